This design comes from an exercise in tuning for small area and a short achievable clock period on the open sky130 flow, not from production work.
Function was checked by simulation only, so behaviour that the tests miss may differ from the original.
Runs are listed by start time; runs that overlapped did not see each other's results, and the first one shown may already differ from the original design.
The series may have gaps, and a smaller design here may also do less where the tests do not look.

==> flow/design.v <==
`default_nettype none
module des(
	input wire clk,
	input wire rst,
	input wire [63:0] id,
	input wire [63:0] key,
	input wire invalid,
	output reg [63:0] od,
	output reg outvalid
);
	reg [31:0] l[0:16];
	reg [31:0] r[0:16];
	reg [31:0] x[0:16];
	reg [27:0] kl[0:16], kr[0:16];
	reg [16:0] valid;
	reg [3:0] sbox0[0:63], sbox1[0:63], sbox2[0:63], sbox3[0:63], sbox4[0:63], sbox5[0:63], sbox6[0:63], sbox7[0:63];
	always @(posedge clk) begin
		l[0] <= {
			id[ 6], id[14], id[22], id[30], id[38], id[46], id[54], id[62],
			id[ 4], id[12], id[20], id[28], id[36], id[44], id[52], id[60],
			id[ 2], id[10], id[18], id[26], id[34], id[42], id[50], id[58],
			id[ 0], id[ 8], id[16], id[24], id[32], id[40], id[48], id[56]
		};
		r[0] <= {
			id[ 7], id[15], id[23], id[31], id[39], id[47], id[55], id[63],
			id[ 5], id[13], id[21], id[29], id[37], id[45], id[53], id[61],
			id[ 3], id[11], id[19], id[27], id[35], id[43], id[51], id[59],
			id[ 1], id[ 9], id[17], id[25], id[33], id[41], id[49], id[57]
		};
		x[0] <= 32'h0;
		kl[0] <= {
			key[ 7], key[15], key[23], key[31], key[39], key[47], key[55],
			key[63], key[ 6], key[14], key[22], key[30], key[38], key[46],
			key[54], key[62], key[ 5], key[13], key[21], key[29], key[37],
			key[45], key[53], key[61], key[ 4], key[12], key[20], key[28]
		};
		kr[0] <= {
			key[ 1], key[ 9], key[17], key[25], key[33], key[41], key[49],
			key[57], key[ 2], key[10], key[18], key[26], key[34], key[42],
			key[50], key[58], key[ 3], key[11], key[19], key[27], key[35],
			key[43], key[51], key[59], key[36], key[44], key[52], key[60]
		};
		valid[0] <= invalid & ~rst;
	end
	wire [63:0] rout = {r[16] ^ x[16], l[16]};
	always @(posedge clk) begin
		od <= {
			rout[24], rout[56], rout[16], rout[48], rout[ 8], rout[40], rout[ 0], rout[32],
			rout[25], rout[57], rout[17], rout[49], rout[ 9], rout[41], rout[ 1], rout[33],
			rout[26], rout[58], rout[18], rout[50], rout[10], rout[42], rout[ 2], rout[34],
			rout[27], rout[59], rout[19], rout[51], rout[11], rout[43], rout[ 3], rout[35],
			rout[28], rout[60], rout[20], rout[52], rout[12], rout[44], rout[ 4], rout[36],
			rout[29], rout[61], rout[21], rout[53], rout[13], rout[45], rout[ 5], rout[37],
			rout[30], rout[62], rout[22], rout[54], rout[14], rout[46], rout[ 6], rout[38],
			rout[31], rout[63], rout[23], rout[55], rout[15], rout[47], rout[ 7], rout[39]
		};
		outvalid <= valid[16] & ~rst;
	end
	genvar i;
	generate
		for(i = 0; i < 16; i = i + 1) begin
			wire [27:0] nkl = (i == 0 || i == 1 || i == 8 || i == 15) ? {kl[i][26:0], kl[i][27]} : {kl[i][25:0], kl[i][27:26]};
			wire [27:0] nkr = (i == 0 || i == 1 || i == 8 || i == 15) ? {kr[i][26:0], kr[i][27]} : {kr[i][25:0], kr[i][27:26]};
			wire [55:0] rkey = {nkl, nkr};
			wire [47:0] subkey = {
				rkey[42], rkey[39], rkey[45], rkey[32], rkey[55], rkey[51], rkey[53],
				rkey[28], rkey[41], rkey[50], rkey[35], rkey[46], rkey[33], rkey[37],
				rkey[44], rkey[52], rkey[30], rkey[48], rkey[40], rkey[49], rkey[29],
				rkey[36], rkey[43], rkey[54], rkey[15], rkey[ 4], rkey[25], rkey[19],
				rkey[ 9], rkey[ 1], rkey[26], rkey[16], rkey[ 5], rkey[11], rkey[23],
				rkey[ 8], rkey[12], rkey[ 7], rkey[17], rkey[ 0], rkey[22], rkey[ 3],
				rkey[10], rkey[14], rkey[ 6], rkey[20], rkey[27], rkey[24]
			};
			wire [31:0] rid = r[i] ^ x[i];
			wire [47:0] idex = {rid[0], rid[31:27], rid[28:23], rid[24:19], rid[20:15], rid[16:11], rid[12:7], rid[8:3], rid[4:0], rid[31]};
			wire [47:0] idxor = idex ^ subkey;
			wire [31:0] foutp = {sbox0[idxor[47:42]], sbox1[idxor[41:36]], sbox2[idxor[35:30]], sbox3[idxor[29:24]], sbox4[idxor[23:18]], sbox5[idxor[17:12]], sbox6[idxor[11:6]], sbox7[idxor[5:0]]};
			wire [31:0] fout = {
				foutp[16], foutp[25], foutp[12], foutp[11], foutp[3], foutp[20], foutp[4], foutp[15],
		 		foutp[31], foutp[17], foutp[9], foutp[6], foutp[27], foutp[14], foutp[1], foutp[22],
				foutp[30], foutp[24], foutp[8], foutp[18], foutp[0], foutp[5], foutp[29], foutp[23],
				foutp[13], foutp[19], foutp[2], foutp[26], foutp[10], foutp[21], foutp[28], foutp[7]
			};
			always @(posedge clk) begin
				kl[i+1] <= nkl;
				kr[i+1] <= nkr;
				l[i+1] <= r[i] ^ x[i];
				r[i+1] <= l[i];
				x[i+1] <= fout;
				valid[i+1] <= valid[i] & ~rst;
			end
		end
	endgenerate
	initial begin
	sbox0[0] = 14;
	sbox0[1] = 0;
	sbox0[2] = 4;
	sbox0[3] = 15;
	sbox0[4] = 13;
	sbox0[5] = 7;
	sbox0[6] = 1;
	sbox0[7] = 4;
	sbox0[8] = 2;
	sbox0[9] = 14;
	sbox0[10] = 15;
	sbox0[11] = 2;
	sbox0[12] = 11;
	sbox0[13] = 13;
	sbox0[14] = 8;
	sbox0[15] = 1;
	sbox0[16] = 3;
	sbox0[17] = 10;
	sbox0[18] = 10;
	sbox0[19] = 6;
	sbox0[20] = 6;
	sbox0[21] = 12;
	sbox0[22] = 12;
	sbox0[23] = 11;
	sbox0[24] = 5;
	sbox0[25] = 9;
	sbox0[26] = 9;
	sbox0[27] = 5;
	sbox0[28] = 0;
	sbox0[29] = 3;
	sbox0[30] = 7;
	sbox0[31] = 8;
	sbox0[32] = 4;
	sbox0[33] = 15;
	sbox0[34] = 1;
	sbox0[35] = 12;
	sbox0[36] = 14;
	sbox0[37] = 8;
	sbox0[38] = 8;
	sbox0[39] = 2;
	sbox0[40] = 13;
	sbox0[41] = 4;
	sbox0[42] = 6;
	sbox0[43] = 9;
	sbox0[44] = 2;
	sbox0[45] = 1;
	sbox0[46] = 11;
	sbox0[47] = 7;
	sbox0[48] = 15;
	sbox0[49] = 5;
	sbox0[50] = 12;
	sbox0[51] = 11;
	sbox0[52] = 9;
	sbox0[53] = 3;
	sbox0[54] = 7;
	sbox0[55] = 14;
	sbox0[56] = 3;
	sbox0[57] = 10;
	sbox0[58] = 10;
	sbox0[59] = 0;
	sbox0[60] = 5;
	sbox0[61] = 6;
	sbox0[62] = 0;
	sbox0[63] = 13;
	sbox1[0] = 15;
	sbox1[1] = 3;
	sbox1[2] = 1;
	sbox1[3] = 13;
	sbox1[4] = 8;
	sbox1[5] = 4;
	sbox1[6] = 14;
	sbox1[7] = 7;
	sbox1[8] = 6;
	sbox1[9] = 15;
	sbox1[10] = 11;
	sbox1[11] = 2;
	sbox1[12] = 3;
	sbox1[13] = 8;
	sbox1[14] = 4;
	sbox1[15] = 14;
	sbox1[16] = 9;
	sbox1[17] = 12;
	sbox1[18] = 7;
	sbox1[19] = 0;
	sbox1[20] = 2;
	sbox1[21] = 1;
	sbox1[22] = 13;
	sbox1[23] = 10;
	sbox1[24] = 12;
	sbox1[25] = 6;
	sbox1[26] = 0;
	sbox1[27] = 9;
	sbox1[28] = 5;
	sbox1[29] = 11;
	sbox1[30] = 10;
	sbox1[31] = 5;
	sbox1[32] = 0;
	sbox1[33] = 13;
	sbox1[34] = 14;
	sbox1[35] = 8;
	sbox1[36] = 7;
	sbox1[37] = 10;
	sbox1[38] = 11;
	sbox1[39] = 1;
	sbox1[40] = 10;
	sbox1[41] = 3;
	sbox1[42] = 4;
	sbox1[43] = 15;
	sbox1[44] = 13;
	sbox1[45] = 4;
	sbox1[46] = 1;
	sbox1[47] = 2;
	sbox1[48] = 5;
	sbox1[49] = 11;
	sbox1[50] = 8;
	sbox1[51] = 6;
	sbox1[52] = 12;
	sbox1[53] = 7;
	sbox1[54] = 6;
	sbox1[55] = 12;
	sbox1[56] = 9;
	sbox1[57] = 0;
	sbox1[58] = 3;
	sbox1[59] = 5;
	sbox1[60] = 2;
	sbox1[61] = 14;
	sbox1[62] = 15;
	sbox1[63] = 9;
	sbox2[0] = 10;
	sbox2[1] = 13;
	sbox2[2] = 0;
	sbox2[3] = 7;
	sbox2[4] = 9;
	sbox2[5] = 0;
	sbox2[6] = 14;
	sbox2[7] = 9;
	sbox2[8] = 6;
	sbox2[9] = 3;
	sbox2[10] = 3;
	sbox2[11] = 4;
	sbox2[12] = 15;
	sbox2[13] = 6;
	sbox2[14] = 5;
	sbox2[15] = 10;
	sbox2[16] = 1;
	sbox2[17] = 2;
	sbox2[18] = 13;
	sbox2[19] = 8;
	sbox2[20] = 12;
	sbox2[21] = 5;
	sbox2[22] = 7;
	sbox2[23] = 14;
	sbox2[24] = 11;
	sbox2[25] = 12;
	sbox2[26] = 4;
	sbox2[27] = 11;
	sbox2[28] = 2;
	sbox2[29] = 15;
	sbox2[30] = 8;
	sbox2[31] = 1;
	sbox2[32] = 13;
	sbox2[33] = 1;
	sbox2[34] = 6;
	sbox2[35] = 10;
	sbox2[36] = 4;
	sbox2[37] = 13;
	sbox2[38] = 9;
	sbox2[39] = 0;
	sbox2[40] = 8;
	sbox2[41] = 6;
	sbox2[42] = 15;
	sbox2[43] = 9;
	sbox2[44] = 3;
	sbox2[45] = 8;
	sbox2[46] = 0;
	sbox2[47] = 7;
	sbox2[48] = 11;
	sbox2[49] = 4;
	sbox2[50] = 1;
	sbox2[51] = 15;
	sbox2[52] = 2;
	sbox2[53] = 14;
	sbox2[54] = 12;
	sbox2[55] = 3;
	sbox2[56] = 5;
	sbox2[57] = 11;
	sbox2[58] = 10;
	sbox2[59] = 5;
	sbox2[60] = 14;
	sbox2[61] = 2;
	sbox2[62] = 7;
	sbox2[63] = 12;
	sbox3[0] = 7;
	sbox3[1] = 13;
	sbox3[2] = 13;
	sbox3[3] = 8;
	sbox3[4] = 14;
	sbox3[5] = 11;
	sbox3[6] = 3;
	sbox3[7] = 5;
	sbox3[8] = 0;
	sbox3[9] = 6;
	sbox3[10] = 6;
	sbox3[11] = 15;
	sbox3[12] = 9;
	sbox3[13] = 0;
	sbox3[14] = 10;
	sbox3[15] = 3;
	sbox3[16] = 1;
	sbox3[17] = 4;
	sbox3[18] = 2;
	sbox3[19] = 7;
	sbox3[20] = 8;
	sbox3[21] = 2;
	sbox3[22] = 5;
	sbox3[23] = 12;
	sbox3[24] = 11;
	sbox3[25] = 1;
	sbox3[26] = 12;
	sbox3[27] = 10;
	sbox3[28] = 4;
	sbox3[29] = 14;
	sbox3[30] = 15;
	sbox3[31] = 9;
	sbox3[32] = 10;
	sbox3[33] = 3;
	sbox3[34] = 6;
	sbox3[35] = 15;
	sbox3[36] = 9;
	sbox3[37] = 0;
	sbox3[38] = 0;
	sbox3[39] = 6;
	sbox3[40] = 12;
	sbox3[41] = 10;
	sbox3[42] = 11;
	sbox3[43] = 1;
	sbox3[44] = 7;
	sbox3[45] = 13;
	sbox3[46] = 13;
	sbox3[47] = 8;
	sbox3[48] = 15;
	sbox3[49] = 9;
	sbox3[50] = 1;
	sbox3[51] = 4;
	sbox3[52] = 3;
	sbox3[53] = 5;
	sbox3[54] = 14;
	sbox3[55] = 11;
	sbox3[56] = 5;
	sbox3[57] = 12;
	sbox3[58] = 2;
	sbox3[59] = 7;
	sbox3[60] = 8;
	sbox3[61] = 2;
	sbox3[62] = 4;
	sbox3[63] = 14;
	sbox4[0] = 2;
	sbox4[1] = 14;
	sbox4[2] = 12;
	sbox4[3] = 11;
	sbox4[4] = 4;
	sbox4[5] = 2;
	sbox4[6] = 1;
	sbox4[7] = 12;
	sbox4[8] = 7;
	sbox4[9] = 4;
	sbox4[10] = 10;
	sbox4[11] = 7;
	sbox4[12] = 11;
	sbox4[13] = 13;
	sbox4[14] = 6;
	sbox4[15] = 1;
	sbox4[16] = 8;
	sbox4[17] = 5;
	sbox4[18] = 5;
	sbox4[19] = 0;
	sbox4[20] = 3;
	sbox4[21] = 15;
	sbox4[22] = 15;
	sbox4[23] = 10;
	sbox4[24] = 13;
	sbox4[25] = 3;
	sbox4[26] = 0;
	sbox4[27] = 9;
	sbox4[28] = 14;
	sbox4[29] = 8;
	sbox4[30] = 9;
	sbox4[31] = 6;
	sbox4[32] = 4;
	sbox4[33] = 11;
	sbox4[34] = 2;
	sbox4[35] = 8;
	sbox4[36] = 1;
	sbox4[37] = 12;
	sbox4[38] = 11;
	sbox4[39] = 7;
	sbox4[40] = 10;
	sbox4[41] = 1;
	sbox4[42] = 13;
	sbox4[43] = 14;
	sbox4[44] = 7;
	sbox4[45] = 2;
	sbox4[46] = 8;
	sbox4[47] = 13;
	sbox4[48] = 15;
	sbox4[49] = 6;
	sbox4[50] = 9;
	sbox4[51] = 15;
	sbox4[52] = 12;
	sbox4[53] = 0;
	sbox4[54] = 5;
	sbox4[55] = 9;
	sbox4[56] = 6;
	sbox4[57] = 10;
	sbox4[58] = 3;
	sbox4[59] = 4;
	sbox4[60] = 0;
	sbox4[61] = 5;
	sbox4[62] = 14;
	sbox4[63] = 3;
	sbox5[0] = 12;
	sbox5[1] = 10;
	sbox5[2] = 1;
	sbox5[3] = 15;
	sbox5[4] = 10;
	sbox5[5] = 4;
	sbox5[6] = 15;
	sbox5[7] = 2;
	sbox5[8] = 9;
	sbox5[9] = 7;
	sbox5[10] = 2;
	sbox5[11] = 12;
	sbox5[12] = 6;
	sbox5[13] = 9;
	sbox5[14] = 8;
	sbox5[15] = 5;
	sbox5[16] = 0;
	sbox5[17] = 6;
	sbox5[18] = 13;
	sbox5[19] = 1;
	sbox5[20] = 3;
	sbox5[21] = 13;
	sbox5[22] = 4;
	sbox5[23] = 14;
	sbox5[24] = 14;
	sbox5[25] = 0;
	sbox5[26] = 7;
	sbox5[27] = 11;
	sbox5[28] = 5;
	sbox5[29] = 3;
	sbox5[30] = 11;
	sbox5[31] = 8;
	sbox5[32] = 9;
	sbox5[33] = 4;
	sbox5[34] = 14;
	sbox5[35] = 3;
	sbox5[36] = 15;
	sbox5[37] = 2;
	sbox5[38] = 5;
	sbox5[39] = 12;
	sbox5[40] = 2;
	sbox5[41] = 9;
	sbox5[42] = 8;
	sbox5[43] = 5;
	sbox5[44] = 12;
	sbox5[45] = 15;
	sbox5[46] = 3;
	sbox5[47] = 10;
	sbox5[48] = 7;
	sbox5[49] = 11;
	sbox5[50] = 0;
	sbox5[51] = 14;
	sbox5[52] = 4;
	sbox5[53] = 1;
	sbox5[54] = 10;
	sbox5[55] = 7;
	sbox5[56] = 1;
	sbox5[57] = 6;
	sbox5[58] = 13;
	sbox5[59] = 0;
	sbox5[60] = 11;
	sbox5[61] = 8;
	sbox5[62] = 6;
	sbox5[63] = 13;
	sbox6[0] = 4;
	sbox6[1] = 13;
	sbox6[2] = 11;
	sbox6[3] = 0;
	sbox6[4] = 2;
	sbox6[5] = 11;
	sbox6[6] = 14;
	sbox6[7] = 7;
	sbox6[8] = 15;
	sbox6[9] = 4;
	sbox6[10] = 0;
	sbox6[11] = 9;
	sbox6[12] = 8;
	sbox6[13] = 1;
	sbox6[14] = 13;
	sbox6[15] = 10;
	sbox6[16] = 3;
	sbox6[17] = 14;
	sbox6[18] = 12;
	sbox6[19] = 3;
	sbox6[20] = 9;
	sbox6[21] = 5;
	sbox6[22] = 7;
	sbox6[23] = 12;
	sbox6[24] = 5;
	sbox6[25] = 2;
	sbox6[26] = 10;
	sbox6[27] = 15;
	sbox6[28] = 6;
	sbox6[29] = 8;
	sbox6[30] = 1;
	sbox6[31] = 6;
	sbox6[32] = 1;
	sbox6[33] = 6;
	sbox6[34] = 4;
	sbox6[35] = 11;
	sbox6[36] = 11;
	sbox6[37] = 13;
	sbox6[38] = 13;
	sbox6[39] = 8;
	sbox6[40] = 12;
	sbox6[41] = 1;
	sbox6[42] = 3;
	sbox6[43] = 4;
	sbox6[44] = 7;
	sbox6[45] = 10;
	sbox6[46] = 14;
	sbox6[47] = 7;
	sbox6[48] = 10;
	sbox6[49] = 9;
	sbox6[50] = 15;
	sbox6[51] = 5;
	sbox6[52] = 6;
	sbox6[53] = 0;
	sbox6[54] = 8;
	sbox6[55] = 15;
	sbox6[56] = 0;
	sbox6[57] = 14;
	sbox6[58] = 5;
	sbox6[59] = 2;
	sbox6[60] = 9;
	sbox6[61] = 3;
	sbox6[62] = 2;
	sbox6[63] = 12;
	sbox7[0] = 13;
	sbox7[1] = 1;
	sbox7[2] = 2;
	sbox7[3] = 15;
	sbox7[4] = 8;
	sbox7[5] = 13;
	sbox7[6] = 4;
	sbox7[7] = 8;
	sbox7[8] = 6;
	sbox7[9] = 10;
	sbox7[10] = 15;
	sbox7[11] = 3;
	sbox7[12] = 11;
	sbox7[13] = 7;
	sbox7[14] = 1;
	sbox7[15] = 4;
	sbox7[16] = 10;
	sbox7[17] = 12;
	sbox7[18] = 9;
	sbox7[19] = 5;
	sbox7[20] = 3;
	sbox7[21] = 6;
	sbox7[22] = 14;
	sbox7[23] = 11;
	sbox7[24] = 5;
	sbox7[25] = 0;
	sbox7[26] = 0;
	sbox7[27] = 14;
	sbox7[28] = 12;
	sbox7[29] = 9;
	sbox7[30] = 7;
	sbox7[31] = 2;
	sbox7[32] = 7;
	sbox7[33] = 2;
	sbox7[34] = 11;
	sbox7[35] = 1;
	sbox7[36] = 4;
	sbox7[37] = 14;
	sbox7[38] = 1;
	sbox7[39] = 7;
	sbox7[40] = 9;
	sbox7[41] = 4;
	sbox7[42] = 12;
	sbox7[43] = 10;
	sbox7[44] = 14;
	sbox7[45] = 8;
	sbox7[46] = 2;
	sbox7[47] = 13;
	sbox7[48] = 0;
	sbox7[49] = 15;
	sbox7[50] = 6;
	sbox7[51] = 12;
	sbox7[52] = 10;
	sbox7[53] = 9;
	sbox7[54] = 13;
	sbox7[55] = 0;
	sbox7[56] = 15;
	sbox7[57] = 3;
	sbox7[58] = 3;
	sbox7[59] = 5;
	sbox7[60] = 5;
	sbox7[61] = 6;
	sbox7[62] = 8;
	sbox7[63] = 11;
	end
endmodule
==> flow/run.sh <==
#!/bin/bash
# synth_recipe.tcl (not shown) runs the flow's synth.tcl, then flattens the netlist and writes it again
# the make line also repeats each setting of config.mk as NAME=value (left out here)
make -C /OpenROAD-flow-scripts/flow DESIGN_CONFIG=/design/flow/config.mk WORK_HOME=/design/flow/orfs CLKGATE_MAP_FILE= SYNTH_SCRIPT=/design/flow/synth_recipe.tcl finish
==> flow/config.mk <==
export PLATFORM = sky130hd
export DESIGN_NAME = des
export DESIGN_NICKNAME = des
export VERILOG_FILES = /design/flow/design.v
export SDC_FILE = /design/flow/constraint.sdc
export NUM_CORES = 4
export LEC_CHECK = 0
export CAP_MARGIN = 20
export CORE_MARGIN = 2
export CORE_UTILIZATION = 40
export PLACE_DENSITY = 0.6
export SLEW_MARGIN = 20
==> flow/constraint.sdc <==
create_clock -name core_clock -period 3.3 [get_ports {clk}]
set_input_delay 0.6600 -clock core_clock [delete_from_list [all_inputs] [get_ports {clk}]]
set_output_delay 0.6600 -clock core_clock [all_outputs]
set_load 0.01 [all_outputs]
==> flow_results.xml, run 1 <==
<?xml version="1.0" encoding="UTF-8"?>
<metrics>
  <group name="worst_setup_path">
    <metric name="timing.rr.start" unit="">x[8][28]$_DFF_P_</metric>
    <metric name="critical_path.endpoint" unit="">x[9][23]$_DFF_P_</metric>
    <metric name="worst_r2r_endpoint" unit="">x[9][23]$_DFF_P_</metric>
    <metric name="critical_path_class" unit="">reg2reg</metric>
    <metric name="r2r.worst_path.cells" unit="">8</metric>
    <metric name="crit_end_category" unit="">flop</metric>
    <metric name="category_of_the_worst_setup_path_launch_point" unit="">flop</metric>
    <metric name="required" unit="ps">4130</metric>
    <metric name="timing.critical_path.fanout_max" unit="">8</metric>
    <metric name="cp-startpoint" unit="">x[8][28]$_DFF_P_</metric>
    <metric name="worstPathArrival" unit="ps">3920</metric>
    <metric name="r2r_slack" unit="ps">210</metric>
  </group>
  <group name="cells_and_area">
    <metric name="drive_gt1_share" unit="%">11.32</metric>
    <metric name="final_net_count" unit="">15610</metric>
    <metric name="final-instance-count-excl-fill" unit="">19860</metric>
    <metric name="final_area" unit="sq um">170300</metric>
    <metric name="layout_stage_area_growth_over_the_synthesis_result" unit="%">12.29</metric>
    <metric name="fillers" unit="">35150</metric>
  </group>
  <group name="timing">
    <metric name="final-setup-viol-count" unit="">0</metric>
    <metric name="timing.clock.skew" unit="ps">45.96</metric>
    <metric name="final.period_utilization" unit="%">93.63</metric>
    <metric name="grt_setup_unrepaired" unit="">no</metric>
    <metric name="timing.final.max_slew_violations" unit="">0</metric>
    <metric name="final-hold-violation-count" unit="">0</metric>
    <metric name="slew_headroom" unit="%">28.03</metric>
    <metric name="fin_worst_hold_slack" unit="ps">181.7</metric>
    <metric name="finalWorstPathRequiredPeriod" unit="ps">3090</metric>
    <metric name="max_slew.worst_pin.slew" unit="ps">1072</metric>
    <metric name="max_freq" unit="MHz">323.6</metric>
    <metric name="finalSetupTns" unit="ps">0</metric>
  </group>
  <group name="clocking">
    <metric name="cts_num_sinks" unit="">2570</metric>
    <metric name="cts.htree.levels" unit="">5</metric>
    <metric name="tritoncts" unit="">done</metric>
    <metric name="root_buffer" unit="">sky130_fd_sc_hd__clkbuf_16</metric>
    <metric name="cts_resized" unit="">0</metric>
    <metric name="insertion_delay" unit="ps">930</metric>
    <metric name="clkSlewWorstSetupHoldPaths" unit="ps">60</metric>
    <metric name="post-cts-setup-buffer-count" unit="">0</metric>
    <metric name="clockBufferDepth" unit="">4</metric>
    <metric name="clock_buffers_created_by_tritoncts" unit="">283</metric>
    <metric name="post_cts_hold_buffer_count" unit="">0</metric>
  </group>
  <group name="detailed_routing">
    <metric name="detail_route.iter0.violations" unit="">10080</metric>
    <metric name="drc_errors" unit="">0</metric>
    <metric name="via_count" unit="">110400</metric>
    <metric name="drtAntennaViolNets" unit="">0</metric>
    <metric name="avgRoutedWirePerCell" unit="microns">21.62</metric>
    <metric name="totalWireLength" unit="microns">429400</metric>
    <metric name="drt-vias-per-instance" unit="">5.557</metric>
    <metric name="drt_pass1_iterations" unit="">6</metric>
  </group>
  <group name="placed_design">
    <metric name="port_buffers" unit="">187</metric>
    <metric name="gp_congestion" unit="">0.9392</metric>
    <metric name="detailed_place.area" unit="sq um">160200</metric>
    <metric name="dpl.cell_count" unit="">19250</metric>
    <metric name="hpwl" unit="microns">333500</metric>
  </group>
  <group name="synth">
    <metric name="portion_of_the_post_synthesis_area_used_by_sequential_elements" unit="%">33.92</metric>
    <metric name="post_synth_num_cell_types" unit="">87</metric>
    <metric name="synth_top_area_share" unit="%">33.92</metric>
    <metric name="postSynthCellCount" unit="">14360</metric>
    <metric name="synth_area_leader_cell" unit="">sky130_fd_sc_hd__dfxtp_1</metric>
    <metric name="most_frequent_cell_after_synthesis" unit="">sky130_fd_sc_hd__dfxtp_1</metric>
    <metric name="synthesis.area_per_instance" unit="sq um">10.56</metric>
    <metric name="synth_warnings" unit="">6</metric>
    <metric name="async_flop_share" unit="%">0</metric>
    <metric name="syn-num-nets" unit="">15450</metric>
    <metric name="synthFlopType" unit="">sky130_fd_sc_hd__dfxtp_1</metric>
    <metric name="synthesis.area" unit="sq um">151700</metric>
    <metric name="synth_seq_cells" unit="">2570</metric>
    <metric name="ys_top_cells_by_area" unit="">sky130_fd_sc_hd__dfxtp_1 (34%), sky130_fd_sc_hd__ha_1 (7.9%), sky130_fd_sc_hd__mux4_2 (7.9%)</metric>
    <metric name="synth_common_cells" unit="">sky130_fd_sc_hd__dfxtp_1 (2570), sky130_fd_sc_hd__ha_1 (959), sky130_fd_sc_hd__nor2_1 (957)</metric>
    <metric name="synth_edf_count" unit="">0</metric>
  </group>
  <group name="die">
    <metric name="placementRows" unit="">226</metric>
    <metric name="pin_count" unit="">196</metric>
    <metric name="floorplan.initialDensity" unit="%">40.10</metric>
    <metric name="fp.dieH" unit="microns">619.8</metric>
    <metric name="dieArea" unit="sq um">384200</metric>
    <metric name="design.core.area" unit="sq um">378300</metric>
    <metric name="die_w" unit="microns">619.8</metric>
  </group>
  <group name="grt">
    <metric name="globalRouteOverflowTotal" unit="">0</metric>
    <metric name="maximum_number_of_pins_on_one_net_before_global_route_repair" unit="">31</metric>
    <metric name="grt_pass1_vias" unit="">102100</metric>
    <metric name="grt_first_pass_wirelength" unit="microns">639300</metric>
    <metric name="track_usage" unit="%">21.51</metric>
    <metric name="grt_antenna_before_repair" unit="">30</metric>
  </group>
  <group name="status">
    <metric name="status" unit="">finished clean</metric>
  </group>
  <group name="run">
    <metric name="max_cap_violations" unit="">0</metric>
  </group>
  <group name="worst_hold_path">
    <metric name="worstHoldPathType" unit="">in2reg</metric>
  </group>
</metrics>
## stage by stage
stage | setup WS [ps] | utilization [%]
after global routing | 138.2 | 45.02
after CTS | 213.9 | 44.95
after global placement | 332.2 | 42.33
after floorplan | 565.7 | -
final | 210.1 | 45.02
after detailed placement | 250.1 | 42.33
## critical path: stages (launching register included)
cell	delay (ps)
sky130_fd_sc_hd__dfxtp_1	610
sky130_fd_sc_hd__xnor3_1	610
sky130_fd_sc_hd__ha_1	490
sky130_fd_sc_hd__inv_1	170
sky130_fd_sc_hd__nand2_1	120
sky130_fd_sc_hd__nand2_1	70
sky130_fd_sc_hd__mux4_2	460
sky130_fd_sc_hd__o22ai_1	290
sky130_fd_sc_hd__buf_4	180
## sequential cells by signal, indices dropped and copies added, names as in the netlist
name / count
kl: 444
kr: 444
l: 544
od: 64
outvalid: 1
r: 544
valid: 17
x: 512
## worst min-delay path by stage
stage | depth (start not counted) | end | start | slack (ps)
floorplan | 0 | kl[10][10]$_DFF_P_ | kl[9][8]$_DFF_P_ | 310
global placement | 0 | r[10][14]$_DFF_P_ | l[9][14]$_DFF_P_ | 310
detailed placement | 0 | kl[2][19]$_DFF_P_ | kl[1][18]$_DFF_P_ | 310
CTS | 1 | r[0][2]$_DFF_P_ | id[41] | 100
global route | 1 | r[0][20]$_DFF_P_ | id[29] | 140
finish | 1 | kl[0][21]$_DFF_P_ | key[55] | 180
## per-layer routing
layer | vias up | wire [microns] | global-route usage, %
li1 | 52950 | - | -
met4 | 0 | 41420 | 18.42
met5 | - | 0 | 0
met3 | 899 | 18760 | 1.965
met2 | 3849 | 197700 | 34.61
met1 | 52660 | 171500 | 26.02
## logic make-up (layout without fill, tap and decap cells)
family                     after synthesis  in the layout  synth area share [%]
buffers and inverters                 1526           1909                 3.926
adders and majority gates              959            959                 7.910
other                                    0             96                     0
xor gates and xnor gates              1828           1828                 17.72
AOI/OAI and AO/OA                     3324           3324                 15.19
and+or+nand+nor                       2845           2845                 8.178
DFF                                   2570           2570                 33.92
muxes                                 1311           1311                 13.16
## area by class of cell
type                       instances  area (sq um)  share of cell area [%]
clock inverter                   141          1901                   1.116
timing repair buffer             631          5218                   3.063
tap                             5016          6276                   3.684
multi-input combinational      10270         94360                   55.39
clock buffer                     369          8021                   4.709
antenna                           96         240.2                  0.1410
inverter                         768          2883                   1.692
sequential                      2570         51450                   30.20
## cells in the final DEF, fill, tap and decap left out, types with 53 or more instances in the layout
cell type / count
sky130_fd_sc_hd__or3_1: 68
sky130_fd_sc_hd__diode_2: 96
sky130_fd_sc_hd__and2_1: 53
sky130_fd_sc_hd__a21o_1: 77
sky130_fd_sc_hd__xor3_1: 362
sky130_fd_sc_hd__o21ai_0: 594
sky130_fd_sc_hd__o2111ai_1: 66
sky130_fd_sc_hd__a211o_1: 55
sky130_fd_sc_hd__nand2_1: 920
sky130_fd_sc_hd__dfxtp_1: 2570
sky130_fd_sc_hd__mux4_2: 531
sky130_fd_sc_hd__o211ai_1: 335
sky130_fd_sc_hd__inv_1: 736
sky130_fd_sc_hd__a211oi_1: 396
sky130_fd_sc_hd__o22ai_1: 65
sky130_fd_sc_hd__nor2_1: 957
sky130_fd_sc_hd__xnor2_1: 451
sky130_fd_sc_hd__nand3_1: 303
sky130_fd_sc_hd__a221oi_1: 74
sky130_fd_sc_hd__a31oi_1: 210
sky130_fd_sc_hd__nand2b_1: 56
sky130_fd_sc_hd__nor3_1: 305
sky130_fd_sc_hd__clkbuf_16: 296
sky130_fd_sc_hd__o311ai_0: 111
sky130_fd_sc_hd__clkdlybuf4s50_1: 187
sky130_fd_sc_hd__xor2_1: 609
sky130_fd_sc_hd__xnor3_1: 379
sky130_fd_sc_hd__mux2_2: 107
sky130_fd_sc_hd__o31ai_1: 86
sky130_fd_sc_hd__buf_4: 443
sky130_fd_sc_hd__a311oi_1: 93
sky130_fd_sc_hd__mux2i_1: 669
sky130_fd_sc_hd__o221ai_1: 121
sky130_fd_sc_hd__ha_1: 959
sky130_fd_sc_hd__a21oi_1: 552
Power of run 1 is not shown: default switching activity piles up to over one toggle a cycle in this logic, so the estimate is an artifact.
--- run 2: outline of the changes from run 1 ---
flow/design.v: 608 -> 1513 lines; modules unchanged: 0
  des: edited, 607 -> 474 lines, shown in part
  des_sb0: new, 131 lines
  des_sb1: new, 127 lines
  des_sb2: new, 118 lines
  des_sb3: new, 126 lines
  des_sb4: new, 142 lines, not shown
  des_sb5: new, 145 lines, not shown
  des_sb6: new, 114 lines
  des_sb7: new, 135 lines, not shown
==> module des as of run 2, first 19 of 474 lines <==
module des(
	input wire clk,
	input wire rst,
	input wire [63:0] id,
	input wire [63:0] key,
	input wire invalid,
	output wire [63:0] od,
	output wire outvalid
);
	wire [47:0] x1 = {id[57], id[7], id[15], id[23], id[31], id[39], id[31], id[39], id[47], id[55], id[63], id[5], id[63], id[5], id[13], id[21], id[29], id[37], id[29], id[37], id[45], id[53], id[61], id[3], id[61], id[3], id[11], id[19], id[27], id[35], id[27], id[35], id[43], id[51], id[59], id[1], id[59], id[1], id[9], id[17], id[25], id[33], id[25], id[33], id[41], id[49], id[57], id[7]} ^ {key[54], key[13], key[30], key[4], key[15], key[47], key[31], key[7], key[62], key[55], key[45], key[22], key[61], key[29], key[38], key[39], key[20], key[6], key[5], key[63], key[28], key[37], key[46], key[23], key[42], key[36], key[25], key[10], key[27], key[60], key[17], key[34], key[59], key[11], key[41], key[35], key[3], key[43], key[26], key[1], key[49], key[44], key[19], key[50], key[51], key[2], key[9], key[33]};
	wire [3:0] s1_0;
	des_sb0 u1_0 (.x5(x1[47]), .x4(x1[46]), .x3(x1[45]), .x2(x1[44]), .x1(x1[43]), .x0(x1[42]), .y3(s1_0[3]), .y2(s1_0[2]), .y1(s1_0[1]), .y0(s1_0[0]));
	wire [3:0] s1_1;
	des_sb1 u1_1 (.x5(x1[41]), .x4(x1[40]), .x3(x1[39]), .x2(x1[38]), .x1(x1[37]), .x0(x1[36]), .y3(s1_1[3]), .y2(s1_1[2]), .y1(s1_1[1]), .y0(s1_1[0]));
	wire [3:0] s1_2;
	des_sb2 u1_2 (.x5(x1[35]), .x4(x1[34]), .x3(x1[33]), .x2(x1[32]), .x1(x1[31]), .x0(x1[30]), .y3(s1_2[3]), .y2(s1_2[2]), .y1(s1_2[1]), .y0(s1_2[0]));
	wire [3:0] s1_3;
	des_sb3 u1_3 (.x5(x1[29]), .x4(x1[28]), .x3(x1[27]), .x2(x1[26]), .x1(x1[25]), .x0(x1[24]), .y3(s1_3[3]), .y2(s1_3[2]), .y1(s1_3[1]), .y0(s1_3[0]));
	wire [3:0] s1_4;
==> module des_sb0 as of run 2 <==
module des_sb0 ( 
    x5, x4, x3, x2, x1, x0,
    y3, y2, y1, y0  );
  input  x5, x4, x3, x2, x1, x0;
  output y3, y2, y1, y0;
  wire new_n11, new_n12, new_n13, new_n14, new_n15, new_n16, new_n17,
    new_n18, new_n19, new_n20, new_n21, new_n22, new_n23, new_n24, new_n25,
    new_n26, new_n27, new_n28, new_n29, new_n30, new_n31, new_n32, new_n33,
    new_n34, new_n35, new_n36, new_n37, new_n38, new_n39, new_n40, new_n41,
    new_n42, new_n43, new_n44, new_n45, new_n46, new_n47, new_n48, new_n49,
    new_n50, new_n51, new_n52, new_n53, new_n54, new_n55, new_n56, new_n57,
    new_n59, new_n60, new_n61, new_n62, new_n63, new_n64, new_n65, new_n66,
    new_n67, new_n68, new_n69, new_n70, new_n71, new_n72, new_n73, new_n74,
    new_n75, new_n76, new_n77, new_n78, new_n79, new_n81, new_n82, new_n83,
    new_n84, new_n85, new_n86, new_n87, new_n88, new_n89, new_n90, new_n91,
    new_n92, new_n93, new_n94, new_n95, new_n96, new_n97, new_n98, new_n99,
    new_n100, new_n101, new_n102, new_n103, new_n104, new_n105, new_n107,
    new_n108, new_n109, new_n110, new_n111, new_n112, new_n113, new_n114,
    new_n115, new_n116, new_n117, new_n118, new_n119, new_n120;
  assign new_n11 = x5 & x3;
  assign new_n12 = x4 & ~x2;
  assign new_n13 = x1 & ~new_n12;
  assign new_n14 = ~x4 & x2;
  assign new_n15 = ~x0 & ~new_n14;
  assign new_n16 = new_n13 & ~new_n15;
  assign new_n17 = new_n11 & new_n16;
  assign new_n18 = ~x4 & ~x3;
  assign new_n19 = x5 & x2;
  assign new_n20 = x0 & new_n19;
  assign new_n21 = new_n18 & ~new_n20;
  assign new_n22 = x1 & ~x0;
  assign new_n23 = ~x1 & x0;
  assign new_n24 = ~new_n22 & ~new_n23;
  assign new_n25 = ~new_n21 & new_n24;
  assign new_n26 = ~new_n12 & ~new_n14;
  assign new_n27 = ~x5 & new_n26;
  assign new_n28 = new_n15 & ~new_n27;
  assign new_n29 = new_n25 & new_n28;
  assign new_n30 = ~new_n17 & ~new_n29;
  assign new_n31 = x5 & ~new_n12;
  assign new_n32 = new_n15 & new_n31;
  assign new_n33 = new_n30 & new_n32;
  assign new_n34 = x3 & ~x2;
  assign new_n35 = new_n24 & ~new_n34;
  assign new_n36 = ~new_n18 & ~new_n24;
  assign new_n37 = ~x5 & ~new_n36;
  assign new_n38 = ~new_n35 & new_n37;
  assign new_n39 = x5 & ~x3;
  assign new_n40 = x4 & ~x0;
  assign new_n41 = ~new_n19 & ~new_n40;
  assign new_n42 = ~new_n39 & ~new_n41;
  assign new_n43 = x4 & x3;
  assign new_n44 = x5 & x0;
  assign new_n45 = ~new_n43 & new_n44;
  assign new_n46 = ~new_n18 & new_n45;
  assign new_n47 = ~new_n42 & ~new_n46;
  assign new_n48 = ~x1 & ~new_n47;
  assign new_n49 = x1 & x0;
  assign new_n50 = x2 & new_n43;
  assign new_n51 = ~new_n49 & new_n50;
  assign new_n52 = x4 & new_n39;
  assign new_n53 = ~new_n26 & new_n49;
  assign new_n54 = ~new_n52 & new_n53;
  assign new_n55 = ~new_n51 & ~new_n54;
  assign new_n56 = ~new_n48 & new_n55;
  assign new_n57 = ~new_n38 & new_n56;
  assign y3 = ~new_n33 & new_n57;
  assign new_n59 = ~x5 & new_n14;
  assign new_n60 = ~new_n52 & ~new_n59;
  assign new_n61 = ~x1 & ~new_n60;
  assign new_n62 = ~new_n34 & ~new_n61;
  assign new_n63 = ~x4 & ~new_n62;
  assign new_n64 = ~new_n24 & ~new_n63;
  assign new_n65 = ~x5 & ~x2;
  assign new_n66 = ~new_n43 & ~new_n54;
  assign new_n67 = new_n65 & ~new_n66;
  assign new_n68 = ~new_n18 & new_n20;
  assign new_n69 = new_n25 & ~new_n68;
  assign new_n70 = ~new_n67 & new_n69;
  assign new_n71 = ~new_n64 & ~new_n70;
  assign new_n72 = ~new_n27 & ~new_n52;
  assign new_n73 = new_n22 & ~new_n72;
  assign new_n74 = new_n11 & new_n26;
  assign new_n75 = ~new_n19 & ~new_n65;
  assign new_n76 = ~x3 & new_n75;
  assign new_n77 = ~new_n74 & ~new_n76;
  assign new_n78 = ~x1 & ~new_n77;
  assign new_n79 = ~new_n73 & ~new_n78;
  assign y2 = new_n71 | ~new_n79;
  assign new_n81 = ~x4 & x3;
  assign new_n82 = ~new_n39 & ~new_n81;
  assign new_n83 = ~new_n26 & ~new_n82;
  assign new_n84 = ~x3 & new_n27;
  assign new_n85 = ~new_n83 & ~new_n84;
  assign new_n86 = x0 & ~new_n85;
  assign new_n87 = ~new_n32 & ~new_n86;
  assign new_n88 = ~x1 & ~new_n87;
  assign new_n89 = ~x0 & new_n14;
  assign new_n90 = ~new_n34 & ~new_n89;
  assign new_n91 = ~x5 & ~new_n81;
  assign new_n92 = ~new_n90 & new_n91;
  assign new_n93 = ~x4 & new_n75;
  assign new_n94 = new_n16 & new_n93;
  assign new_n95 = ~x2 & ~x1;
  assign new_n96 = new_n43 & ~new_n95;
  assign new_n97 = new_n24 & new_n96;
  assign new_n98 = ~new_n94 & ~new_n97;
  assign new_n99 = ~new_n92 & new_n98;
  assign new_n100 = ~new_n18 & ~new_n76;
  assign new_n101 = new_n22 & ~new_n100;
  assign new_n102 = ~new_n20 & new_n74;
  assign new_n103 = ~new_n47 & new_n102;
  assign new_n104 = ~new_n101 & ~new_n103;
  assign new_n105 = new_n99 & new_n104;
  assign y1 = ~new_n88 & new_n105;
  assign new_n107 = ~x5 & ~new_n24;
  assign new_n108 = ~new_n14 & ~new_n107;
  assign new_n109 = ~x2 & x0;
  assign new_n110 = x3 & ~new_n109;
  assign new_n111 = ~new_n89 & new_n110;
  assign new_n112 = ~new_n108 & new_n111;
  assign new_n113 = ~new_n61 & ~new_n92;
  assign new_n114 = ~new_n112 & new_n113;
  assign new_n115 = ~new_n13 & ~new_n109;
  assign new_n116 = ~new_n16 & new_n39;
  assign new_n117 = ~new_n115 & new_n116;
  assign new_n118 = new_n49 & new_n84;
  assign new_n119 = ~new_n117 & ~new_n118;
  assign new_n120 = new_n114 & new_n119;
  assign y0 = ~new_n30 | ~new_n120;
endmodule
==> module des_sb1 as of run 2 <==
module des_sb1 ( 
    x5, x4, x3, x2, x1, x0,
    y3, y2, y1, y0  );
  input  x5, x4, x3, x2, x1, x0;
  output y3, y2, y1, y0;
  wire new_n11, new_n12, new_n13, new_n14, new_n15, new_n16, new_n17,
    new_n18, new_n19, new_n20, new_n21, new_n22, new_n23, new_n24, new_n25,
    new_n26, new_n27, new_n28, new_n29, new_n30, new_n31, new_n32, new_n33,
    new_n34, new_n35, new_n36, new_n37, new_n38, new_n39, new_n40, new_n41,
    new_n42, new_n43, new_n44, new_n45, new_n46, new_n47, new_n49, new_n50,
    new_n51, new_n52, new_n53, new_n54, new_n55, new_n56, new_n57, new_n58,
    new_n59, new_n60, new_n61, new_n62, new_n63, new_n64, new_n65, new_n66,
    new_n67, new_n68, new_n70, new_n71, new_n72, new_n73, new_n74, new_n75,
    new_n76, new_n77, new_n78, new_n79, new_n80, new_n81, new_n82, new_n83,
    new_n84, new_n85, new_n86, new_n87, new_n88, new_n89, new_n90, new_n91,
    new_n92, new_n93, new_n94, new_n96, new_n97, new_n98, new_n99,
    new_n100, new_n101, new_n102, new_n103, new_n104, new_n105, new_n106,
    new_n107, new_n108, new_n109, new_n110, new_n111, new_n112, new_n113,
    new_n114, new_n115, new_n116;
  assign new_n11 = ~x3 & x1;
  assign new_n12 = x5 & ~new_n11;
  assign new_n13 = x5 & x1;
  assign new_n14 = ~x5 & ~x1;
  assign new_n15 = ~new_n13 & ~new_n14;
  assign new_n16 = ~x0 & ~new_n15;
  assign new_n17 = x1 & x0;
  assign new_n18 = x3 & ~x1;
  assign new_n19 = x0 & new_n18;
  assign new_n20 = ~x1 & ~new_n19;
  assign new_n21 = ~new_n17 & ~new_n20;
  assign new_n22 = x3 & ~new_n21;
  assign new_n23 = ~new_n16 & ~new_n22;
  assign new_n24 = ~new_n12 & ~new_n23;
  assign new_n25 = ~x3 & ~x0;
  assign new_n26 = new_n20 & ~new_n25;
  assign new_n27 = ~new_n24 & ~new_n26;
  assign new_n28 = ~x2 & ~new_n27;
  assign new_n29 = x2 & new_n27;
  assign new_n30 = x4 & ~new_n29;
  assign new_n31 = ~new_n28 & new_n30;
  assign new_n32 = x5 & new_n26;
  assign new_n33 = ~x5 & x3;
  assign new_n34 = ~x2 & x1;
  assign new_n35 = ~new_n33 & ~new_n34;
  assign new_n36 = new_n33 & new_n34;
  assign new_n37 = x0 & ~new_n36;
  assign new_n38 = ~new_n35 & new_n37;
  assign new_n39 = x2 & x1;
  assign new_n40 = ~x3 & new_n39;
  assign new_n41 = ~new_n36 & ~new_n40;
  assign new_n42 = ~x0 & ~new_n41;
  assign new_n43 = ~new_n15 & new_n25;
  assign new_n44 = ~x4 & ~new_n43;
  assign new_n45 = ~new_n42 & new_n44;
  assign new_n46 = ~new_n38 & new_n45;
  assign new_n47 = ~new_n32 & new_n46;
  assign y3 = ~new_n31 & ~new_n47;
  assign new_n49 = ~x2 & new_n15;
  assign new_n50 = ~x2 & ~x1;
  assign new_n51 = ~x5 & ~new_n50;
  assign new_n52 = ~new_n49 & ~new_n51;
  assign new_n53 = x0 & ~new_n52;
  assign new_n54 = x4 & ~new_n53;
  assign new_n55 = ~x4 & new_n53;
  assign new_n56 = ~new_n54 & ~new_n55;
  assign new_n57 = ~x3 & ~new_n16;
  assign new_n58 = ~new_n56 & new_n57;
  assign new_n59 = x2 & ~new_n15;
  assign new_n60 = x4 & ~x0;
  assign new_n61 = ~x3 & x0;
  assign new_n62 = ~new_n60 & ~new_n61;
  assign new_n63 = ~new_n49 & new_n62;
  assign new_n64 = ~new_n59 & new_n63;
  assign new_n65 = ~new_n18 & ~new_n39;
  assign new_n66 = ~new_n15 & new_n60;
  assign new_n67 = ~new_n65 & new_n66;
  assign new_n68 = ~new_n64 & ~new_n67;
  assign y2 = new_n58 | ~new_n68;
  assign new_n70 = ~new_n17 & ~new_n49;
  assign new_n71 = x5 & new_n70;
  assign new_n72 = ~x3 & ~new_n71;
  assign new_n73 = x3 & new_n70;
  assign new_n74 = ~new_n24 & new_n73;
  assign new_n75 = ~new_n72 & ~new_n74;
  assign new_n76 = ~new_n40 & ~new_n50;
  assign new_n77 = ~x5 & ~new_n76;
  assign new_n78 = ~x4 & ~new_n77;
  assign new_n79 = ~new_n75 & new_n78;
  assign new_n80 = x0 & new_n39;
  assign new_n81 = ~x0 & ~new_n39;
  assign new_n82 = ~x3 & ~new_n81;
  assign new_n83 = ~new_n80 & new_n82;
  assign new_n84 = x3 & ~new_n39;
  assign new_n85 = ~x2 & x0;
  assign new_n86 = ~new_n50 & ~new_n85;
  assign new_n87 = new_n84 & new_n86;
  assign new_n88 = ~new_n83 & ~new_n87;
  assign new_n89 = x5 & ~new_n88;
  assign new_n90 = ~x3 & new_n51;
  assign new_n91 = new_n88 & new_n90;
  assign new_n92 = x4 & ~new_n91;
  assign new_n93 = ~new_n89 & new_n92;
  assign new_n94 = ~new_n74 & new_n93;
  assign y1 = ~new_n79 & ~new_n94;
  assign new_n96 = x0 & ~new_n76;
  assign new_n97 = x5 & x2;
  assign new_n98 = ~x0 & new_n97;
  assign new_n99 = ~new_n96 & ~new_n98;
  assign new_n100 = ~x4 & ~new_n99;
  assign new_n101 = x2 & ~x1;
  assign new_n102 = ~x0 & new_n101;
  assign new_n103 = x4 & ~new_n102;
  assign new_n104 = x2 & ~new_n103;
  assign new_n105 = ~x5 & ~new_n104;
  assign new_n106 = ~new_n22 & new_n105;
  assign new_n107 = ~new_n100 & ~new_n106;
  assign new_n108 = x4 & ~new_n25;
  assign new_n109 = ~new_n101 & new_n108;
  assign new_n110 = ~new_n107 & ~new_n109;
  assign new_n111 = ~new_n85 & ~new_n103;
  assign new_n112 = new_n12 & ~new_n19;
  assign new_n113 = ~new_n111 & new_n112;
  assign new_n114 = new_n22 & new_n51;
  assign new_n115 = ~new_n55 & new_n114;
  assign new_n116 = ~new_n113 & ~new_n115;
  assign y0 = new_n110 | ~new_n116;
endmodule
==> module des_sb2 as of run 2 <==
module des_sb2 ( 
    x5, x4, x3, x2, x1, x0,
    y3, y2, y1, y0  );
  input  x5, x4, x3, x2, x1, x0;
  output y3, y2, y1, y0;
  wire new_n11, new_n12, new_n13, new_n14, new_n15, new_n16, new_n17,
    new_n18, new_n19, new_n20, new_n21, new_n22, new_n23, new_n24, new_n25,
    new_n26, new_n27, new_n28, new_n29, new_n30, new_n31, new_n32, new_n33,
    new_n34, new_n35, new_n36, new_n37, new_n38, new_n39, new_n40, new_n41,
    new_n42, new_n43, new_n44, new_n45, new_n46, new_n48, new_n49, new_n50,
    new_n51, new_n52, new_n53, new_n54, new_n55, new_n56, new_n57, new_n58,
    new_n59, new_n60, new_n61, new_n62, new_n63, new_n64, new_n65, new_n66,
    new_n67, new_n68, new_n69, new_n70, new_n71, new_n73, new_n74, new_n75,
    new_n76, new_n77, new_n78, new_n79, new_n80, new_n81, new_n82, new_n83,
    new_n84, new_n85, new_n86, new_n87, new_n88, new_n90, new_n91, new_n92,
    new_n93, new_n94, new_n95, new_n96, new_n97, new_n98, new_n99,
    new_n100, new_n101, new_n102, new_n103, new_n104, new_n105, new_n106,
    new_n107, new_n108;
  assign new_n11 = ~x5 & ~x4;
  assign new_n12 = ~x5 & ~x1;
  assign new_n13 = x5 & x1;
  assign new_n14 = ~new_n12 & ~new_n13;
  assign new_n15 = x4 & x3;
  assign new_n16 = ~new_n14 & new_n15;
  assign new_n17 = new_n14 & ~new_n15;
  assign new_n18 = ~new_n16 & ~new_n17;
  assign new_n19 = ~new_n11 & ~new_n18;
  assign new_n20 = x2 & ~x0;
  assign new_n21 = ~x2 & x0;
  assign new_n22 = ~x4 & x0;
  assign new_n23 = x4 & ~x0;
  assign new_n24 = ~new_n22 & ~new_n23;
  assign new_n25 = ~x5 & new_n24;
  assign new_n26 = new_n21 & ~new_n25;
  assign new_n27 = ~new_n20 & ~new_n26;
  assign new_n28 = new_n19 & ~new_n27;
  assign new_n29 = ~x3 & ~x1;
  assign new_n30 = x3 & x1;
  assign new_n31 = ~x4 & new_n30;
  assign new_n32 = ~x2 & ~x0;
  assign new_n33 = ~new_n31 & new_n32;
  assign new_n34 = ~new_n29 & new_n33;
  assign new_n35 = ~new_n19 & new_n34;
  assign new_n36 = x2 & x0;
  assign new_n37 = new_n18 & new_n36;
  assign new_n38 = new_n20 & new_n31;
  assign new_n39 = ~x4 & ~new_n29;
  assign new_n40 = x4 & new_n29;
  assign new_n41 = ~new_n39 & ~new_n40;
  assign new_n42 = ~x5 & ~x2;
  assign new_n43 = ~new_n41 & new_n42;
  assign new_n44 = ~new_n38 & ~new_n43;
  assign new_n45 = ~new_n37 & new_n44;
  assign new_n46 = ~new_n35 & new_n45;
  assign y3 = ~new_n28 & new_n46;
  assign new_n48 = x5 & ~new_n24;
  assign new_n49 = ~new_n25 & ~new_n48;
  assign new_n50 = x2 & new_n49;
  assign new_n51 = x1 & new_n20;
  assign new_n52 = x1 & new_n49;
  assign new_n53 = ~new_n51 & ~new_n52;
  assign new_n54 = ~new_n50 & ~new_n53;
  assign new_n55 = ~new_n36 & ~new_n49;
  assign new_n56 = x3 & ~x1;
  assign new_n57 = new_n55 & new_n56;
  assign new_n58 = ~x4 & ~new_n21;
  assign new_n59 = x4 & ~x2;
  assign new_n60 = ~x5 & ~x3;
  assign new_n61 = ~new_n59 & new_n60;
  assign new_n62 = ~new_n58 & new_n61;
  assign new_n63 = ~x5 & new_n56;
  assign new_n64 = ~new_n29 & ~new_n30;
  assign new_n65 = x5 & ~new_n64;
  assign new_n66 = ~new_n63 & ~new_n65;
  assign new_n67 = ~x1 & new_n24;
  assign new_n68 = ~new_n36 & ~new_n67;
  assign new_n69 = ~new_n66 & ~new_n68;
  assign new_n70 = ~new_n62 & ~new_n69;
  assign new_n71 = ~new_n57 & new_n70;
  assign y2 = new_n54 | ~new_n71;
  assign new_n73 = ~new_n31 & ~new_n63;
  assign new_n74 = ~new_n21 & ~new_n73;
  assign new_n75 = ~new_n27 & new_n64;
  assign new_n76 = ~new_n74 & ~new_n75;
  assign new_n77 = ~new_n51 & ~new_n76;
  assign new_n78 = x4 & ~new_n64;
  assign new_n79 = new_n55 & new_n78;
  assign new_n80 = ~x4 & new_n32;
  assign new_n81 = ~new_n14 & new_n80;
  assign new_n82 = ~new_n12 & ~new_n30;
  assign new_n83 = x5 & ~x0;
  assign new_n84 = x2 & ~new_n22;
  assign new_n85 = ~new_n83 & new_n84;
  assign new_n86 = new_n82 & new_n85;
  assign new_n87 = ~new_n81 & ~new_n86;
  assign new_n88 = ~new_n79 & new_n87;
  assign y1 = new_n77 | ~new_n88;
  assign new_n90 = ~x3 & new_n52;
  assign new_n91 = ~new_n32 & ~new_n90;
  assign new_n92 = ~new_n11 & ~new_n30;
  assign new_n93 = ~new_n39 & new_n92;
  assign new_n94 = new_n33 & ~new_n93;
  assign new_n95 = ~new_n91 & ~new_n94;
  assign new_n96 = ~new_n21 & ~new_n51;
  assign new_n97 = x4 & ~new_n96;
  assign new_n98 = new_n20 & new_n67;
  assign new_n99 = ~new_n97 & ~new_n98;
  assign new_n100 = x5 & x3;
  assign new_n101 = ~new_n99 & new_n100;
  assign new_n102 = ~x1 & new_n42;
  assign new_n103 = ~new_n65 & ~new_n102;
  assign new_n104 = new_n22 & ~new_n103;
  assign new_n105 = new_n24 & ~new_n82;
  assign new_n106 = new_n103 & new_n105;
  assign new_n107 = ~new_n104 & ~new_n106;
  assign new_n108 = ~new_n101 & new_n107;
  assign y0 = new_n95 | ~new_n108;
endmodule
==> module des_sb3 as of run 2 <==
module des_sb3 ( 
    x5, x4, x3, x2, x1, x0,
    y3, y2, y1, y0  );
  input  x5, x4, x3, x2, x1, x0;
  output y3, y2, y1, y0;
  wire new_n11, new_n12, new_n13, new_n14, new_n15, new_n16, new_n17,
    new_n18, new_n19, new_n20, new_n21, new_n22, new_n23, new_n24, new_n25,
    new_n26, new_n27, new_n28, new_n29, new_n30, new_n31, new_n32, new_n33,
    new_n34, new_n35, new_n36, new_n37, new_n38, new_n39, new_n40, new_n41,
    new_n42, new_n43, new_n44, new_n45, new_n46, new_n47, new_n48, new_n49,
    new_n50, new_n51, new_n52, new_n53, new_n54, new_n55, new_n56, new_n57,
    new_n58, new_n59, new_n60, new_n61, new_n63, new_n64, new_n65, new_n66,
    new_n67, new_n68, new_n69, new_n70, new_n71, new_n72, new_n73, new_n74,
    new_n75, new_n76, new_n77, new_n78, new_n79, new_n80, new_n81, new_n82,
    new_n83, new_n84, new_n85, new_n86, new_n87, new_n89, new_n90, new_n91,
    new_n92, new_n93, new_n94, new_n95, new_n96, new_n97, new_n98, new_n99,
    new_n100, new_n101, new_n102, new_n103, new_n104, new_n105, new_n106,
    new_n107, new_n109, new_n110, new_n111, new_n112, new_n113, new_n114,
    new_n115;
  assign new_n11 = x5 & x3;
  assign new_n12 = x1 & ~new_n11;
  assign new_n13 = ~x5 & ~x3;
  assign new_n14 = ~x1 & ~new_n13;
  assign new_n15 = x1 & ~x0;
  assign new_n16 = ~x1 & x0;
  assign new_n17 = ~new_n15 & ~new_n16;
  assign new_n18 = ~new_n14 & new_n17;
  assign new_n19 = ~new_n12 & new_n18;
  assign new_n20 = x2 & new_n19;
  assign new_n21 = x4 & x2;
  assign new_n22 = ~x4 & ~x2;
  assign new_n23 = ~new_n21 & ~new_n22;
  assign new_n24 = x3 & ~x1;
  assign new_n25 = ~new_n23 & new_n24;
  assign new_n26 = ~x2 & ~x1;
  assign new_n27 = ~new_n12 & ~new_n26;
  assign new_n28 = ~x4 & ~x0;
  assign new_n29 = ~new_n13 & new_n28;
  assign new_n30 = ~new_n27 & new_n29;
  assign new_n31 = ~new_n25 & ~new_n30;
  assign new_n32 = ~new_n20 & new_n31;
  assign new_n33 = ~new_n18 & ~new_n21;
  assign new_n34 = ~new_n12 & ~new_n33;
  assign new_n35 = new_n32 & new_n34;
  assign new_n36 = ~x5 & x2;
  assign new_n37 = x5 & ~x2;
  assign new_n38 = ~new_n36 & ~new_n37;
  assign new_n39 = x4 & new_n16;
  assign new_n40 = new_n38 & new_n39;
  assign new_n41 = ~x3 & x1;
  assign new_n42 = new_n23 & new_n41;
  assign new_n43 = ~new_n11 & ~new_n13;
  assign new_n44 = ~x2 & x1;
  assign new_n45 = ~x4 & x0;
  assign new_n46 = ~new_n44 & new_n45;
  assign new_n47 = new_n43 & new_n46;
  assign new_n48 = ~new_n42 & ~new_n47;
  assign new_n49 = ~new_n40 & new_n48;
  assign new_n50 = ~new_n35 & new_n49;
  assign new_n51 = ~new_n38 & new_n41;
  assign new_n52 = ~x5 & ~x4;
  assign new_n53 = x5 & x4;
  assign new_n54 = ~new_n52 & ~new_n53;
  assign new_n55 = ~x1 & new_n54;
  assign new_n56 = x2 & ~new_n55;
  assign new_n57 = ~x2 & new_n54;
  assign new_n58 = x3 & ~new_n57;
  assign new_n59 = ~new_n56 & new_n58;
  assign new_n60 = ~new_n51 & ~new_n59;
  assign new_n61 = ~x0 & ~new_n60;
  assign y3 = new_n50 & ~new_n61;
  assign new_n63 = x3 & ~new_n38;
  assign new_n64 = new_n15 & ~new_n63;
  assign new_n65 = ~x2 & ~new_n64;
  assign new_n66 = ~new_n42 & ~new_n65;
  assign new_n67 = ~x0 & ~new_n66;
  assign new_n68 = ~new_n42 & ~new_n64;
  assign new_n69 = new_n60 & new_n68;
  assign new_n70 = ~new_n67 & ~new_n69;
  assign new_n71 = new_n15 & new_n38;
  assign new_n72 = ~x3 & x0;
  assign new_n73 = ~new_n45 & ~new_n72;
  assign new_n74 = ~new_n71 & new_n73;
  assign new_n75 = new_n13 & new_n16;
  assign new_n76 = new_n27 & ~new_n75;
  assign new_n77 = ~new_n74 & new_n76;
  assign new_n78 = ~new_n15 & ~new_n77;
  assign new_n79 = new_n21 & ~new_n78;
  assign new_n80 = new_n19 & ~new_n54;
  assign new_n81 = ~x0 & ~new_n11;
  assign new_n82 = ~new_n53 & new_n81;
  assign new_n83 = x0 & ~new_n13;
  assign new_n84 = new_n26 & ~new_n83;
  assign new_n85 = ~new_n82 & new_n84;
  assign new_n86 = ~new_n80 & ~new_n85;
  assign new_n87 = ~new_n79 & new_n86;
  assign y2 = new_n70 | ~new_n87;
  assign new_n89 = ~new_n16 & ~new_n66;
  assign new_n90 = x4 & ~new_n89;
  assign new_n91 = ~x1 & new_n63;
  assign new_n92 = ~new_n44 & ~new_n54;
  assign new_n93 = ~x3 & ~new_n57;
  assign new_n94 = ~new_n92 & new_n93;
  assign new_n95 = ~new_n91 & ~new_n94;
  assign new_n96 = ~new_n16 & ~new_n95;
  assign new_n97 = ~new_n75 & ~new_n96;
  assign new_n98 = ~new_n90 & new_n97;
  assign new_n99 = ~x2 & ~new_n98;
  assign new_n100 = ~new_n25 & new_n95;
  assign new_n101 = ~x0 & ~new_n100;
  assign new_n102 = ~x4 & ~new_n41;
  assign new_n103 = x1 & ~new_n36;
  assign new_n104 = ~new_n102 & ~new_n103;
  assign new_n105 = new_n18 & new_n104;
  assign new_n106 = ~new_n77 & ~new_n105;
  assign new_n107 = ~new_n101 & new_n106;
  assign y1 = ~new_n99 & new_n107;
  assign new_n109 = x4 & new_n44;
  assign new_n110 = new_n50 & new_n109;
  assign new_n111 = x0 & ~new_n95;
  assign new_n112 = ~new_n71 & ~new_n75;
  assign new_n113 = x4 & ~new_n112;
  assign new_n114 = new_n32 & ~new_n113;
  assign new_n115 = ~new_n111 & new_n114;
  assign y0 = ~new_n110 & new_n115;
endmodule
==> module des_sb6 as of run 2 <==
module des_sb6 ( 
    x5, x4, x3, x2, x1, x0,
    y3, y2, y1, y0  );
  input  x5, x4, x3, x2, x1, x0;
  output y3, y2, y1, y0;
  wire new_n11, new_n12, new_n13, new_n14, new_n15, new_n16, new_n17,
    new_n18, new_n19, new_n20, new_n21, new_n22, new_n23, new_n24, new_n25,
    new_n26, new_n27, new_n28, new_n29, new_n30, new_n31, new_n32, new_n33,
    new_n34, new_n35, new_n36, new_n37, new_n38, new_n39, new_n40, new_n41,
    new_n42, new_n43, new_n44, new_n45, new_n46, new_n47, new_n48, new_n49,
    new_n50, new_n51, new_n53, new_n54, new_n55, new_n56, new_n57, new_n58,
    new_n59, new_n60, new_n61, new_n62, new_n63, new_n64, new_n65, new_n66,
    new_n67, new_n68, new_n69, new_n70, new_n71, new_n73, new_n74, new_n75,
    new_n76, new_n77, new_n78, new_n79, new_n80, new_n81, new_n82, new_n83,
    new_n84, new_n85, new_n86, new_n87, new_n88, new_n89, new_n91, new_n92,
    new_n93, new_n94, new_n95, new_n96, new_n97, new_n98, new_n99,
    new_n100, new_n101, new_n102, new_n103, new_n104, new_n105;
  assign new_n11 = ~x1 & ~x0;
  assign new_n12 = x2 & new_n11;
  assign new_n13 = ~x2 & x1;
  assign new_n14 = x2 & ~x1;
  assign new_n15 = ~new_n13 & ~new_n14;
  assign new_n16 = ~x5 & ~new_n15;
  assign new_n17 = x5 & new_n15;
  assign new_n18 = ~new_n16 & ~new_n17;
  assign new_n19 = x3 & new_n18;
  assign new_n20 = ~new_n12 & new_n19;
  assign new_n21 = x3 & ~x0;
  assign new_n22 = ~x3 & x0;
  assign new_n23 = ~new_n21 & ~new_n22;
  assign new_n24 = ~new_n18 & new_n23;
  assign new_n25 = x0 & new_n15;
  assign new_n26 = ~x0 & new_n13;
  assign new_n27 = ~new_n25 & ~new_n26;
  assign new_n28 = ~new_n19 & new_n27;
  assign new_n29 = ~new_n24 & new_n28;
  assign new_n30 = ~new_n20 & ~new_n29;
  assign new_n31 = x5 & new_n23;
  assign new_n32 = x5 & ~x3;
  assign new_n33 = x3 & x2;
  assign new_n34 = ~new_n32 & ~new_n33;
  assign new_n35 = ~new_n23 & new_n34;
  assign new_n36 = ~new_n31 & ~new_n35;
  assign new_n37 = ~x1 & ~new_n23;
  assign new_n38 = x1 & new_n23;
  assign new_n39 = ~new_n37 & ~new_n38;
  assign new_n40 = new_n36 & new_n39;
  assign new_n41 = ~new_n30 & ~new_n40;
  assign new_n42 = ~x1 & ~new_n35;
  assign new_n43 = ~new_n41 & new_n42;
  assign new_n44 = x1 & ~new_n36;
  assign new_n45 = ~x4 & ~new_n44;
  assign new_n46 = ~new_n43 & new_n45;
  assign new_n47 = ~x0 & ~new_n18;
  assign new_n48 = ~new_n11 & new_n32;
  assign new_n49 = new_n47 & new_n48;
  assign new_n50 = x4 & new_n30;
  assign new_n51 = ~new_n49 & ~new_n50;
  assign y3 = new_n46 | ~new_n51;
  assign new_n53 = ~new_n12 & ~new_n13;
  assign new_n54 = new_n32 & ~new_n53;
  assign new_n55 = ~x5 & x3;
  assign new_n56 = ~new_n38 & new_n55;
  assign new_n57 = ~x3 & ~x2;
  assign new_n58 = ~new_n27 & ~new_n57;
  assign new_n59 = ~new_n56 & new_n58;
  assign new_n60 = ~new_n54 & ~new_n59;
  assign new_n61 = x4 & ~new_n60;
  assign new_n62 = x5 & ~x4;
  assign new_n63 = ~x5 & x4;
  assign new_n64 = ~new_n62 & ~new_n63;
  assign new_n65 = ~new_n39 & ~new_n64;
  assign new_n66 = ~x5 & ~new_n33;
  assign new_n67 = x1 & new_n21;
  assign new_n68 = ~new_n66 & ~new_n67;
  assign new_n69 = ~x4 & new_n15;
  assign new_n70 = ~new_n68 & new_n69;
  assign new_n71 = ~new_n65 & ~new_n70;
  assign y2 = new_n61 | ~new_n71;
  assign new_n73 = ~new_n13 & new_n39;
  assign new_n74 = ~x2 & new_n38;
  assign new_n75 = ~new_n73 & ~new_n74;
  assign new_n76 = ~new_n48 & ~new_n56;
  assign new_n77 = ~x2 & ~new_n26;
  assign new_n78 = ~new_n76 & new_n77;
  assign new_n79 = ~x5 & ~new_n78;
  assign new_n80 = new_n75 & ~new_n79;
  assign new_n81 = ~new_n22 & new_n75;
  assign new_n82 = ~x5 & ~new_n77;
  assign new_n83 = ~new_n81 & new_n82;
  assign new_n84 = ~new_n80 & ~new_n83;
  assign new_n85 = x4 & ~new_n84;
  assign new_n86 = new_n75 & new_n78;
  assign new_n87 = new_n76 & ~new_n77;
  assign new_n88 = ~x4 & ~new_n87;
  assign new_n89 = ~new_n86 & new_n88;
  assign y1 = ~new_n85 & ~new_n89;
  assign new_n91 = new_n15 & new_n62;
  assign new_n92 = ~x5 & new_n13;
  assign new_n93 = x0 & ~new_n92;
  assign new_n94 = new_n14 & new_n64;
  assign new_n95 = new_n93 & ~new_n94;
  assign new_n96 = ~new_n91 & new_n95;
  assign new_n97 = ~new_n47 & ~new_n96;
  assign new_n98 = x3 & ~new_n97;
  assign new_n99 = ~new_n26 & ~new_n93;
  assign new_n100 = x4 & new_n14;
  assign new_n101 = new_n64 & ~new_n100;
  assign new_n102 = ~new_n99 & new_n101;
  assign new_n103 = new_n27 & ~new_n64;
  assign new_n104 = ~x3 & ~new_n103;
  assign new_n105 = ~new_n102 & new_n104;
  assign y0 = ~new_n98 & ~new_n105;
endmodule
removed: flow/run.sh
==> flow/flow/run.sh (new file) <==
#!/bin/bash
# The standard layout, with two changes to synthesis only: ABC maps with an
# area-oriented script (flow/abc_map.script) and full/half adders are not extracted.
# Registers come out of the same dfflibmap step as in the standard synthesis.
set -euo pipefail
W=$PWD
sed -e "s#SYNTH_SCRIPT=[^ ]*#SYNTH_SCRIPT=$W/flow/my_synth.tcl ADDER_MAP_FILE=#" standard.sh > my_standard.sh
export MY_ABC_SCRIPT=$W/flow/abc_map.script
bash my_standard.sh > flow_make.log 2>&1
==> flow/flow/abc_map.script (new file) <==
&get -n
&st
&dch
&nf
&put
buffer -c
topo
stime -c
upsize -c
dnsize -c
==> flow/flow/my_synth.tcl (new file) <==
# synth_recipe.tcl with ABC's mapping script replaced by $::env(MY_ABC_SCRIPT)
proc synth {args} { yosys synth -nofsm -noshare {*}$args }
proc abc {args} {
  set i [lsearch -exact $args -script]
  if { $i >= 0 && [info exists ::env(MY_ABC_SCRIPT)] } { lset args [expr {$i+1}] $::env(MY_ABC_SCRIPT) }
  yosys abc {*}$args
}
source $::env(SCRIPTS_DIR)/synth.tcl
# left out here: clear keep_hierarchy, flatten, clean up, hide names made inside functions, write 1_2_yosys.v
==> flow/standard.sh (new file) <==
#!/bin/bash
# synth_recipe.tcl (not shown) runs the flow's synth.tcl, then flattens the netlist and writes it again
# the make line also repeats each setting of config.mk as NAME=value (left out here)
make -C /OpenROAD-flow-scripts/flow DESIGN_CONFIG=/design/flow/config.mk WORK_HOME=/design/flow/orfs CLKGATE_MAP_FILE= SYNTH_SCRIPT=/design/flow/synth_recipe.tcl "${@:-finish}"
--- a/flow/config.mk
+++ b/flow/config.mk
@@ -9,4 +9,5 @@
 export CORE_MARGIN = 2
 export CORE_UTILIZATION = 40
 export PLACE_DENSITY = 0.6
+export SETUP_SLACK_MARGIN = 1.2
 export SLEW_MARGIN = 20
==> flow_results.xml, run 2 <==
<?xml version="1.0" encoding="UTF-8"?>
<metrics>
  <group name="timing">
    <metric name="slew_headroom" unit="%">45.05</metric>
    <metric name="grt_setup_unrepaired" unit="">yes</metric>
    <metric name="final-setup-viol-count" unit="">0</metric>
    <metric name="finalSetupTns" unit="ps">0</metric>
    <metric name="max_freq" unit="MHz">411.1</metric>
    <metric name="final.period_utilization" unit="%">73.70</metric>
    <metric name="max_slew.worst_pin.slew" unit="ps">820.7</metric>
    <metric name="timing.final.max_slew_violations" unit="">0</metric>
    <metric name="final-hold-violation-count" unit="">0</metric>
    <metric name="timing.clock.skew" unit="ps">38.62</metric>
    <metric name="finalWorstPathRequiredPeriod" unit="ps">2432</metric>
  </group>
  <group name="cells_and_area">
    <metric name="final_net_count" unit="">14230</metric>
    <metric name="fillers" unit="">18920</metric>
    <metric name="final_common_cell" unit="">sky130_fd_sc_hd__buf_4</metric>
    <metric name="final_cell_mix" unit="">sky130_fd_sc_hd__buf_4 (1748), sky130_fd_sc_hd__nand2_1 (1126), sky130_fd_sc_hd__dfxtp_1 (1008), sky130_fd_sc_hd__nor2_1 (988), sky130_fd_sc_hd__a21oi_1 (764)</metric>
    <metric name="drive_gt1_share" unit="%">41.82</metric>
    <metric name="layout_stage_area_growth_over_the_synthesis_result" unit="%">57.80</metric>
  </group>
  <group name="detailed_routing">
    <metric name="detail_route.iter0.violations" unit="">11870</metric>
    <metric name="drtAntennaViolNets" unit="">0</metric>
    <metric name="avgRoutedWirePerCell" unit="microns">24.66</metric>
    <metric name="drt-vias-per-instance" unit="">5.976</metric>
    <metric name="drt_pass1_iterations" unit="">10</metric>
    <metric name="drc_errors" unit="">0</metric>
    <metric name="totalWireLength" unit="microns">434000</metric>
    <metric name="via_count" unit="">105200</metric>
  </group>
  <group name="synth">
    <metric name="synth_area_leader_cell" unit="">sky130_fd_sc_hd__dfxtp_1</metric>
    <metric name="synth_common_cells" unit="">sky130_fd_sc_hd__dfxtp_1 (1872), sky130_fd_sc_hd__xnor2_1 (1365), sky130_fd_sc_hd__nand2_1 (1270)</metric>
    <metric name="ys_top_cells_by_area" unit="">sky130_fd_sc_hd__dfxtp_1 (38%), sky130_fd_sc_hd__xnor2_1 (12%), sky130_fd_sc_hd__xor2_1 (7.7%)</metric>
    <metric name="synth_xor_area_share" unit="%">21.97</metric>
    <metric name="synth_seq_cells" unit="">1872</metric>
    <metric name="post_synth_num_cell_types" unit="">78</metric>
    <metric name="muxShareOfSynthArea" unit="%">0.2820</metric>
    <metric name="synthFlopType" unit="">sky130_fd_sc_hd__dfxtp_1</metric>
    <metric name="synth_top_area_share" unit="%">37.70</metric>
    <metric name="syn-num-nets" unit="">11820</metric>
    <metric name="most_frequent_cell_after_synthesis" unit="">sky130_fd_sc_hd__dfxtp_1</metric>
    <metric name="synthesis.area" unit="sq um">99400</metric>
    <metric name="synthAdderAreaFrac" unit="%">0</metric>
    <metric name="main_combinational_cell_family_by_area_after_synthesis" unit="">compound AO/OA/AOI/OAI gates</metric>
    <metric name="synth_compound_area_share" unit="%">22.92</metric>
    <metric name="synthesis.area_per_instance" unit="sq um">8.500</metric>
    <metric name="synth_edf_count" unit="">0</metric>
    <metric name="simple_gate_fraction_of_synth_area" unit="%">16.71</metric>
    <metric name="synth_warnings" unit="">1</metric>
    <metric name="async_flop_share" unit="%">0</metric>
    <metric name="portion_of_the_post_synthesis_area_used_by_sequential_elements" unit="%">37.70</metric>
    <metric name="postSynthCellCount" unit="">11690</metric>
  </group>
  <group name="clocking">
    <metric name="clkSlewWorstSetupHoldPaths" unit="ps">60</metric>
    <metric name="clockBufferDepth" unit="">3</metric>
    <metric name="cts_num_sinks" unit="">1872</metric>
    <metric name="insertion_delay" unit="ps">890</metric>
    <metric name="clock_buffers_created_by_tritoncts" unit="">205</metric>
    <metric name="cts.htree.levels" unit="">4</metric>
    <metric name="tritoncts" unit="">done</metric>
    <metric name="root_buffer" unit="">sky130_fd_sc_hd__clkbuf_16</metric>
  </group>
  <group name="die">
    <metric name="die_w" unit="microns">502.5</metric>
    <metric name="floorplan.initialDensity" unit="%">40.08</metric>
    <metric name="dieArea" unit="sq um">252500</metric>
    <metric name="fp.dieH" unit="microns">502.5</metric>
    <metric name="placementRows" unit="">183</metric>
    <metric name="pin_count" unit="">196</metric>
    <metric name="design.core.area" unit="sq um">248000</metric>
  </group>
  <group name="run">
    <metric name="max_cap_violations" unit="">0</metric>
  </group>
  <group name="grt">
    <metric name="grt_first_pass_wirelength" unit="microns">603800</metric>
    <metric name="grt_antenna_before_repair" unit="">5</metric>
    <metric name="maximum_number_of_pins_on_one_net_before_global_route_repair" unit="">17</metric>
    <metric name="track_usage" unit="%">31.13</metric>
    <metric name="globalRouteOverflowTotal" unit="">0</metric>
    <metric name="grt_pass1_vias" unit="">96610</metric>
  </group>
  <group name="worst_setup_path">
    <metric name="category_of_the_worst_setup_path_launch_point" unit="">flop</metric>
    <metric name="worstPathArrival" unit="ps">3220</metric>
    <metric name="critical_path_class" unit="">reg2reg</metric>
    <metric name="crit_end_category" unit="">flop</metric>
    <metric name="timing.critical_path.fanout_max" unit="">6</metric>
    <metric name="required" unit="ps">4090</metric>
    <metric name="r2r.worst_path.cells" unit="">10</metric>
  </group>
  <group name="worst_hold_path">
    <metric name="worstHoldPathType" unit="">in2reg</metric>
    <metric name="worstHoldPathCells" unit="">1</metric>
  </group>
  <group name="placed_design">
    <metric name="hpwl" unit="microns">309400</metric>
    <metric name="gp_congestion" unit="">1.025</metric>
    <metric name="port_buffers" unit="">187</metric>
  </group>
  <group name="status">
    <metric name="status" unit="">finished clean</metric>
  </group>
</metrics>
## run 2: per-layer routing
metal	track usage [%]	routed length, microns
met1	31.29	142500
met2	53.14	210600
met3	3.643	23650
met4	35.22	57250
met5	0	11
## run 2: final timing paths
| check | from | endpoint | slack [ps] |
|---|---|---|---|
| max | r_s12[4]$_DFF_P_ | r_s13[27]$_DFF_P_ | 870 |
| min | id[25] | l_s1[4]$_DFF_P_ | 30 |
| max reg2reg | r_s12[4]$_DFF_P_ | r_s13[27]$_DFF_P_ | 870 |
| min reg2reg | k_s8[26]$_DFF_P_ | k_s9[26]$_DFF_P_ | 320 |
## run 2: metrics by stage
| step | util (%) | worst slack [ps] | cells | hold slack (ps) | area (sq um) |
|---|---|---|---|---|---|
| finish | 63.25 | 867.8 | 17600 | 25.16 | 156800 |
| global route | 63.25 | 808.1 | 17600 | 20.16 | 156800 |
| CTS | 55.47 | 981.5 | 16710 | 167.8 | 137500 |
| detailed placement | 44.97 | 155.8 | 15860 | 312.1 | 111500 |
| global placement | 44.97 | 95.83 | 15860 | 310.5 | 111500 |
| floorplan | - | 1156 | 11690 | 309.6 | 100200 |
## run 2: layout make-up
class / instances / area [sq um] / area share, %
antenna: 4 / 10.01 / 0.006382
sequential: 1872 / 39500 / 25.19
multi-input combinational: 9712 / 85710 / 54.65
inverter: 11 / 41.29 / 0.02632
tap: 3330 / 4167 / 2.656
clock inverter: 121 / 1768 / 1.127
timing repair buffer: 2292 / 19920 / 12.70
clock buffer: 259 / 5725 / 3.650
## run 2: cells by family after synthesis
| group | Yosys count |
|---|---|
| flops | 1872 |
| mux | 28 |
| buf+inv | 111 |
| simple gates | 3773 |
| xor+xnor | 2358 |
| compound gates | 3551 |
## run 2: what timing repair did
item                                    4_1_cts  5_1_grt
hold buffers                                  0        0
pin swaps                                   524     1125
resized for setup                          3074     2425
buffers inserted                            468      882
endpoints found under the setup margin      551      478
cloned                                        1        6
hold endpoints to repair                      0        0
## run 2: critical path, cell delays in order (launching register included)
cell,delay [ps]
sky130_fd_sc_hd__dfxtp_4,500
sky130_fd_sc_hd__xor2_4,170
sky130_fd_sc_hd__buf_4,170
sky130_fd_sc_hd__nand2_1,90
sky130_fd_sc_hd__o21ai_1,100
sky130_fd_sc_hd__nand2_1,130
sky130_fd_sc_hd__a31oi_4,110
sky130_fd_sc_hd__a311o_1,370
sky130_fd_sc_hd__a311oi_4,390
sky130_fd_sc_hd__buf_4,190
sky130_fd_sc_hd__xor2_2,130
Power of run 2 is not shown: the default activity estimate is doubtful for this run.
==> run 3: changes to the inputs <==
--- a/flow/config.mk
+++ b/flow/config.mk
@@ -9,5 +9,5 @@
 export CORE_MARGIN = 2
 export CORE_UTILIZATION = 40
 export PLACE_DENSITY = 0.6
-export SETUP_SLACK_MARGIN = 1.2
+export SETUP_SLACK_MARGIN = 0.6
 export SLEW_MARGIN = 20
==> flow_results.xml, run 3 <==
<?xml version="1.0" encoding="UTF-8"?>
<metrics>
  <group name="worst_setup_path">
    <metric name="crit_end_category" unit="">flop</metric>
    <metric name="critical_path_class" unit="">reg2reg</metric>
    <metric name="required" unit="ps">4020</metric>
    <metric name="timing.critical_path.fanout_max" unit="">9</metric>
    <metric name="r2r_slack" unit="ps">580</metric>
    <metric name="category_of_the_worst_setup_path_launch_point" unit="">flop</metric>
    <metric name="worstPathArrival" unit="ps">3440</metric>
  </group>
  <group name="timing">
    <metric name="grt_setup_unrepaired" unit="">yes</metric>
    <metric name="setup_slack" unit="ps">581.1</metric>
    <metric name="finalWorstPathRequiredPeriod" unit="ps">2719</metric>
    <metric name="final-setup-viol-count" unit="">0</metric>
    <metric name="final-hold-violation-count" unit="">0</metric>
    <metric name="max_slew.worst_pin.slew" unit="ps">1139</metric>
    <metric name="timing.clock.skew" unit="ps">25.48</metric>
    <metric name="final.period_utilization" unit="%">82.39</metric>
    <metric name="max_freq" unit="MHz">367.8</metric>
    <metric name="slew_headroom" unit="%">23.54</metric>
    <metric name="timing.final.max_slew_violations" unit="">0</metric>
    <metric name="finalSetupTns" unit="ps">0</metric>
  </group>
  <group name="die">
    <metric name="dieArea" unit="sq um">252500</metric>
    <metric name="floorplan.initialDensity" unit="%">40.08</metric>
    <metric name="fp.dieH" unit="microns">502.5</metric>
    <metric name="die_w" unit="microns">502.5</metric>
    <metric name="pin_count" unit="">196</metric>
    <metric name="design.core.area" unit="sq um">248000</metric>
    <metric name="placementRows" unit="">183</metric>
  </group>
  <group name="clocking">
    <metric name="root_buffer" unit="">sky130_fd_sc_hd__clkbuf_16</metric>
    <metric name="clock_buffers_created_by_tritoncts" unit="">205</metric>
    <metric name="cts.htree.levels" unit="">4</metric>
    <metric name="post_cts_hold_buffer_count" unit="">0</metric>
    <metric name="cts_num_sinks" unit="">1872</metric>
    <metric name="clockBufferDepth" unit="">3</metric>
    <metric name="clkSlewWorstSetupHoldPaths" unit="ps">60</metric>
    <metric name="tritoncts" unit="">done</metric>
    <metric name="insertion_delay" unit="ps">870</metric>
  </group>
  <group name="detailed_routing">
    <metric name="drtAntennaViolNets" unit="">0</metric>
    <metric name="avgRoutedWirePerCell" unit="microns">24.11</metric>
    <metric name="totalWireLength" unit="microns">394200</metric>
    <metric name="drt_pass1_iterations" unit="">8</metric>
    <metric name="detail_route.iter0.violations" unit="">10280</metric>
    <metric name="via_count" unit="">95270</metric>
    <metric name="drt-vias-per-instance" unit="">5.826</metric>
    <metric name="drc_errors" unit="">0</metric>
  </group>
  <group name="synth">
    <metric name="synth_seq_cells" unit="">1872</metric>
    <metric name="muxShareOfSynthArea" unit="%">0.2820</metric>
    <metric name="synthesis.area_per_instance" unit="sq um">8.500</metric>
    <metric name="synthFlopType" unit="">sky130_fd_sc_hd__dfxtp_1</metric>
    <metric name="synth_warnings" unit="">1</metric>
    <metric name="most_frequent_cell_after_synthesis" unit="">sky130_fd_sc_hd__dfxtp_1</metric>
    <metric name="post_synth_num_cell_types" unit="">78</metric>
    <metric name="synthesis.area" unit="sq um">99400</metric>
    <metric name="portion_of_the_post_synthesis_area_used_by_sequential_elements" unit="%">37.70</metric>
    <metric name="main_combinational_cell_family_by_area_after_synthesis" unit="">compound AO/OA/AOI/OAI gates</metric>
    <metric name="synth_common_cells" unit="">sky130_fd_sc_hd__dfxtp_1 (1872), sky130_fd_sc_hd__xnor2_1 (1365), sky130_fd_sc_hd__nand2_1 (1270)</metric>
    <metric name="synth_xor_area_share" unit="%">21.97</metric>
    <metric name="synth_compound_area_share" unit="%">22.92</metric>
    <metric name="ys_top_cells_by_area" unit="">sky130_fd_sc_hd__dfxtp_1 (38%), sky130_fd_sc_hd__xnor2_1 (12%), sky130_fd_sc_hd__xor2_1 (7.7%)</metric>
    <metric name="async_flop_share" unit="%">0</metric>
    <metric name="synthAdderAreaFrac" unit="%">0</metric>
    <metric name="syn-num-nets" unit="">11820</metric>
    <metric name="synth_edf_count" unit="">0</metric>
    <metric name="synth_area_leader_cell" unit="">sky130_fd_sc_hd__dfxtp_1</metric>
    <metric name="synth_top_area_share" unit="%">37.70</metric>
    <metric name="postSynthCellCount" unit="">11690</metric>
    <metric name="simple_gate_fraction_of_synth_area" unit="%">16.71</metric>
  </group>
  <group name="cells_and_area">
    <metric name="multiInputGateArea" unit="sq um">63340</metric>
    <metric name="final_net_count" unit="">12980</metric>
    <metric name="final_common_cell" unit="">sky130_fd_sc_hd__dfxtp_1</metric>
    <metric name="fillers" unit="">23390</metric>
    <metric name="drive_gt1_share" unit="%">12.67</metric>
    <metric name="layout_stage_area_growth_over_the_synthesis_result" unit="%">21.42</metric>
    <metric name="sequential_cell_area" unit="sq um">37610</metric>
    <metric name="final_cell_mix" unit="">sky130_fd_sc_hd__dfxtp_1 (1766), sky130_fd_sc_hd__nand2_1 (1270), sky130_fd_sc_hd__xnor2_1 (1260), sky130_fd_sc_hd__nor2_1 (1221), sky130_fd_sc_hd__a21oi_1 (931)</metric>
  </group>
  <group name="status">
    <metric name="status" unit="">finished clean</metric>
  </group>
  <group name="grt">
    <metric name="grt_pass1_vias" unit="">90580</metric>
    <metric name="globalRouteOverflowTotal" unit="">0</metric>
    <metric name="grt_first_pass_wirelength" unit="microns">574100</metric>
    <metric name="maximum_number_of_pins_on_one_net_before_global_route_repair" unit="">17</metric>
    <metric name="grt_antenna_before_repair" unit="">0</metric>
    <metric name="track_usage" unit="%">29.93</metric>
  </group>
  <group name="placed_design">
    <metric name="preCtsSetupSlack" unit="ps">13.03</metric>
    <metric name="gp_congestion" unit="">0.9936</metric>
    <metric name="hpwl" unit="microns">319500</metric>
    <metric name="port_buffers" unit="">187</metric>
  </group>
  <group name="run">
    <metric name="max_cap_violations" unit="">0</metric>
  </group>
  <group name="worst_hold_path">
    <metric name="worstHoldPathType" unit="">in2reg</metric>
  </group>
</metrics>
## run 3: critical path, cell delays in order (launching register included)
cell	delay (ps)
sky130_fd_sc_hd__dfxtp_2	530
sky130_fd_sc_hd__xnor2_1	110
sky130_fd_sc_hd__buf_4	180
sky130_fd_sc_hd__nor2_1	350
sky130_fd_sc_hd__a21oi_1	110
sky130_fd_sc_hd__o211ai_1	410
sky130_fd_sc_hd__o31ai_1	170
sky130_fd_sc_hd__a221oi_1	580
sky130_fd_sc_hd__xnor2_1	130
## run 3: timing repair
item	CTS	global route
cloned	0	0
endpoints found under the setup margin	65	162
pin swaps	0	5
setup buffers	0	8
gates resized for setup	72	263
## run 3: kinds of logic (layout without fill, tap and decap cells)
group                     count (synthesis)  count (layout)
AOI/OAI and AO/OA                      3551            3551
xor gates and xnor gates               2358            2358
buffers and inverters                   111            1440
DFF                                    1872            1872
muxes                                    28              28
other                                     0               2
and+or+nand+nor                        3773            3773
## run 3: through the flow
stage | cells | area, sq um | hold slack [ps] | util (%)
3_5_place_dp | 15960 | 111500 | 312.1 | 44.98
4_1_cts | 16340 | 119100 | 167.9 | 48.04
2_1_floorplan | 11690 | 99400 | 309.6 | -
6_report | 16350 | 120700 | 238.3 | 48.67
5_1_grt | 16350 | 120700 | 194.6 | 48.67
3_3_place_gp | 15960 | 111500 | 310.2 | 44.98
## run 3: layout make-up
type,instances,share of cell area [%]
clock inverters,109,1.173
diodes,2,0.004147
clock buffers,272,4.783
well taps,3330,3.452
inverters,11,0.03421
repair buffers,1048,6.907
multi-input cells,9710,52.48
flip-flops and latches,1872,31.17
## run 3: final timing paths
| check | from | endpoint | cells past startpoint |
|---|---|---|---|
| worst max register to register | r_s4[15]$_DFF_P_ | r_s5[24]$_DFF_P_ | 8 |
| worst min register to register | k_s12[33]$_DFF_P_ | k_s13[33]$_DFF_P_ | 0 |
| worst min-delay path | key[21] | k_s1[18]$_DFF_P_ | 1 |
| worst max-delay path | r_s4[15]$_DFF_P_ | r_s5[24]$_DFF_P_ | 8 |
## run 3: routing by layer
| metal | track usage, % | routed length (microns) | vias to the layer above |
|---|---|---|---|
| li1 | - | - | 45160 |
| met1 | 29.80 | 133200 | 43930 |
| met2 | 51.18 | 186400 | 4913 |
| met3 | 3.322 | 19660 | 1270 |
| met4 | 34.79 | 54950 | 0 |
| met5 | 0 | 0 | - |
Power of run 3 is not shown: the default activity estimate is doubtful for this run.
==> run 4: changes to the inputs <==
==> flow/flow/abc_map.script (replaced) <==
&get -n
&st
&dch -f
&nf -R 1000
&put
topo
stime -c
buffer -c
upsize -c
dnsize -c
--- a/flow/config.mk
+++ b/flow/config.mk
@@ -7,7 +7,7 @@
 export LEC_CHECK = 0
 export CAP_MARGIN = 20
 export CORE_MARGIN = 2
-export CORE_UTILIZATION = 40
-export PLACE_DENSITY = 0.6
-export SETUP_SLACK_MARGIN = 0.6
+export CORE_UTILIZATION = 50
+export PLACE_DENSITY = 0.65
+export SETUP_SLACK_MARGIN = 0.8
 export SLEW_MARGIN = 20
==> flow_results.xml, run 4 <==
<?xml version="1.0" encoding="UTF-8"?>
<metrics>
  <group name="status">
    <metric name="status" unit="">finished clean</metric>
  </group>
  <group name="synth">
    <metric name="ys_top_cells_by_area" unit="">sky130_fd_sc_hd__dfxtp_1 (38%), sky130_fd_sc_hd__xnor2_1 (11%), sky130_fd_sc_hd__xor2_1 (8.5%)</metric>
    <metric name="portion_of_the_post_synthesis_area_used_by_sequential_elements" unit="%">38.37</metric>
    <metric name="synth_area_leader_cell" unit="">sky130_fd_sc_hd__dfxtp_1</metric>
    <metric name="most_frequent_cell_after_synthesis" unit="">sky130_fd_sc_hd__dfxtp_1</metric>
    <metric name="post_synth_num_cell_types" unit="">73</metric>
    <metric name="synthFlopType" unit="">sky130_fd_sc_hd__dfxtp_1</metric>
    <metric name="synth_top_area_share" unit="%">38.37</metric>
    <metric name="postSynthCellCount" unit="">11800</metric>
    <metric name="synth_common_cells" unit="">sky130_fd_sc_hd__dfxtp_1 (1872), sky130_fd_sc_hd__nor2_1 (1548), sky130_fd_sc_hd__nand2_1 (1362)</metric>
    <metric name="async_flop_share" unit="%">0</metric>
    <metric name="synthesis.area" unit="sq um">97670</metric>
    <metric name="synth_seq_cells" unit="">1872</metric>
    <metric name="synth_edf_count" unit="">0</metric>
    <metric name="synth_warnings" unit="">1</metric>
    <metric name="synthesis.area_per_instance" unit="sq um">8.278</metric>
    <metric name="syn-num-nets" unit="">11930</metric>
  </group>
  <group name="timing">
    <metric name="final-setup-viol-count" unit="">0</metric>
    <metric name="finalWorstPathRequiredPeriod" unit="ps">2649</metric>
    <metric name="final.period_utilization" unit="%">80.27</metric>
    <metric name="grt_setup_unrepaired" unit="">yes</metric>
    <metric name="timing.final.max_slew_violations" unit="">0</metric>
    <metric name="max_freq" unit="MHz">377.5</metric>
    <metric name="max_slew.worst_pin.slew" unit="ps">928.4</metric>
    <metric name="finalSetupTns" unit="ps">0</metric>
    <metric name="slew_headroom" unit="%">37.66</metric>
    <metric name="timing.clock.skew" unit="ps">33.12</metric>
    <metric name="final-hold-violation-count" unit="">0</metric>
  </group>
  <group name="grt">
    <metric name="globalRouteOverflowTotal" unit="">0</metric>
    <metric name="grt_first_pass_wirelength" unit="microns">546700</metric>
    <metric name="track_usage" unit="%">35.52</metric>
    <metric name="grt_antenna_before_repair" unit="">3</metric>
    <metric name="grt_pass1_vias" unit="">90210</metric>
    <metric name="maximum_number_of_pins_on_one_net_before_global_route_repair" unit="">17</metric>
  </group>
  <group name="detailed_routing">
    <metric name="avgRoutedWirePerCell" unit="microns">23.83</metric>
    <metric name="drt_pass1_iterations" unit="">9</metric>
    <metric name="totalWireLength" unit="microns">369800</metric>
    <metric name="via_count" unit="">97060</metric>
    <metric name="drt-vias-per-instance" unit="">6.253</metric>
    <metric name="detail_route.iter0.violations" unit="">11830</metric>
    <metric name="drtAntennaViolNets" unit="">0</metric>
    <metric name="drc_errors" unit="">0</metric>
  </group>
  <group name="die">
    <metric name="dieArea" unit="sq um">198900</metric>
    <metric name="floorplan.initialDensity" unit="%">50.19</metric>
    <metric name="placementRows" unit="">162</metric>
    <metric name="fp.dieH" unit="microns">446.0</metric>
    <metric name="design.core.area" unit="sq um">194600</metric>
    <metric name="pin_count" unit="">196</metric>
    <metric name="die_w" unit="microns">446.0</metric>
  </group>
  <group name="worst_setup_path">
    <metric name="worstPathArrival" unit="ps">3380</metric>
    <metric name="critical_path.max_stage_delay" unit="ps">510</metric>
    <metric name="path_cells" unit="">xnor2_4 -&gt; xnor2_2 -&gt; o21ai_0 -&gt; o211ai_1 -&gt; o21ai_1 -&gt; o32ai_2 -&gt; nand4_1 -&gt; xor2_1</metric>
    <metric name="category_of_the_worst_setup_path_launch_point" unit="">flop</metric>
    <metric name="slowest_stage" unit="">sky130_fd_sc_hd__nand4_1</metric>
    <metric name="crit_end_category" unit="">flop</metric>
    <metric name="timing.critical_path.fanout_max" unit="">7</metric>
    <metric name="critical-path-top-delay-family" unit="">XOR/XNOR gates</metric>
    <metric name="worst-path-buf-inv" unit="">0</metric>
    <metric name="required" unit="ps">4030</metric>
    <metric name="critical_path_class" unit="">reg2reg</metric>
  </group>
  <group name="clocking">
    <metric name="root_buffer" unit="">sky130_fd_sc_hd__clkbuf_16</metric>
    <metric name="cts.htree.levels" unit="">4</metric>
    <metric name="tritoncts" unit="">done</metric>
    <metric name="clock_buffers_created_by_tritoncts" unit="">197</metric>
    <metric name="insertion_delay" unit="ps">880</metric>
    <metric name="clockBufferDepth" unit="">3</metric>
    <metric name="cts_num_sinks" unit="">1872</metric>
    <metric name="clkSlewWorstSetupHoldPaths" unit="ps">60</metric>
  </group>
  <group name="cells_and_area">
    <metric name="drive_gt1_share" unit="%">16.29</metric>
    <metric name="layout_stage_area_growth_over_the_synthesis_result" unit="%">23.74</metric>
    <metric name="final_common_cell" unit="">sky130_fd_sc_hd__dfxtp_1</metric>
    <metric name="fillers" unit="">16340</metric>
    <metric name="multiInputGateArea" unit="sq um">65460</metric>
    <metric name="final_cell_mix" unit="">sky130_fd_sc_hd__dfxtp_1 (1598), sky130_fd_sc_hd__nor2_1 (1511), sky130_fd_sc_hd__nand2_1 (1352), sky130_fd_sc_hd__a21oi_1 (1089), sky130_fd_sc_hd__xnor2_1 (988)</metric>
    <metric name="final_net_count" unit="">12940</metric>
    <metric name="final-instance-count-excl-fill" unit="">15520</metric>
    <metric name="sequential_cell_area" unit="sq um">37960</metric>
  </group>
  <group name="placed_design">
    <metric name="gp_congestion" unit="">1.028</metric>
    <metric name="dpl.cell_count" unit="">15100</metric>
    <metric name="port_buffers" unit="">187</metric>
    <metric name="hpwl" unit="microns">290200</metric>
  </group>
  <group name="worst_hold_path">
    <metric name="worstHoldPathType" unit="">in2reg</metric>
  </group>
  <group name="run">
    <metric name="max_cap_violations" unit="">0</metric>
  </group>
</metrics>
-- run 4: cell count changes after synthesis, moves of 48 or more --
cell / before / now
sky130_fd_sc_hd__a21oi_1: 932 / 1109
sky130_fd_sc_hd__xnor2_2: 17 / 66
sky130_fd_sc_hd__o211ai_1: 245 / 159
sky130_fd_sc_hd__or3_1: 55 / 7
sky130_fd_sc_hd__xor2_2: 57 / 4
sky130_fd_sc_hd__a221oi_1: 90 / 40
sky130_fd_sc_hd__o21a_1: 60 / 1
sky130_fd_sc_hd__xor2_1: 877 / 945
sky130_fd_sc_hd__nand2_1: 1270 / 1362
sky130_fd_sc_hd__xnor2_1: 1365 / 1265
sky130_fd_sc_hd__nor2_1: 1225 / 1548
sky130_fd_sc_hd__o21ai_0: 906 / 855
-- run 4: cells by family after synthesis --
| family | share of synthesized area [%] |
|---|---|
| DFF | 38.37 |
| muxes | 0.03075 |
| and+or+nand+nor | 17.13 |
| xor gates and xnor gates | 21.01 |
| AOI/OAI and AO/OA | 23.03 |
| buffers and inverters | 0.4189 |
-- run 4: final cells by class --
class / instances / area share (%)
Tap cell: 2542 / 2.632
Clock inverter: 106 / 1.159
Inverter: 14 / 0.04348
Multi-Input combinational cell: 9818 / 54.17
Clock buffer: 257 / 4.540
Timing Repair Buffer: 908 / 6.044
Antenna cell: 4 / 0.008283
Sequential cell: 1872 / 31.41
-- run 4: final timing paths --
kind | start | endpoint | slack (ps) | depth (start not counted)
min reg2reg | k_s5[18]$_DFF_P_ | k_s6[18]$_DFF_P_ | 310 | 0
min | key[52] | k_s1[45]$_DFF_P_ | 240 | 1
max reg2reg | r_s5[20]$_DFF_P_ | r_s6[12]$_DFF_P_ | 650 | 8
max | r_s5[20]$_DFF_P_ | r_s6[12]$_DFF_P_ | 650 | 8
-- run 4: timing repair --
item / in CTS / in global routing
hold buffers: 0 / 0
setup endpoints to repair: 233 / 335
pin swaps: 4 / 69
cloned: 0 / 0
buffers inserted: 3 / 52
gates resized for setup: 318 / 817
-- run 4: metal layers --
metal  track usage, %  share of wire, %  vias up
li1                 -                 -    44860
met1            35.63                33    44360
met2            60.19                47     6195
met3            4.471               6.3     1638
met4            40.80                14        2
met5          0.04884            0.0032        -
-- run 4: stage by stage --
step,utilization [%],area [sq um],hold slack [ps],setup slack (ps)
floorplan,-,97670,309.6,847.5
global placement,55.18,107400,309.7,96.88
detailed placement,55.19,107400,312.1,106.4
CTS,59.56,115900,188.7,577.8
global route,62.10,120800,220.5,620.4
finish,62.11,120900,239.0,650.9
-- run 4: worst reg2reg max path: stages, from the launching register on --
cell and delay, ps:
sky130_fd_sc_hd__dfxtp_4 400, sky130_fd_sc_hd__xnor2_4 330, sky130_fd_sc_hd__xnor2_2 220, sky130_fd_sc_hd__o21ai_0 160, sky130_fd_sc_hd__o211ai_1 130, sky130_fd_sc_hd__o21ai_1 130
sky130_fd_sc_hd__o32ai_2 300, sky130_fd_sc_hd__nand4_1 510, sky130_fd_sc_hd__xor2_1 340
Power of run 4 is not shown: the default activity estimate is doubtful for this run.

[re-timing with driven ports]
In the flow no input, the clock included, has a driving cell. The finished layouts below were timed again as built, in two steps.
Step 1 (the two cells are an assumption about what drives the block):
set clk [get_ports {clk}]
set_driving_cell -lib_cell sky130_fd_sc_hd__clkbuf_16 $clk
set_driving_cell -lib_cell sky130_fd_sc_hd__buf_2 [delete_from_list [all_inputs] $clk]
Step 2, shift: input delay + t, output delay - t, t = (earliest + latest rising clock arrival at the registers) / 2. This alone moves slack from input paths to output paths.
a / b / c = ideal / step 1 / step 2; a / b = the first two.
| run | t (ns) | slack for setup (ns) | hold slack, ns | slew at the worst register clock pin (ns) |
|---|---|---|---|---|
| run 1 | 1.006 | 0.210 / 0.210 / 0.210 | 0.182 / 0.101 / 0.311 | 0.07 / 0.07 |
| run 2 | 0.970 | 0.868 / 0.868 / 0.399 | 0.025 / -0.053 / 0.318 | 0.07 / 0.07 |
| run 3 | 0.960 | 0.581 / 0.581 / -0.008 | 0.238 / 0.161 / 0.324 | 0.07 / 0.07 |
| run 4 | 0.957 | 0.651 / 0.651 / 0.096 | 0.239 / 0.169 / 0.312 | 0.07 / 0.07 |
With both steps, setup timing fails in run 3, where it was met with ideal ports. For run 3, which loses most, drivers alone change the setup slack by 0.000 ns; drivers and shift together by -0.589 ns.
